What follows belongs to an exercise in optimizing a design on an open flow for small area; a production flow would make more cautious choices.
RTL that was checked went through simulation tests only; none was proved equivalent to the original.
The runs stand in the order in which they began. Some may have run side by side, so a run need not build on the results above it, and the first need not be the original design.
The series may have gaps, and a smaller design here may also do less where the tests do not look.
Function not checked in runs 2 and 3: the RTL went through the layout flow alone.
Power and IR drop assume default switching activity.

`design/flow/run.sh`:
```
#!/bin/bash
# synth_recipe.tcl (not shown) runs the flow's synth.tcl, then flattens the netlist and writes it again
# the make line also repeats each setting of config.mk as NAME=value (left out here)
make -C /OpenROAD-flow-scripts/flow DESIGN_CONFIG=/design/flow/config.mk WORK_HOME=/design/flow/orfs CLKGATE_MAP_FILE= SYNTH_SCRIPT=/design/flow/synth_recipe.tcl finish
```
`design/flow/config.mk`:
```
export PLATFORM = sky130hd
export DESIGN_NAME = fixed_point_mul
export DESIGN_NICKNAME = fixed_point_mul
export VERILOG_FILES = /design/flow/design.v
export SDC_FILE = /design/flow/constraint.sdc
export NUM_CORES = 4
export LEC_CHECK = 0
export CAP_MARGIN = 20
export CORE_MARGIN = 2
export CORE_UTILIZATION = 40
export SLEW_MARGIN = 20
```
`design/flow/constraint.sdc`:
```
create_clock -name core_clock -period 7.2 [get_ports {clk}]
set_input_delay 1.4400 -clock core_clock [delete_from_list [all_inputs] [get_ports {clk}]]
set_output_delay 1.4400 -clock core_clock [all_outputs]
set_load 0.01 [all_outputs]
```
`design/flow/design.v`:
```
`timescale 1ns / 1ps
module fixed_point_mul#(
           parameter int_bits_A = 3,
                     frac_bits_A = 14,
                     int_bits_B = 3,
                     frac_bits_B = 14,
                     int_bits_out = 6,
                     frac_bits_out = 28,
                     intL = int_bits_A + int_bits_B,
                     fracL =  frac_bits_A + frac_bits_B
                     )(
                     input wire clk,
                     input wire rst,
                     input wire signed [int_bits_A + frac_bits_A - 1 : 0] A,
                     input wire signed [int_bits_B + frac_bits_B - 1 : 0] B,
                     output wire signed [int_bits_out + frac_bits_out - 1 : 0] product,
                     output reg overflow,
                     output reg underflow);
               reg [(intL + fracL ) : 0 ] tempprod ;
               reg sign;
               reg [( int_bits_out - 1) : 0] int_bits_outI;
               reg [( frac_bits_out - 1) : 0] frac_bits_outF;
               always @ (posedge clk) begin
                if(rst) begin
                 tempprod <= 0;
                 end else begin
                   tempprod <= $signed(A) * $signed (B);
                 end
               end 
                always @(posedge clk) begin
                  if(rst) begin
                        frac_bits_outF <= 0;
                    end else begin
                      if( frac_bits_out > fracL ) begin
                         frac_bits_outF <= {tempprod[fracL - 1 :0] , {( frac_bits_out - fracL){1'b0}}};
                      end else  begin 
                          frac_bits_outF <= tempprod[(fracL - 1) : (fracL - frac_bits_out)];
                       end
                   end
                   end
               always @(posedge clk) begin
                      if (rst) begin
                          sign <= 0;
                      end else begin
                           sign <= A[int_bits_A + frac_bits_A - 1] ^ B[int_bits_B + frac_bits_B - 1];
                       end
               end
             always @ (posedge clk ) begin
                if(rst) begin
                   int_bits_outI <= 0;
                  end else begin
                     if(int_bits_out  >= intL + 1 ) begin
                         int_bits_outI <= {{(int_bits_out - intL){sign}} , tempprod[int_bits_out  + fracL : fracL]};
                     end else begin
                       if(int_bits_out == 1 ) begin
                          int_bits_outI <= tempprod[intL + fracL - 1];
                        end else begin
                          int_bits_outI <= {sign , tempprod[int_bits_out  + fracL - 1 : fracL]};
                        end
                      end
                    end
              end
               always @ (posedge clk) begin
                  if (rst) begin
                    overflow <= 0;
                      end else begin
                         if (intL >= int_bits_out) begin
                            if (tempprod[intL + fracL]) begin
                        overflow <= (~&tempprod[intL + fracL : fracL + int_bits_out - 1] != tempprod[intL + fracL]);
                        end else begin
                        overflow <= (|tempprod[intL + fracL - 1 : fracL + int_bits_out - 1]);
                      end
                  end else begin 
                overflow <= 0;
               end
              end
             end
           always @ (posedge clk) begin
               if (rst) begin
                  underflow <= 0;
              end else begin
                  if (frac_bits_out == fracL) begin
                   underflow <= 0;
                 end else begin
                   underflow <= |tempprod[fracL - frac_bits_out - 1 : 0];
                end
               end
            end
             assign product = {frac_bits_outF  , int_bits_outI};
endmodule
```
==> impl_summary.txt, run 1 <==
----------------------------------------------------
[Status]
  Status ... timing/DRC/antenna clean

[Floorplan]
  Height of the die ... roughly 180 um
  Top-level port count ... 72
  Die area ... 32800 sq um
  Starting density of the core ... 0.408
  Num rows ... 64
  Core region area ... 30700 sq um
  Die extent in x ... approximately 180 um

[Layout]
  Area occupied by registers ... 1360 sq um
  Post-route design area ... 15700 sq um
  Area occupied by multi-input gates ... 10100 sq um
  Ratio of cells with drive above 1 in the final layout ... 0.163
  Area grow syn2layout ... 25.4%
  Number of fill cells in the layout ... ~2900
  Leading cell types in the layout, fill and taps excluded ... 297 x sky130_fd_sc_hd__inv_1, 286 x sky130_fd_sc_hd__fa_1, 144 x sky130_fd_sc_hd__and2_1, 138 x sky130_fd_sc_hd__buf_4, 128 x sky130_fd_sc_hd__nand2_1
  Layout Nets ... roughly 1900
  Final antenna diode count ... 0
  Most common library cell in the layout ignoring fill and taps ... sky130_fd_sc_hd__inv_1

[Timing]
  Achievable frequency ... approximately 0.14 GHz
  Slew at the pin with the worst max-slew slack ... 707 ps
  Final Hold Viols ... 0
  Final period utilization ... 0.973
  Setup skew after layout ... slightly below 6 ps
  Number of max-slew violations in the final report ... 0
  Final Critical Period ... roughly 7000 ps
  Max-slew headroom ... 0.529
  Setup_tns ... 0 ps
  Setup-violating endpoint count in the final report ... 0

[Clocking]
  # clock sinks ... 68
  Clock slew at reported path FFs ... 50 ps
  Worst-case clock buffer depth ... 2
  Worst-skew pair later-pin latency ... 320 ps
  Maximum level of the CTS H-tree ... 3
  Inserted Clock Buffers ... 9
  CTS Root Buffer Type ... sky130_fd_sc_hd__clkbuf_16
  TritonCTS clock tree ... done

[Critical path]
  Largest fanout of any net on the critical path ... 6
  Setup slack on the worst flop-to-flop path ... 6590 ps
  Type of element launching the critical path ... input pin
  Master of the slowest instance on the critical path ... sky130_fd_sc_hd__fa_1
  Depth of the worst register-to-register path ... 1
  Required time worst endpoint ... 7450 ps
  Crit path cell chain ... clkdlybuf4s50_1 -> buf_6 -> buf_6 -> nand2_1 -> fa_1 -> inv_1 -> fa_1 -> fa_1 -> fa_1 -> fa_1 -> inv_1 -> fa_1 -> inv_1 -> ha_4 -> and3_4 -> buf_4 -> a31oi_2 -> o31a_1 -> o21ai_2 -> a31oi_4 -> a2111oi_4 -> o21bai_1
  CP Capture Type ... flop
  Worst Path Class, Setup ... in2reg
  Critical Path Max Stage Delay ... 570 ps
  R2R Path Start ... tempprod[15]$_SDFF_PP0_
  Crit path top cell by count ... sky130_fd_sc_hd__fa_1
  End of the worst register-to-register path ... frac_bits_outF[15]$_SDFF_PP0_
  Kind of cell with the highest combined delay on the critical path ... adder cells
  Crit path DAT ... 7250 ps
  Number of stages on the worst setup path ... 22
  Number of buffer and inverter instances along the worst setup path ... 7

[Logic synthesis]
  Mapped Area ... roughly 13000 sq um
  Number of nets in the synthesized netlist ... 1732
  Leading register cell type out of synthesis ... sky130_fd_sc_hd__dfxtp_1
  Number of enable flip-flop cells after synthesis ... 0
  Synth cell types ... 45
  Mean Syn Cell Area ... 9.53 sq um
  Share of synthesized flip-flops with an asynchronous set or reset ... 0
  Post-synthesis instance total ... 1315
  Warning count from the yosys run ... 1
  Sequential cell area fraction in the yosys report ... 0.109
  Flip-flop and latch count after synthesis ... 68

[Placement]
  Standard cell area after detailed placement ... about 15000 sq um
  GPL Wtd Cong ... 0.851
  Final HPWL from detailed placement ... ~25000 um
  Number of input and output port buffers inserted ... 70

[Drt]
  Routed vias ... 9193
  Average wire per standard cell ... 15.4 um
  Count of antenna-violating nets left after detailed routing ... 0
  Total iterations of the first detailed-routing run ... 5
  Post-Route WL ... 29600 um
  Residual DRC ... 0
  Starting DRT DRC Count ... 356
  Vias per inst ... 4.78

[Worst hold path]
  Worst hold path endpoint ... frac_bits_outF[4]$_SDFF_PP0_
  Worst hold path type ... reg2reg
  Hold Crit Start ... tempprod[4]$_SDFF_PP0_
  WHS Path Cells ... 1

[GRT]
  First-pass GRT wire length ... 49300 um
  Total track usage ... 0.187
  Antenna violations before repair ... 0
  Via count of the first global-routing pass ... around 10000
  Maximum number of pins on one net before global-route repair ... 71
  Congestion Overflow GR ... 0

[Flow run]
  Max capacitance violation total ... 0

----------------------------------------------------
-- state kept, by name (all words and copies together) (netlist names) --
| register | flops |
|---|---|
| int_bits_outI | 6 |
| frac_bits_outF | 28 |
| tempprod | 34 |
-- final cells by class --
cell class / count / share of cell area
Clock buffer: 12 / 0.0163
Clock inverter: 4 / 0.00605
Inverter: 304 / 0.0726
Multi-Input combinational cell: 896 / 0.644
Sequential cell: 68 / 0.0866
Tap cell: 396 / 0.0315
Timing Repair Buffer: 242 / 0.143
-- logic make-up (layout without fill, tap and decap cells) --
group           count (synthesis)  count (layout)  synth area share
flops                          68              68             0.109
fa+ha+maj                     381             381             0.558
compound gates                 84              84            0.0439
buf+inv                       351             562             0.106
mux                             1               1          0.000899
xor+xnor                       32              32            0.0224
simple gates                  397             397             0.160
other cells                     1               1          0.000299
-- synth_stat cells, drive strengths merged (3+ instances only) --
cell,instances,area [sq um]
a211oi,4,35.0
xnor2,19,166
o21ai,19,98.9
o21a,3,22.5
inv,304,1140
nand2,135,507
ha,85,1060
and2,146,913
dfxtp,68,1360
nor2,50,188
xor2,13,114
nand3,4,20.0
a21o,6,45.0
nor2b,41,257
a31oi,3,25.0
nand2b,7,43.8
o211ai,6,50.1
buf,5,26.3
and3,3,18.8
clkbuf,42,158
fa,296,5930
nor3,6,30.0
a21oi,29,145
-- stage by stage --
step           utilization  hold WS (ps)  std cells  setup WS [ps]
3_5_place_dp         0.480           427       1878           -494
5_1_grt              0.511           461       1922          -38.5
2_1_floorplan            -           414       1315           65.6
6_report             0.511           435       1922            197
3_3_place_gp         0.480           427       1878           -426
4_1_cts              0.493           440       1894           1.97
-- what timing repair did --
item	CTS	global route
hold buffers	0	0
setup endpoints to repair	7	11
gates cloned	0	6
setup buffers	0	23
pin swaps	8	52
resized for setup	9	93
-- how the worst max path moves through the flow --
stage	from	to
global placement	A[16]	tempprod[33]$_SDFF_PP0_
global route	B[14]	tempprod[32]$_SDFF_PP0_
finish	B[9]	tempprod[33]$_SDFF_PP0_
floorplan	B[8]	tempprod[32]$_SDFF_PP0_
CTS	B[16]	tempprod[32]$_SDFF_PP0_
detailed placement	A[16]	tempprod[33]$_SDFF_PP0_
-- routing by layer --
layer / part of all wire / vias up / track usage
met5: 0 / - / 0
met4: 0.020 / 0 / 0.0410
met3: 0.031 / 37 / 0.0187
met2: 0.53 / 167 / 0.362
met1: 0.41 / 4750 / 0.223
li1: - / 4239 / -
Power of run 1 is left out: the tool's default activity adds up to more than one toggle a clock period on the data nets, which glitch-free logic cannot reach.
==> run 2, diff against run 1 <==
==> design/flow/design.v (replaced) <==
module fixed_point_mul (
    input  wire        clk,
    input  wire        rst,
    input  wire signed [16:0] A,
    input  wire signed [16:0] B,
    output wire signed [33:0] product,
    output wire        overflow,
    output reg         underflow
);
  reg [16:0] a;
  reg [16:0] b;
  reg        r1;
  wire [16:0] ag;
  wire [33:0] P;
  reg  [33:0] pr;
  always @(posedge clk) begin
    a  <= A;
    b  <= B;
    r1 <= rst;
  end
  wire clr = rst | r1;
  assign ag = clr ? 17'd0 : a;
  always @(posedge clk) begin
    pr        <= P;
    underflow <= 1'b0;
  end
  wire pn_0_0;
  wire pn_0_1;
  wire pn_0_2;
  wire pn_0_3;
  wire pn_0_4;
  wire pn_0_5;
  wire pn_0_6;
  wire pn_0_7;
  wire pn_0_8;
  wire pn_0_9;
  wire pn_0_10;
  wire pn_0_11;
  wire pn_0_12;
  wire pn_0_13;
  wire pn_0_14;
  wire pn_0_15;
  wire pn_0_16;
  wire pn_1_0;
  wire pn_1_1;
  wire pn_1_2;
  wire pn_1_3;
  wire pn_1_4;
  wire pn_1_5;
  wire pn_1_6;
  wire pn_1_7;
  wire pn_1_8;
  wire pn_1_9;
  wire pn_1_10;
  wire pn_1_11;
  wire pn_1_12;
  wire pn_1_13;
  wire pn_1_14;
  wire pn_1_15;
  wire pn_1_16;
  wire pn_2_0;
  wire pn_2_1;
  wire pn_2_2;
  wire pn_2_3;
  wire pn_2_4;
  wire pn_2_5;
  wire pn_2_6;
  wire pn_2_7;
  wire pn_2_8;
  wire pn_2_9;
  wire pn_2_10;
  wire pn_2_11;
  wire pn_2_12;
  wire pn_2_13;
  wire pn_2_14;
  wire pn_2_15;
  wire pn_2_16;
  wire pn_3_0;
  wire pn_3_1;
  wire pn_3_2;
  wire pn_3_3;
  wire pn_3_4;
  wire pn_3_5;
  wire pn_3_6;
  wire pn_3_7;
  wire pn_3_8;
  wire pn_3_9;
  wire pn_3_10;
  wire pn_3_11;
  wire pn_3_12;
  wire pn_3_13;
  wire pn_3_14;
  wire pn_3_15;
  wire pn_3_16;
  wire pn_4_0;
  wire pn_4_1;
  wire pn_4_2;
  wire pn_4_3;
  wire pn_4_4;
  wire pn_4_5;
  wire pn_4_6;
  wire pn_4_7;
  wire pn_4_8;
  wire pn_4_9;
  wire pn_4_10;
  wire pn_4_11;
  wire pn_4_12;
  wire pn_4_13;
  wire pn_4_14;
  wire pn_4_15;
  wire pn_4_16;
  wire pn_5_0;
  wire pn_5_1;
  wire pn_5_2;
  wire pn_5_3;
  wire pn_5_4;
  wire pn_5_5;
  wire pn_5_6;
  wire pn_5_7;
  wire pn_5_8;
  wire pn_5_9;
  wire pn_5_10;
  wire pn_5_11;
  wire pn_5_12;
  wire pn_5_13;
  wire pn_5_14;
  wire pn_5_15;
  wire pn_5_16;
  wire pn_6_0;
  wire pn_6_1;
  wire pn_6_2;
  wire pn_6_3;
  wire pn_6_4;
  wire pn_6_5;
  wire pn_6_6;
  wire pn_6_7;
  wire pn_6_8;
  wire pn_6_9;
  wire pn_6_10;
  wire pn_6_11;
  wire pn_6_12;
  wire pn_6_13;
  wire pn_6_14;
  wire pn_6_15;
  wire pn_6_16;
  wire pn_7_0;
  wire pn_7_1;
  wire pn_7_2;
  wire pn_7_3;
  wire pn_7_4;
  wire pn_7_5;
  wire pn_7_6;
  wire pn_7_7;
  wire pn_7_8;
  wire pn_7_9;
  wire pn_7_10;
  wire pn_7_11;
  wire pn_7_12;
  wire pn_7_13;
  wire pn_7_14;
  wire pn_7_15;
  wire pn_7_16;
  wire pn_8_0;
  wire pn_8_1;
  wire pn_8_2;
  wire pn_8_3;
  wire pn_8_4;
  wire pn_8_5;
  wire pn_8_6;
  wire pn_8_7;
  wire pn_8_8;
  wire pn_8_9;
  wire pn_8_10;
  wire pn_8_11;
  wire pn_8_12;
  wire pn_8_13;
  wire pn_8_14;
  wire pn_8_15;
  wire pn_8_16;
  wire pn_9_0;
  wire pn_9_1;
  wire pn_9_2;
  wire pn_9_3;
  wire pn_9_4;
  wire pn_9_5;
  wire pn_9_6;
  wire pn_9_7;
  wire pn_9_8;
  wire pn_9_9;
  wire pn_9_10;
  wire pn_9_11;
  wire pn_9_12;
  wire pn_9_13;
  wire pn_9_14;
  wire pn_9_15;
  wire pn_9_16;
  wire pn_10_0;
  wire pn_10_1;
  wire pn_10_2;
  wire pn_10_3;
  wire pn_10_4;
  wire pn_10_5;
  wire pn_10_6;
  wire pn_10_7;
  wire pn_10_8;
  wire pn_10_9;
  wire pn_10_10;
  wire pn_10_11;
  wire pn_10_12;
  wire pn_10_13;
  wire pn_10_14;
  wire pn_10_15;
  wire pn_10_16;
  wire pn_11_0;
  wire pn_11_1;
  wire pn_11_2;
  wire pn_11_3;
  wire pn_11_4;
  wire pn_11_5;
  wire pn_11_6;
  wire pn_11_7;
  wire pn_11_8;
  wire pn_11_9;
  wire pn_11_10;
  wire pn_11_11;
  wire pn_11_12;
  wire pn_11_13;
  wire pn_11_14;
  wire pn_11_15;
  wire pn_11_16;
  wire pn_12_0;
  wire pn_12_1;
  wire pn_12_2;
  wire pn_12_3;
  wire pn_12_4;
  wire pn_12_5;
  wire pn_12_6;
  wire pn_12_7;
  wire pn_12_8;
  wire pn_12_9;
  wire pn_12_10;
  wire pn_12_11;
  wire pn_12_12;
  wire pn_12_13;
  wire pn_12_14;
  wire pn_12_15;
  wire pn_12_16;
  wire pn_13_0;
  wire pn_13_1;
  wire pn_13_2;
  wire pn_13_3;
  wire pn_13_4;
  wire pn_13_5;
  wire pn_13_6;
  wire pn_13_7;
  wire pn_13_8;
  wire pn_13_9;
  wire pn_13_10;
  wire pn_13_11;
  wire pn_13_12;
  wire pn_13_13;
  wire pn_13_14;
  wire pn_13_15;
  wire pn_13_16;
  wire pn_14_0;
  wire pn_14_1;
  wire pn_14_2;
  wire pn_14_3;
  wire pn_14_4;
  wire pn_14_5;
  wire pn_14_6;
  wire pn_14_7;
  wire pn_14_8;
  wire pn_14_9;
  wire pn_14_10;
  wire pn_14_11;
  wire pn_14_12;
  wire pn_14_13;
  wire pn_14_14;
  wire pn_14_15;
  wire pn_14_16;
  wire pn_15_0;
  wire pn_15_1;
  wire pn_15_2;
  wire pn_15_3;
  wire pn_15_4;
  wire pn_15_5;
  wire pn_15_6;
  wire pn_15_7;
  wire pn_15_8;
  wire pn_15_9;
  wire pn_15_10;
  wire pn_15_11;
  wire pn_15_12;
  wire pn_15_13;
  wire pn_15_14;
  wire pn_15_15;
  wire pn_15_16;
  wire pn_16_0;
  wire pn_16_1;
  wire pn_16_2;
  wire pn_16_3;
  wire pn_16_4;
  wire pn_16_5;
  wire pn_16_6;
  wire pn_16_7;
  wire pn_16_8;
  wire pn_16_9;
  wire pn_16_10;
  wire pn_16_11;
  wire pn_16_12;
  wire pn_16_13;
  wire pn_16_14;
  wire pn_16_15;
  wire pn_16_16;
  wire xs289;
  wire xc289;
  wire fs1;
  wire fc1;
  wire xs293;
  wire xc293;
  wire fs2;
  wire fc2;
  wire fs3;
  wire fc3;
  wire xs299;
  wire xc299;
  wire fs4;
  wire fc4;
  wire fs5;
  wire fc5;
  wire fs6;
  wire fc6;
  wire xs307;
  wire xc307;
  wire fs7;
  wire fc7;
  wire fs8;
  wire fc8;
  wire fs9;
  wire fc9;
  wire fs10;
  wire fc10;
  wire xs317;
  wire xc317;
  wire fs11;
  wire fc11;
  wire fs12;
  wire fc12;
  wire fs13;
  wire fc13;
  wire fs14;
  wire fc14;
  wire fs15;
  wire fc15;
  wire xs329;
  wire xc329;
  wire fs16;
  wire fc16;
  wire fs17;
  wire fc17;
  wire fs18;
  wire fc18;
  wire fs19;
  wire fc19;
  wire fs20;
  wire fc20;
  wire fs21;
  wire fc21;
  wire xs343;
  wire xc343;
  wire fs22;
  wire fc22;
  wire fs23;
  wire fc23;
  wire fs24;
  wire fc24;
  wire fs25;
  wire fc25;
  wire fs26;
  wire fc26;
  wire fs27;
  wire fc27;
  wire fs28;
  wire fc28;
  wire xs359;
  wire xc359;
  wire fs29;
  wire fc29;
  wire fs30;
  wire fc30;
  wire fs31;
  wire fc31;
  wire fs32;
  wire fc32;
  wire fs33;
  wire fc33;
  wire fs34;
  wire fc34;
  wire fs35;
  wire fc35;
  wire fs36;
  wire fc36;
  wire xs377;
  wire xc377;
  wire fs37;
  wire fc37;
  wire fs38;
  wire fc38;
  wire fs39;
  wire fc39;
  wire fs40;
  wire fc40;
  wire fs41;
  wire fc41;
  wire fs42;
  wire fc42;
  wire fs43;
  wire fc43;
  wire fs44;
  wire fc44;
  wire fs45;
  wire fc45;
  wire xs397;
  wire xc397;
  wire fs46;
  wire fc46;
  wire fs47;
  wire fc47;
  wire fs48;
  wire fc48;
  wire fs49;
  wire fc49;
  wire fs50;
  wire fc50;
  wire fs51;
  wire fc51;
  wire fs52;
  wire fc52;
  wire fs53;
  wire fc53;
  wire fs54;
  wire fc54;
  wire fs55;
  wire fc55;
  wire xs419;
  wire xc419;
  wire fs56;
  wire fc56;
  wire fs57;
  wire fc57;
  wire fs58;
  wire fc58;
  wire fs59;
  wire fc59;
  wire fs60;
  wire fc60;
  wire fs61;
  wire fc61;
  wire fs62;
  wire fc62;
  wire fs63;
  wire fc63;
  wire fs64;
  wire fc64;
  wire fs65;
  wire fc65;
  wire fs66;
  wire fc66;
  wire xs443;
  wire xc443;
  wire fs67;
  wire fc67;
  wire fs68;
  wire fc68;
  wire fs69;
  wire fc69;
  wire fs70;
  wire fc70;
  wire fs71;
  wire fc71;
  wire fs72;
  wire fc72;
  wire fs73;
  wire fc73;
  wire fs74;
  wire fc74;
  wire fs75;
  wire fc75;
  wire fs76;
  wire fc76;
  wire fs77;
  wire fc77;
  wire fs78;
  wire fc78;
  wire xs469;
  wire xc469;
  wire fs79;
  wire fc79;
  wire fs80;
  wire fc80;
  wire fs81;
  wire fc81;
  wire fs82;
  wire fc82;
  wire fs83;
  wire fc83;
  wire fs84;
  wire fc84;
  wire fs85;
  wire fc85;
  wire fs86;
  wire fc86;
  wire fs87;
  wire fc87;
  wire fs88;
  wire fc88;
  wire fs89;
  wire fc89;
  wire fs90;
  wire fc90;
  wire fs91;
  wire fc91;
  wire xs497;
  wire xc497;
  wire fs92;
  wire fc92;
  wire fs93;
  wire fc93;
  wire fs94;
  wire fc94;
  wire fs95;
  wire fc95;
  wire fs96;
  wire fc96;
  wire fs97;
  wire fc97;
  wire fs98;
  wire fc98;
  wire fs99;
  wire fc99;
  wire fs100;
  wire fc100;
  wire fs101;
  wire fc101;
  wire fs102;
  wire fc102;
  wire fs103;
  wire fc103;
  wire fs104;
  wire fc104;
  wire fs105;
  wire fc105;
  wire xs527;
  wire xc527;
  wire fs106;
  wire fc106;
  wire fs107;
  wire fc107;
  wire fs108;
  wire fc108;
  wire fs109;
  wire fc109;
  wire fs110;
  wire fc110;
  wire fs111;
  wire fc111;
  wire fs112;
  wire fc112;
  wire fs113;
  wire fc113;
  wire fs114;
  wire fc114;
  wire fs115;
  wire fc115;
  wire fs116;
  wire fc116;
  wire fs117;
  wire fc117;
  wire fs118;
  wire fc118;
  wire fs119;
  wire fc119;
  wire fs120;
  wire fc120;
  wire hs1;
  wire hc1;
  wire fs121;
  wire fc121;
  wire fs122;
  wire fc122;
  wire fs123;
  wire fc123;
  wire fs124;
  wire fc124;
  wire fs125;
  wire fc125;
  wire fs126;
  wire fc126;
  wire fs127;
  wire fc127;
  wire fs128;
  wire fc128;
  wire fs129;
  wire fc129;
  wire fs130;
  wire fc130;
  wire fs131;
  wire fc131;
  wire fs132;
  wire fc132;
  wire fs133;
  wire fc133;
  wire fs134;
  wire fc134;
  wire fs135;
  wire fc135;
  wire fs136;
  wire fc136;
  wire fs137;
  wire fc137;
  wire fs138;
  wire fc138;
  wire fs139;
  wire fc139;
  wire fs140;
  wire fc140;
  wire fs141;
  wire fc141;
  wire fs142;
  wire fc142;
  wire fs143;
  wire fc143;
  wire fs144;
  wire fc144;
  wire fs145;
  wire fc145;
  wire fs146;
  wire fc146;
  wire fs147;
  wire fc147;
  wire fs148;
  wire fc148;
  wire fs149;
  wire fc149;
  wire fs150;
  wire fc150;
  wire fs151;
  wire fc151;
  wire fs152;
  wire fc152;
  wire fs153;
  wire fc153;
  wire fs154;
  wire fc154;
  wire fs155;
  wire fc155;
  wire fs156;
  wire fc156;
  wire fs157;
  wire fc157;
  wire fs158;
  wire fc158;
  wire fs159;
  wire fc159;
  wire fs160;
  wire fc160;
  wire fs161;
  wire fc161;
  wire fs162;
  wire fc162;
  wire fs163;
  wire fc163;
  wire fs164;
  wire fc164;
  wire fs165;
  wire fc165;
  wire fs166;
  wire fc166;
  wire fs167;
  wire fc167;
  wire fs168;
  wire fc168;
  wire fs169;
  wire fc169;
  wire fs170;
  wire fc170;
  wire fs171;
  wire fc171;
  wire fs172;
  wire fc172;
  wire fs173;
  wire fc173;
  wire fs174;
  wire fc174;
  wire fs175;
  wire fc175;
  wire fs176;
  wire fc176;
  wire fs177;
  wire fc177;
  wire fs178;
  wire fc178;
  wire fs179;
  wire fc179;
  wire fs180;
  wire fc180;
  wire fs181;
  wire fc181;
  wire fs182;
  wire fc182;
  wire fs183;
  wire fc183;
  wire fs184;
  wire fc184;
  wire fs185;
  wire fc185;
  wire fs186;
  wire fc186;
  wire fs187;
  wire fc187;
  wire fs188;
  wire fc188;
  wire fs189;
  wire fc189;
  wire fs190;
  wire fc190;
  wire fs191;
  wire fc191;
  wire fs192;
  wire fc192;
  wire fs193;
  wire fc193;
  wire fs194;
  wire fc194;
  wire fs195;
  wire fc195;
  wire fs196;
  wire fc196;
  wire fs197;
  wire fc197;
  wire fs198;
  wire fc198;
  wire fs199;
  wire fc199;
  wire fs200;
  wire fc200;
  wire fs201;
  wire fc201;
  wire fs202;
  wire fc202;
  wire fs203;
  wire fc203;
  wire fs204;
  wire fc204;
  wire fs205;
  wire fc205;
  wire fs206;
  wire fc206;
  wire fs207;
  wire fc207;
  wire fs208;
  wire fc208;
  wire fs209;
  wire fc209;
  wire fs210;
  wire fc210;
  wire fs211;
  wire fc211;
  wire fs212;
  wire fc212;
  wire fs213;
  wire fc213;
  wire fs214;
  wire fc214;
  wire fs215;
  wire fc215;
  wire fs216;
  wire fc216;
  wire fs217;
  wire fc217;
  wire fs218;
  wire fc218;
  wire fs219;
  wire fc219;
  wire fs220;
  wire fc220;
  wire fs221;
  wire fc221;
  wire fs222;
  wire fc222;
  wire fs223;
  wire fc223;
  wire fs224;
  wire fc224;
  wire fs225;
  wire fc225;
  wire fs226;
  wire fc226;
  wire fs227;
  wire fc227;
  wire fs228;
  wire fc228;
  wire fs229;
  wire fc229;
  wire fs230;
  wire fc230;
  wire fs231;
  wire fc231;
  wire fs232;
  wire fc232;
  wire fs233;
  wire fc233;
  wire fs234;
  wire fc234;
  wire fs235;
  wire fc235;
  wire fs236;
  wire fc236;
  wire fs237;
  wire fc237;
  wire fs238;
  wire fc238;
  wire fs239;
  wire fc239;
  assign pn_0_0 = ~(ag[0] & b[0]);
  assign pn_0_1 = ~(ag[0] & b[1]);
  assign pn_0_2 = ~(ag[0] & b[2]);
  assign pn_0_3 = ~(ag[0] & b[3]);
  assign pn_0_4 = ~(ag[0] & b[4]);
  assign pn_0_5 = ~(ag[0] & b[5]);
  assign pn_0_6 = ~(ag[0] & b[6]);
  assign pn_0_7 = ~(ag[0] & b[7]);
  assign pn_0_8 = ~(ag[0] & b[8]);
  assign pn_0_9 = ~(ag[0] & b[9]);
  assign pn_0_10 = ~(ag[0] & b[10]);
  assign pn_0_11 = ~(ag[0] & b[11]);
  assign pn_0_12 = ~(ag[0] & b[12]);
  assign pn_0_13 = ~(ag[0] & b[13]);
  assign pn_0_14 = ~(ag[0] & b[14]);
  assign pn_0_15 = ~(ag[0] & b[15]);
  assign pn_0_16 = ag[0] & b[16];
  assign pn_1_0 = ~(ag[1] & b[0]);
  assign pn_1_1 = ~(ag[1] & b[1]);
  assign pn_1_2 = ~(ag[1] & b[2]);
  assign pn_1_3 = ~(ag[1] & b[3]);
  assign pn_1_4 = ~(ag[1] & b[4]);
  assign pn_1_5 = ~(ag[1] & b[5]);
  assign pn_1_6 = ~(ag[1] & b[6]);
  assign pn_1_7 = ~(ag[1] & b[7]);
  assign pn_1_8 = ~(ag[1] & b[8]);
  assign pn_1_9 = ~(ag[1] & b[9]);
  assign pn_1_10 = ~(ag[1] & b[10]);
  assign pn_1_11 = ~(ag[1] & b[11]);
  assign pn_1_12 = ~(ag[1] & b[12]);
  assign pn_1_13 = ~(ag[1] & b[13]);
  assign pn_1_14 = ~(ag[1] & b[14]);
  assign pn_1_15 = ~(ag[1] & b[15]);
  assign pn_1_16 = ag[1] & b[16];
  assign pn_2_0 = ~(ag[2] & b[0]);
  assign pn_2_1 = ~(ag[2] & b[1]);
  assign pn_2_2 = ~(ag[2] & b[2]);
  assign pn_2_3 = ~(ag[2] & b[3]);
  assign pn_2_4 = ~(ag[2] & b[4]);
  assign pn_2_5 = ~(ag[2] & b[5]);
  assign pn_2_6 = ~(ag[2] & b[6]);
  assign pn_2_7 = ~(ag[2] & b[7]);
  assign pn_2_8 = ~(ag[2] & b[8]);
  assign pn_2_9 = ~(ag[2] & b[9]);
  assign pn_2_10 = ~(ag[2] & b[10]);
  assign pn_2_11 = ~(ag[2] & b[11]);
  assign pn_2_12 = ~(ag[2] & b[12]);
  assign pn_2_13 = ~(ag[2] & b[13]);
  assign pn_2_14 = ~(ag[2] & b[14]);
  assign pn_2_15 = ~(ag[2] & b[15]);
  assign pn_2_16 = ag[2] & b[16];
  assign pn_3_0 = ~(ag[3] & b[0]);
  assign pn_3_1 = ~(ag[3] & b[1]);
  assign pn_3_2 = ~(ag[3] & b[2]);
  assign pn_3_3 = ~(ag[3] & b[3]);
  assign pn_3_4 = ~(ag[3] & b[4]);
  assign pn_3_5 = ~(ag[3] & b[5]);
  assign pn_3_6 = ~(ag[3] & b[6]);
  assign pn_3_7 = ~(ag[3] & b[7]);
  assign pn_3_8 = ~(ag[3] & b[8]);
  assign pn_3_9 = ~(ag[3] & b[9]);
  assign pn_3_10 = ~(ag[3] & b[10]);
  assign pn_3_11 = ~(ag[3] & b[11]);
  assign pn_3_12 = ~(ag[3] & b[12]);
  assign pn_3_13 = ~(ag[3] & b[13]);
  assign pn_3_14 = ~(ag[3] & b[14]);
  assign pn_3_15 = ~(ag[3] & b[15]);
  assign pn_3_16 = ag[3] & b[16];
  assign pn_4_0 = ~(ag[4] & b[0]);
  assign pn_4_1 = ~(ag[4] & b[1]);
  assign pn_4_2 = ~(ag[4] & b[2]);
  assign pn_4_3 = ~(ag[4] & b[3]);
  assign pn_4_4 = ~(ag[4] & b[4]);
  assign pn_4_5 = ~(ag[4] & b[5]);
  assign pn_4_6 = ~(ag[4] & b[6]);
  assign pn_4_7 = ~(ag[4] & b[7]);
  assign pn_4_8 = ~(ag[4] & b[8]);
  assign pn_4_9 = ~(ag[4] & b[9]);
  assign pn_4_10 = ~(ag[4] & b[10]);
  assign pn_4_11 = ~(ag[4] & b[11]);
  assign pn_4_12 = ~(ag[4] & b[12]);
  assign pn_4_13 = ~(ag[4] & b[13]);
  assign pn_4_14 = ~(ag[4] & b[14]);
  assign pn_4_15 = ~(ag[4] & b[15]);
  assign pn_4_16 = ag[4] & b[16];
  assign pn_5_0 = ~(ag[5] & b[0]);
  assign pn_5_1 = ~(ag[5] & b[1]);
  assign pn_5_2 = ~(ag[5] & b[2]);
  assign pn_5_3 = ~(ag[5] & b[3]);
  assign pn_5_4 = ~(ag[5] & b[4]);
  assign pn_5_5 = ~(ag[5] & b[5]);
  assign pn_5_6 = ~(ag[5] & b[6]);
  assign pn_5_7 = ~(ag[5] & b[7]);
  assign pn_5_8 = ~(ag[5] & b[8]);
  assign pn_5_9 = ~(ag[5] & b[9]);
  assign pn_5_10 = ~(ag[5] & b[10]);
  assign pn_5_11 = ~(ag[5] & b[11]);
  assign pn_5_12 = ~(ag[5] & b[12]);
  assign pn_5_13 = ~(ag[5] & b[13]);
  assign pn_5_14 = ~(ag[5] & b[14]);
  assign pn_5_15 = ~(ag[5] & b[15]);
  assign pn_5_16 = ag[5] & b[16];
  assign pn_6_0 = ~(ag[6] & b[0]);
  assign pn_6_1 = ~(ag[6] & b[1]);
  assign pn_6_2 = ~(ag[6] & b[2]);
  assign pn_6_3 = ~(ag[6] & b[3]);
  assign pn_6_4 = ~(ag[6] & b[4]);
  assign pn_6_5 = ~(ag[6] & b[5]);
  assign pn_6_6 = ~(ag[6] & b[6]);
  assign pn_6_7 = ~(ag[6] & b[7]);
  assign pn_6_8 = ~(ag[6] & b[8]);
  assign pn_6_9 = ~(ag[6] & b[9]);
  assign pn_6_10 = ~(ag[6] & b[10]);
  assign pn_6_11 = ~(ag[6] & b[11]);
  assign pn_6_12 = ~(ag[6] & b[12]);
  assign pn_6_13 = ~(ag[6] & b[13]);
  assign pn_6_14 = ~(ag[6] & b[14]);
  assign pn_6_15 = ~(ag[6] & b[15]);
  assign pn_6_16 = ag[6] & b[16];
  assign pn_7_0 = ~(ag[7] & b[0]);
  assign pn_7_1 = ~(ag[7] & b[1]);
  assign pn_7_2 = ~(ag[7] & b[2]);
  assign pn_7_3 = ~(ag[7] & b[3]);
  assign pn_7_4 = ~(ag[7] & b[4]);
  assign pn_7_5 = ~(ag[7] & b[5]);
  assign pn_7_6 = ~(ag[7] & b[6]);
  assign pn_7_7 = ~(ag[7] & b[7]);
  assign pn_7_8 = ~(ag[7] & b[8]);
  assign pn_7_9 = ~(ag[7] & b[9]);
  assign pn_7_10 = ~(ag[7] & b[10]);
  assign pn_7_11 = ~(ag[7] & b[11]);
  assign pn_7_12 = ~(ag[7] & b[12]);
  assign pn_7_13 = ~(ag[7] & b[13]);
  assign pn_7_14 = ~(ag[7] & b[14]);
  assign pn_7_15 = ~(ag[7] & b[15]);
  assign pn_7_16 = ag[7] & b[16];
  assign pn_8_0 = ~(ag[8] & b[0]);
  assign pn_8_1 = ~(ag[8] & b[1]);
  assign pn_8_2 = ~(ag[8] & b[2]);
  assign pn_8_3 = ~(ag[8] & b[3]);
  assign pn_8_4 = ~(ag[8] & b[4]);
  assign pn_8_5 = ~(ag[8] & b[5]);
  assign pn_8_6 = ~(ag[8] & b[6]);
  assign pn_8_7 = ~(ag[8] & b[7]);
  assign pn_8_8 = ~(ag[8] & b[8]);
  assign pn_8_9 = ~(ag[8] & b[9]);
  assign pn_8_10 = ~(ag[8] & b[10]);
  assign pn_8_11 = ~(ag[8] & b[11]);
  assign pn_8_12 = ~(ag[8] & b[12]);
  assign pn_8_13 = ~(ag[8] & b[13]);
  assign pn_8_14 = ~(ag[8] & b[14]);
  assign pn_8_15 = ~(ag[8] & b[15]);
  assign pn_8_16 = ag[8] & b[16];
  assign pn_9_0 = ~(ag[9] & b[0]);
  assign pn_9_1 = ~(ag[9] & b[1]);
  assign pn_9_2 = ~(ag[9] & b[2]);
  assign pn_9_3 = ~(ag[9] & b[3]);
  assign pn_9_4 = ~(ag[9] & b[4]);
  assign pn_9_5 = ~(ag[9] & b[5]);
  assign pn_9_6 = ~(ag[9] & b[6]);
  assign pn_9_7 = ~(ag[9] & b[7]);
  assign pn_9_8 = ~(ag[9] & b[8]);
  assign pn_9_9 = ~(ag[9] & b[9]);
  assign pn_9_10 = ~(ag[9] & b[10]);
  assign pn_9_11 = ~(ag[9] & b[11]);
  assign pn_9_12 = ~(ag[9] & b[12]);
  assign pn_9_13 = ~(ag[9] & b[13]);
  assign pn_9_14 = ~(ag[9] & b[14]);
  assign pn_9_15 = ~(ag[9] & b[15]);
  assign pn_9_16 = ag[9] & b[16];
  assign pn_10_0 = ~(ag[10] & b[0]);
  assign pn_10_1 = ~(ag[10] & b[1]);
  assign pn_10_2 = ~(ag[10] & b[2]);
  assign pn_10_3 = ~(ag[10] & b[3]);
  assign pn_10_4 = ~(ag[10] & b[4]);
  assign pn_10_5 = ~(ag[10] & b[5]);
  assign pn_10_6 = ~(ag[10] & b[6]);
  assign pn_10_7 = ~(ag[10] & b[7]);
  assign pn_10_8 = ~(ag[10] & b[8]);
  assign pn_10_9 = ~(ag[10] & b[9]);
  assign pn_10_10 = ~(ag[10] & b[10]);
  assign pn_10_11 = ~(ag[10] & b[11]);
  assign pn_10_12 = ~(ag[10] & b[12]);
  assign pn_10_13 = ~(ag[10] & b[13]);
  assign pn_10_14 = ~(ag[10] & b[14]);
  assign pn_10_15 = ~(ag[10] & b[15]);
  assign pn_10_16 = ag[10] & b[16];
  assign pn_11_0 = ~(ag[11] & b[0]);
  assign pn_11_1 = ~(ag[11] & b[1]);
  assign pn_11_2 = ~(ag[11] & b[2]);
  assign pn_11_3 = ~(ag[11] & b[3]);
  assign pn_11_4 = ~(ag[11] & b[4]);
  assign pn_11_5 = ~(ag[11] & b[5]);
  assign pn_11_6 = ~(ag[11] & b[6]);
  assign pn_11_7 = ~(ag[11] & b[7]);
  assign pn_11_8 = ~(ag[11] & b[8]);
  assign pn_11_9 = ~(ag[11] & b[9]);
  assign pn_11_10 = ~(ag[11] & b[10]);
  assign pn_11_11 = ~(ag[11] & b[11]);
  assign pn_11_12 = ~(ag[11] & b[12]);
  assign pn_11_13 = ~(ag[11] & b[13]);
  assign pn_11_14 = ~(ag[11] & b[14]);
  assign pn_11_15 = ~(ag[11] & b[15]);
  assign pn_11_16 = ag[11] & b[16];
  assign pn_12_0 = ~(ag[12] & b[0]);
  assign pn_12_1 = ~(ag[12] & b[1]);
  assign pn_12_2 = ~(ag[12] & b[2]);
  assign pn_12_3 = ~(ag[12] & b[3]);
  assign pn_12_4 = ~(ag[12] & b[4]);
  assign pn_12_5 = ~(ag[12] & b[5]);
  assign pn_12_6 = ~(ag[12] & b[6]);
  assign pn_12_7 = ~(ag[12] & b[7]);
  assign pn_12_8 = ~(ag[12] & b[8]);
  assign pn_12_9 = ~(ag[12] & b[9]);
  assign pn_12_10 = ~(ag[12] & b[10]);
  assign pn_12_11 = ~(ag[12] & b[11]);
  assign pn_12_12 = ~(ag[12] & b[12]);
  assign pn_12_13 = ~(ag[12] & b[13]);
  assign pn_12_14 = ~(ag[12] & b[14]);
  assign pn_12_15 = ~(ag[12] & b[15]);
  assign pn_12_16 = ag[12] & b[16];
  assign pn_13_0 = ~(ag[13] & b[0]);
  assign pn_13_1 = ~(ag[13] & b[1]);
  assign pn_13_2 = ~(ag[13] & b[2]);
  assign pn_13_3 = ~(ag[13] & b[3]);
  assign pn_13_4 = ~(ag[13] & b[4]);
  assign pn_13_5 = ~(ag[13] & b[5]);
  assign pn_13_6 = ~(ag[13] & b[6]);
  assign pn_13_7 = ~(ag[13] & b[7]);
  assign pn_13_8 = ~(ag[13] & b[8]);
  assign pn_13_9 = ~(ag[13] & b[9]);
  assign pn_13_10 = ~(ag[13] & b[10]);
  assign pn_13_11 = ~(ag[13] & b[11]);
  assign pn_13_12 = ~(ag[13] & b[12]);
  assign pn_13_13 = ~(ag[13] & b[13]);
  assign pn_13_14 = ~(ag[13] & b[14]);
  assign pn_13_15 = ~(ag[13] & b[15]);
  assign pn_13_16 = ag[13] & b[16];
  assign pn_14_0 = ~(ag[14] & b[0]);
  assign pn_14_1 = ~(ag[14] & b[1]);
  assign pn_14_2 = ~(ag[14] & b[2]);
  assign pn_14_3 = ~(ag[14] & b[3]);
  assign pn_14_4 = ~(ag[14] & b[4]);
  assign pn_14_5 = ~(ag[14] & b[5]);
  assign pn_14_6 = ~(ag[14] & b[6]);
  assign pn_14_7 = ~(ag[14] & b[7]);
  assign pn_14_8 = ~(ag[14] & b[8]);
  assign pn_14_9 = ~(ag[14] & b[9]);
  assign pn_14_10 = ~(ag[14] & b[10]);
  assign pn_14_11 = ~(ag[14] & b[11]);
  assign pn_14_12 = ~(ag[14] & b[12]);
  assign pn_14_13 = ~(ag[14] & b[13]);
  assign pn_14_14 = ~(ag[14] & b[14]);
  assign pn_14_15 = ~(ag[14] & b[15]);
  assign pn_14_16 = ag[14] & b[16];
  assign pn_15_0 = ~(ag[15] & b[0]);
  assign pn_15_1 = ~(ag[15] & b[1]);
  assign pn_15_2 = ~(ag[15] & b[2]);
  assign pn_15_3 = ~(ag[15] & b[3]);
  assign pn_15_4 = ~(ag[15] & b[4]);
  assign pn_15_5 = ~(ag[15] & b[5]);
  assign pn_15_6 = ~(ag[15] & b[6]);
  assign pn_15_7 = ~(ag[15] & b[7]);
  assign pn_15_8 = ~(ag[15] & b[8]);
  assign pn_15_9 = ~(ag[15] & b[9]);
  assign pn_15_10 = ~(ag[15] & b[10]);
  assign pn_15_11 = ~(ag[15] & b[11]);
  assign pn_15_12 = ~(ag[15] & b[12]);
  assign pn_15_13 = ~(ag[15] & b[13]);
  assign pn_15_14 = ~(ag[15] & b[14]);
  assign pn_15_15 = ~(ag[15] & b[15]);
  assign pn_15_16 = ag[15] & b[16];
  assign pn_16_0 = ag[16] & b[0];
  assign pn_16_1 = ag[16] & b[1];
  assign pn_16_2 = ag[16] & b[2];
  assign pn_16_3 = ag[16] & b[3];
  assign pn_16_4 = ag[16] & b[4];
  assign pn_16_5 = ag[16] & b[5];
  assign pn_16_6 = ag[16] & b[6];
  assign pn_16_7 = ag[16] & b[7];
  assign pn_16_8 = ag[16] & b[8];
  assign pn_16_9 = ag[16] & b[9];
  assign pn_16_10 = ag[16] & b[10];
  assign pn_16_11 = ag[16] & b[11];
  assign pn_16_12 = ag[16] & b[12];
  assign pn_16_13 = ag[16] & b[13];
  assign pn_16_14 = ag[16] & b[14];
  assign pn_16_15 = ag[16] & b[15];
  assign pn_16_16 = ~(ag[16] & b[16]);
  assign xs289 = ~(pn_0_1 ^ pn_1_0);
  assign xc289 = pn_0_1 | pn_1_0;
  mul_fa u_fa1 (.x(pn_0_2), .y(pn_1_1), .z(pn_2_0), .s(fs1), .c(fc1));
  assign xs293 = ~(xc289 ^ fs1);
  assign xc293 = xc289 | fs1;
  mul_fa u_fa2 (.x(pn_0_3), .y(pn_1_2), .z(pn_2_1), .s(fs2), .c(fc2));
  mul_fa u_fa3 (.x(pn_3_0), .y(fc1), .z(fs2), .s(fs3), .c(fc3));
  assign xs299 = ~(xc293 ^ fs3);
  assign xc299 = xc293 | fs3;
  mul_fa u_fa4 (.x(pn_0_4), .y(pn_1_3), .z(pn_2_2), .s(fs4), .c(fc4));
  mul_fa u_fa5 (.x(pn_3_1), .y(pn_4_0), .z(fc2), .s(fs5), .c(fc5));
  mul_fa u_fa6 (.x(fs4), .y(fc3), .z(fs5), .s(fs6), .c(fc6));
  assign xs307 = ~(xc299 ^ fs6);
  assign xc307 = xc299 | fs6;
  mul_fa u_fa7 (.x(pn_0_5), .y(pn_1_4), .z(pn_2_3), .s(fs7), .c(fc7));
  mul_fa u_fa8 (.x(pn_3_2), .y(pn_4_1), .z(pn_5_0), .s(fs8), .c(fc8));
  mul_fa u_fa9 (.x(fc4), .y(fs7), .z(fs8), .s(fs9), .c(fc9));
  mul_fa u_fa10 (.x(fc5), .y(fs9), .z(fc6), .s(fs10), .c(fc10));
  assign xs317 = ~(xc307 ^ fs10);
  assign xc317 = xc307 | fs10;
  mul_fa u_fa11 (.x(pn_0_6), .y(pn_1_5), .z(pn_2_4), .s(fs11), .c(fc11));
  mul_fa u_fa12 (.x(pn_3_3), .y(pn_4_2), .z(pn_5_1), .s(fs12), .c(fc12));
  mul_fa u_fa13 (.x(pn_6_0), .y(fc7), .z(fc8), .s(fs13), .c(fc13));
  mul_fa u_fa14 (.x(fs11), .y(fs12), .z(fc9), .s(fs14), .c(fc14));
  mul_fa u_fa15 (.x(fs13), .y(fs14), .z(fc10), .s(fs15), .c(fc15));
  assign xs329 = ~(xc317 ^ fs15);
  assign xc329 = xc317 | fs15;
  mul_fa u_fa16 (.x(pn_0_7), .y(pn_1_6), .z(pn_2_5), .s(fs16), .c(fc16));
  mul_fa u_fa17 (.x(pn_3_4), .y(pn_4_3), .z(pn_5_2), .s(fs17), .c(fc17));
  mul_fa u_fa18 (.x(pn_6_1), .y(pn_7_0), .z(fc11), .s(fs18), .c(fc18));
  mul_fa u_fa19 (.x(fc12), .y(fs16), .z(fs17), .s(fs19), .c(fc19));
  mul_fa u_fa20 (.x(fc13), .y(fs18), .z(fs19), .s(fs20), .c(fc20));
  mul_fa u_fa21 (.x(fc14), .y(fs20), .z(fc15), .s(fs21), .c(fc21));
  assign xs343 = ~(xc329 ^ fs21);
  assign xc343 = xc329 | fs21;
  mul_fa u_fa22 (.x(pn_0_8), .y(pn_1_7), .z(pn_2_6), .s(fs22), .c(fc22));
  mul_fa u_fa23 (.x(pn_3_5), .y(pn_4_4), .z(pn_5_3), .s(fs23), .c(fc23));
  mul_fa u_fa24 (.x(pn_6_2), .y(pn_7_1), .z(pn_8_0), .s(fs24), .c(fc24));
  mul_fa u_fa25 (.x(fc16), .y(fc17), .z(fs22), .s(fs25), .c(fc25));
  mul_fa u_fa26 (.x(fs23), .y(fs24), .z(fc18), .s(fs26), .c(fc26));
  mul_fa u_fa27 (.x(fc19), .y(fs25), .z(fs26), .s(fs27), .c(fc27));
  mul_fa u_fa28 (.x(fc20), .y(fs27), .z(fc21), .s(fs28), .c(fc28));
  assign xs359 = ~(xc343 ^ fs28);
  assign xc359 = xc343 | fs28;
  mul_fa u_fa29 (.x(pn_0_9), .y(pn_1_8), .z(pn_2_7), .s(fs29), .c(fc29));
  mul_fa u_fa30 (.x(pn_3_6), .y(pn_4_5), .z(pn_5_4), .s(fs30), .c(fc30));
  mul_fa u_fa31 (.x(pn_6_3), .y(pn_7_2), .z(pn_8_1), .s(fs31), .c(fc31));
  mul_fa u_fa32 (.x(pn_9_0), .y(fc22), .z(fc23), .s(fs32), .c(fc32));
  mul_fa u_fa33 (.x(fc24), .y(fs29), .z(fs30), .s(fs33), .c(fc33));
  mul_fa u_fa34 (.x(fs31), .y(fc25), .z(fs32), .s(fs34), .c(fc34));
  mul_fa u_fa35 (.x(fs33), .y(fc26), .z(fs34), .s(fs35), .c(fc35));
  mul_fa u_fa36 (.x(fc27), .y(fs35), .z(fc28), .s(fs36), .c(fc36));
  assign xs377 = ~(xc359 ^ fs36);
  assign xc377 = xc359 | fs36;
  mul_fa u_fa37 (.x(pn_0_10), .y(pn_10_0), .z(pn_1_9), .s(fs37), .c(fc37));
  mul_fa u_fa38 (.x(pn_2_8), .y(pn_3_7), .z(pn_4_6), .s(fs38), .c(fc38));
  mul_fa u_fa39 (.x(pn_5_5), .y(pn_6_4), .z(pn_7_3), .s(fs39), .c(fc39));
  mul_fa u_fa40 (.x(pn_8_2), .y(pn_9_1), .z(fc29), .s(fs40), .c(fc40));
  mul_fa u_fa41 (.x(fc30), .y(fc31), .z(fs37), .s(fs41), .c(fc41));
  mul_fa u_fa42 (.x(fs38), .y(fs39), .z(fc32), .s(fs42), .c(fc42));
  mul_fa u_fa43 (.x(fc33), .y(fs40), .z(fs41), .s(fs43), .c(fc43));
  mul_fa u_fa44 (.x(fc34), .y(fs42), .z(fs43), .s(fs44), .c(fc44));
  mul_fa u_fa45 (.x(fc35), .y(fs44), .z(fc36), .s(fs45), .c(fc45));
  assign xs397 = ~(xc377 ^ fs45);
  assign xc397 = xc377 | fs45;
  mul_fa u_fa46 (.x(pn_0_11), .y(pn_10_1), .z(pn_11_0), .s(fs46), .c(fc46));
  mul_fa u_fa47 (.x(pn_1_10), .y(pn_2_9), .z(pn_3_8), .s(fs47), .c(fc47));
  mul_fa u_fa48 (.x(pn_4_7), .y(pn_5_6), .z(pn_6_5), .s(fs48), .c(fc48));
  mul_fa u_fa49 (.x(pn_7_4), .y(pn_8_3), .z(pn_9_2), .s(fs49), .c(fc49));
  mul_fa u_fa50 (.x(fc37), .y(fc38), .z(fc39), .s(fs50), .c(fc50));
  mul_fa u_fa51 (.x(fs46), .y(fs47), .z(fs48), .s(fs51), .c(fc51));
  mul_fa u_fa52 (.x(fs49), .y(fc40), .z(fc41), .s(fs52), .c(fc52));
  mul_fa u_fa53 (.x(fs50), .y(fs51), .z(fc42), .s(fs53), .c(fc53));
  mul_fa u_fa54 (.x(fc43), .y(fs52), .z(fs53), .s(fs54), .c(fc54));
  mul_fa u_fa55 (.x(fc44), .y(fs54), .z(fc45), .s(fs55), .c(fc55));
  assign xs419 = ~(xc397 ^ fs55);
  assign xc419 = xc397 | fs55;
  mul_fa u_fa56 (.x(pn_0_12), .y(pn_10_2), .z(pn_11_1), .s(fs56), .c(fc56));
  mul_fa u_fa57 (.x(pn_12_0), .y(pn_1_11), .z(pn_2_10), .s(fs57), .c(fc57));
  mul_fa u_fa58 (.x(pn_3_9), .y(pn_4_8), .z(pn_5_7), .s(fs58), .c(fc58));
  mul_fa u_fa59 (.x(pn_6_6), .y(pn_7_5), .z(pn_8_4), .s(fs59), .c(fc59));
  mul_fa u_fa60 (.x(pn_9_3), .y(fc46), .z(fc47), .s(fs60), .c(fc60));
  mul_fa u_fa61 (.x(fc48), .y(fc49), .z(fs56), .s(fs61), .c(fc61));
  mul_fa u_fa62 (.x(fs57), .y(fs58), .z(fs59), .s(fs62), .c(fc62));
  mul_fa u_fa63 (.x(fc50), .y(fc51), .z(fs60), .s(fs63), .c(fc63));
  mul_fa u_fa64 (.x(fs61), .y(fs62), .z(fc52), .s(fs64), .c(fc64));
  mul_fa u_fa65 (.x(fs63), .y(fc53), .z(fs64), .s(fs65), .c(fc65));
  mul_fa u_fa66 (.x(fc54), .y(fs65), .z(fc55), .s(fs66), .c(fc66));
  assign xs443 = ~(xc419 ^ fs66);
  assign xc443 = xc419 | fs66;
  mul_fa u_fa67 (.x(pn_0_13), .y(pn_10_3), .z(pn_11_2), .s(fs67), .c(fc67));
  mul_fa u_fa68 (.x(pn_12_1), .y(pn_13_0), .z(pn_1_12), .s(fs68), .c(fc68));
  mul_fa u_fa69 (.x(pn_2_11), .y(pn_3_10), .z(pn_4_9), .s(fs69), .c(fc69));
  mul_fa u_fa70 (.x(pn_5_8), .y(pn_6_7), .z(pn_7_6), .s(fs70), .c(fc70));
  mul_fa u_fa71 (.x(pn_8_5), .y(pn_9_4), .z(fc56), .s(fs71), .c(fc71));
  mul_fa u_fa72 (.x(fc57), .y(fc58), .z(fc59), .s(fs72), .c(fc72));
  mul_fa u_fa73 (.x(fs67), .y(fs68), .z(fs69), .s(fs73), .c(fc73));
  mul_fa u_fa74 (.x(fs70), .y(fc60), .z(fc61), .s(fs74), .c(fc74));
  mul_fa u_fa75 (.x(fc62), .y(fs71), .z(fs72), .s(fs75), .c(fc75));
  mul_fa u_fa76 (.x(fs73), .y(fc63), .z(fs74), .s(fs76), .c(fc76));
  mul_fa u_fa77 (.x(fs75), .y(fc64), .z(fs76), .s(fs77), .c(fc77));
  mul_fa u_fa78 (.x(fc65), .y(fs77), .z(fc66), .s(fs78), .c(fc78));
  assign xs469 = ~(xc443 ^ fs78);
  assign xc469 = xc443 | fs78;
  mul_fa u_fa79 (.x(pn_0_14), .y(pn_10_4), .z(pn_11_3), .s(fs79), .c(fc79));
  mul_fa u_fa80 (.x(pn_12_2), .y(pn_13_1), .z(pn_14_0), .s(fs80), .c(fc80));
  mul_fa u_fa81 (.x(pn_1_13), .y(pn_2_12), .z(pn_3_11), .s(fs81), .c(fc81));
  mul_fa u_fa82 (.x(pn_4_10), .y(pn_5_9), .z(pn_6_8), .s(fs82), .c(fc82));
  mul_fa u_fa83 (.x(pn_7_7), .y(pn_8_6), .z(pn_9_5), .s(fs83), .c(fc83));
  mul_fa u_fa84 (.x(fc67), .y(fc68), .z(fc69), .s(fs84), .c(fc84));
  mul_fa u_fa85 (.x(fc70), .y(fs79), .z(fs80), .s(fs85), .c(fc85));
  mul_fa u_fa86 (.x(fs81), .y(fs82), .z(fs83), .s(fs86), .c(fc86));
  mul_fa u_fa87 (.x(fc71), .y(fc72), .z(fc73), .s(fs87), .c(fc87));
  mul_fa u_fa88 (.x(fs84), .y(fs85), .z(fs86), .s(fs88), .c(fc88));
  mul_fa u_fa89 (.x(fc74), .y(fc75), .z(fs87), .s(fs89), .c(fc89));
  mul_fa u_fa90 (.x(fs88), .y(fc76), .z(fs89), .s(fs90), .c(fc90));
  mul_fa u_fa91 (.x(fc77), .y(fs90), .z(fc78), .s(fs91), .c(fc91));
  assign xs497 = ~(xc469 ^ fs91);
  assign xc497 = xc469 | fs91;
  mul_fa u_fa92 (.x(pn_0_15), .y(pn_10_5), .z(pn_11_4), .s(fs92), .c(fc92));
  mul_fa u_fa93 (.x(pn_12_3), .y(pn_13_2), .z(pn_14_1), .s(fs93), .c(fc93));
  mul_fa u_fa94 (.x(pn_15_0), .y(pn_1_14), .z(pn_2_13), .s(fs94), .c(fc94));
  mul_fa u_fa95 (.x(pn_3_12), .y(pn_4_11), .z(pn_5_10), .s(fs95), .c(fc95));
  mul_fa u_fa96 (.x(pn_6_9), .y(pn_7_8), .z(pn_8_7), .s(fs96), .c(fc96));
  mul_fa u_fa97 (.x(pn_9_6), .y(fc79), .z(fc80), .s(fs97), .c(fc97));
  mul_fa u_fa98 (.x(fc81), .y(fc82), .z(fc83), .s(fs98), .c(fc98));
  mul_fa u_fa99 (.x(fs92), .y(fs93), .z(fs94), .s(fs99), .c(fc99));
  mul_fa u_fa100 (.x(fs95), .y(fs96), .z(fc84), .s(fs100), .c(fc100));
  mul_fa u_fa101 (.x(fc85), .y(fc86), .z(fs97), .s(fs101), .c(fc101));
  mul_fa u_fa102 (.x(fs98), .y(fs99), .z(fc87), .s(fs102), .c(fc102));
  mul_fa u_fa103 (.x(fs100), .y(fc88), .z(fs101), .s(fs103), .c(fc103));
  mul_fa u_fa104 (.x(fs102), .y(fc89), .z(fs103), .s(fs104), .c(fc104));
  mul_fa u_fa105 (.x(fc90), .y(fs104), .z(fc91), .s(fs105), .c(fc105));
  assign xs527 = ~(xc497 ^ fs105);
  assign xc527 = xc497 | fs105;
  mul_fa u_fa106 (.x(pn_0_16), .y(pn_10_6), .z(pn_11_5), .s(fs106), .c(fc106));
  mul_fa u_fa107 (.x(pn_12_4), .y(pn_13_3), .z(pn_14_2), .s(fs107), .c(fc107));
  mul_fa u_fa108 (.x(pn_15_1), .y(pn_16_0), .z(pn_1_15), .s(fs108), .c(fc108));
  mul_fa u_fa109 (.x(pn_2_14), .y(pn_3_13), .z(pn_4_12), .s(fs109), .c(fc109));
  mul_fa u_fa110 (.x(pn_5_11), .y(pn_6_10), .z(pn_7_9), .s(fs110), .c(fc110));
  mul_fa u_fa111 (.x(pn_8_8), .y(pn_9_7), .z(fc92), .s(fs111), .c(fc111));
  mul_fa u_fa112 (.x(fc93), .y(fc94), .z(fc95), .s(fs112), .c(fc112));
  mul_fa u_fa113 (.x(fc96), .y(fs106), .z(fs107), .s(fs113), .c(fc113));
  mul_fa u_fa114 (.x(fs108), .y(fs109), .z(fs110), .s(fs114), .c(fc114));
  mul_fa u_fa115 (.x(fc97), .y(fc98), .z(fc99), .s(fs115), .c(fc115));
  mul_fa u_fa116 (.x(fs111), .y(fs112), .z(fs113), .s(fs116), .c(fc116));
  mul_fa u_fa117 (.x(fs114), .y(fc100), .z(fc101), .s(fs117), .c(fc117));
  mul_fa u_fa118 (.x(fs115), .y(fs116), .z(fc102), .s(fs118), .c(fc118));
  mul_fa u_fa119 (.x(fs117), .y(fc103), .z(fs118), .s(fs119), .c(fc119));
  mul_fa u_fa120 (.x(fc104), .y(fs119), .z(fc105), .s(fs120), .c(fc120));
  mul_ha u_ha1 (.x(pn_10_7), .y(pn_11_6), .s(hs1), .c(hc1));
  mul_fa u_fa121 (.x(pn_12_5), .y(pn_13_4), .z(pn_14_3), .s(fs121), .c(fc121));
  mul_fa u_fa122 (.x(pn_15_2), .y(pn_16_1), .z(pn_1_16), .s(fs122), .c(fc122));
  mul_fa u_fa123 (.x(pn_2_15), .y(pn_3_14), .z(pn_4_13), .s(fs123), .c(fc123));
  mul_fa u_fa124 (.x(pn_5_12), .y(pn_6_11), .z(pn_7_10), .s(fs124), .c(fc124));
  mul_fa u_fa125 (.x(pn_8_9), .y(pn_9_8), .z(hs1), .s(fs125), .c(fc125));
  mul_fa u_fa126 (.x(fc106), .y(fc107), .z(fc108), .s(fs126), .c(fc126));
  mul_fa u_fa127 (.x(fc109), .y(fc110), .z(fs121), .s(fs127), .c(fc127));
  mul_fa u_fa128 (.x(fs122), .y(fs123), .z(fs124), .s(fs128), .c(fc128));
  mul_fa u_fa129 (.x(fs125), .y(fc111), .z(fc112), .s(fs129), .c(fc129));
  mul_fa u_fa130 (.x(fc113), .y(fc114), .z(fs126), .s(fs130), .c(fc130));
  mul_fa u_fa131 (.x(fs127), .y(fs128), .z(fc115), .s(fs131), .c(fc131));
  mul_fa u_fa132 (.x(fs129), .y(fc116), .z(fs130), .s(fs132), .c(fc132));
  mul_fa u_fa133 (.x(fc117), .y(fs131), .z(fs132), .s(fs133), .c(fc133));
  mul_fa u_fa134 (.x(fc118), .y(fs133), .z(fc119), .s(fs134), .c(fc134));
  mul_fa u_fa135 (.x(pn_10_8), .y(pn_11_7), .z(pn_12_6), .s(fs135), .c(fc135));
  mul_fa u_fa136 (.x(pn_13_5), .y(pn_14_4), .z(pn_15_3), .s(fs136), .c(fc136));
  mul_fa u_fa137 (.x(pn_16_2), .y(pn_2_16), .z(pn_3_15), .s(fs137), .c(fc137));
  mul_fa u_fa138 (.x(pn_4_14), .y(pn_5_13), .z(pn_6_12), .s(fs138), .c(fc138));
  mul_fa u_fa139 (.x(pn_7_11), .y(pn_8_10), .z(pn_9_9), .s(fs139), .c(fc139));
  mul_fa u_fa140 (.x(hc1), .y(fc121), .z(fc122), .s(fs140), .c(fc140));
  mul_fa u_fa141 (.x(fc123), .y(fc124), .z(fs135), .s(fs141), .c(fc141));
  mul_fa u_fa142 (.x(fs136), .y(fs137), .z(fs138), .s(fs142), .c(fc142));
  mul_fa u_fa143 (.x(fs139), .y(fc125), .z(fc126), .s(fs143), .c(fc143));
  mul_fa u_fa144 (.x(fc127), .y(fc128), .z(fs140), .s(fs144), .c(fc144));
  mul_fa u_fa145 (.x(fs141), .y(fs142), .z(fc129), .s(fs145), .c(fc145));
  mul_fa u_fa146 (.x(fc130), .y(fs143), .z(fs144), .s(fs146), .c(fc146));
  mul_fa u_fa147 (.x(fc131), .y(fs145), .z(fc132), .s(fs147), .c(fc147));
  mul_fa u_fa148 (.x(fs146), .y(fc133), .z(fs147), .s(fs148), .c(fc148));
  mul_fa u_fa149 (.x(pn_10_9), .y(pn_11_8), .z(pn_12_7), .s(fs149), .c(fc149));
  mul_fa u_fa150 (.x(pn_13_6), .y(pn_14_5), .z(pn_15_4), .s(fs150), .c(fc150));
  mul_fa u_fa151 (.x(pn_16_3), .y(pn_3_16), .z(pn_4_15), .s(fs151), .c(fc151));
  mul_fa u_fa152 (.x(pn_5_14), .y(pn_6_13), .z(pn_7_12), .s(fs152), .c(fc152));
  mul_fa u_fa153 (.x(pn_8_11), .y(pn_9_10), .z(fc135), .s(fs153), .c(fc153));
  mul_fa u_fa154 (.x(fc136), .y(fc137), .z(fc138), .s(fs154), .c(fc154));
  mul_fa u_fa155 (.x(fc139), .y(fs149), .z(fs150), .s(fs155), .c(fc155));
  mul_fa u_fa156 (.x(fs151), .y(fs152), .z(fc140), .s(fs156), .c(fc156));
  mul_fa u_fa157 (.x(fc141), .y(fc142), .z(fs153), .s(fs157), .c(fc157));
  mul_fa u_fa158 (.x(fs154), .y(fs155), .z(fc143), .s(fs158), .c(fc158));
  mul_fa u_fa159 (.x(fc144), .y(fs156), .z(fs157), .s(fs159), .c(fc159));
  mul_fa u_fa160 (.x(fc145), .y(fs158), .z(fc146), .s(fs160), .c(fc160));
  mul_fa u_fa161 (.x(fs159), .y(fc147), .z(fs160), .s(fs161), .c(fc161));
  mul_fa u_fa162 (.x(pn_10_10), .y(pn_11_9), .z(pn_12_8), .s(fs162), .c(fc162));
  mul_fa u_fa163 (.x(pn_13_7), .y(pn_14_6), .z(pn_15_5), .s(fs163), .c(fc163));
  mul_fa u_fa164 (.x(pn_16_4), .y(pn_4_16), .z(pn_5_15), .s(fs164), .c(fc164));
  mul_fa u_fa165 (.x(pn_6_14), .y(pn_7_13), .z(pn_8_12), .s(fs165), .c(fc165));
  mul_fa u_fa166 (.x(pn_9_11), .y(fc149), .z(fc150), .s(fs166), .c(fc166));
  mul_fa u_fa167 (.x(fc151), .y(fc152), .z(fs162), .s(fs167), .c(fc167));
  mul_fa u_fa168 (.x(fs163), .y(fs164), .z(fs165), .s(fs168), .c(fc168));
  mul_fa u_fa169 (.x(fc153), .y(fc154), .z(fc155), .s(fs169), .c(fc169));
  mul_fa u_fa170 (.x(fs166), .y(fs167), .z(fs168), .s(fs170), .c(fc170));
  mul_fa u_fa171 (.x(fc156), .y(fc157), .z(fs169), .s(fs171), .c(fc171));
  mul_fa u_fa172 (.x(fs170), .y(fc158), .z(fc159), .s(fs172), .c(fc172));
  mul_fa u_fa173 (.x(fs171), .y(fc160), .z(fs172), .s(fs173), .c(fc173));
  mul_fa u_fa174 (.x(pn_10_11), .y(pn_11_10), .z(pn_12_9), .s(fs174), .c(fc174));
  mul_fa u_fa175 (.x(pn_13_8), .y(pn_14_7), .z(pn_15_6), .s(fs175), .c(fc175));
  mul_fa u_fa176 (.x(pn_16_5), .y(pn_5_16), .z(pn_6_15), .s(fs176), .c(fc176));
  mul_fa u_fa177 (.x(pn_7_14), .y(pn_8_13), .z(pn_9_12), .s(fs177), .c(fc177));
  mul_fa u_fa178 (.x(fc162), .y(fc163), .z(fc164), .s(fs178), .c(fc178));
  mul_fa u_fa179 (.x(fc165), .y(fs174), .z(fs175), .s(fs179), .c(fc179));
  mul_fa u_fa180 (.x(fs176), .y(fs177), .z(fc166), .s(fs180), .c(fc180));
  mul_fa u_fa181 (.x(fc167), .y(fc168), .z(fs178), .s(fs181), .c(fc181));
  mul_fa u_fa182 (.x(fs179), .y(fc169), .z(fs180), .s(fs182), .c(fc182));
  mul_fa u_fa183 (.x(fc170), .y(fs181), .z(fs182), .s(fs183), .c(fc183));
  mul_fa u_fa184 (.x(fc171), .y(fc172), .z(fs183), .s(fs184), .c(fc184));
  mul_fa u_fa185 (.x(pn_10_12), .y(pn_11_11), .z(pn_12_10), .s(fs185), .c(fc185));
  mul_fa u_fa186 (.x(pn_13_9), .y(pn_14_8), .z(pn_15_7), .s(fs186), .c(fc186));
  mul_fa u_fa187 (.x(pn_16_6), .y(pn_6_16), .z(pn_7_15), .s(fs187), .c(fc187));
  mul_fa u_fa188 (.x(pn_8_14), .y(pn_9_13), .z(fc174), .s(fs188), .c(fc188));
  mul_fa u_fa189 (.x(fc175), .y(fc176), .z(fc177), .s(fs189), .c(fc189));
  mul_fa u_fa190 (.x(fs185), .y(fs186), .z(fs187), .s(fs190), .c(fc190));
  mul_fa u_fa191 (.x(fc178), .y(fc179), .z(fs188), .s(fs191), .c(fc191));
  mul_fa u_fa192 (.x(fs189), .y(fs190), .z(fc180), .s(fs192), .c(fc192));
  mul_fa u_fa193 (.x(fc181), .y(fs191), .z(fc182), .s(fs193), .c(fc193));
  mul_fa u_fa194 (.x(fs192), .y(fc183), .z(fs193), .s(fs194), .c(fc194));
  mul_fa u_fa195 (.x(pn_10_13), .y(pn_11_12), .z(pn_12_11), .s(fs195), .c(fc195));
  mul_fa u_fa196 (.x(pn_13_10), .y(pn_14_9), .z(pn_15_8), .s(fs196), .c(fc196));
  mul_fa u_fa197 (.x(pn_16_7), .y(pn_7_16), .z(pn_8_15), .s(fs197), .c(fc197));
  mul_fa u_fa198 (.x(pn_9_14), .y(fc185), .z(fc186), .s(fs198), .c(fc198));
  mul_fa u_fa199 (.x(fc187), .y(fs195), .z(fs196), .s(fs199), .c(fc199));
  mul_fa u_fa200 (.x(fs197), .y(fc188), .z(fc189), .s(fs200), .c(fc200));
  mul_fa u_fa201 (.x(fc190), .y(fs198), .z(fs199), .s(fs201), .c(fc201));
  mul_fa u_fa202 (.x(fc191), .y(fs200), .z(fs201), .s(fs202), .c(fc202));
  mul_fa u_fa203 (.x(fc192), .y(fs202), .z(fc193), .s(fs203), .c(fc203));
  mul_fa u_fa204 (.x(pn_10_14), .y(pn_11_13), .z(pn_12_12), .s(fs204), .c(fc204));
  mul_fa u_fa205 (.x(pn_13_11), .y(pn_14_10), .z(pn_15_9), .s(fs205), .c(fc205));
  mul_fa u_fa206 (.x(pn_16_8), .y(pn_8_16), .z(pn_9_15), .s(fs206), .c(fc206));
  mul_fa u_fa207 (.x(fc195), .y(fc196), .z(fc197), .s(fs207), .c(fc207));
  mul_fa u_fa208 (.x(fs204), .y(fs205), .z(fs206), .s(fs208), .c(fc208));
  mul_fa u_fa209 (.x(fc198), .y(fc199), .z(fs207), .s(fs209), .c(fc209));
  mul_fa u_fa210 (.x(fs208), .y(fc200), .z(fc201), .s(fs210), .c(fc210));
  mul_fa u_fa211 (.x(fs209), .y(fc202), .z(fs210), .s(fs211), .c(fc211));
  mul_fa u_fa212 (.x(pn_10_15), .y(pn_11_14), .z(pn_12_13), .s(fs212), .c(fc212));
  mul_fa u_fa213 (.x(pn_13_12), .y(pn_14_11), .z(pn_15_10), .s(fs213), .c(fc213));
  mul_fa u_fa214 (.x(pn_16_9), .y(pn_9_16), .z(fc204), .s(fs214), .c(fc214));
  mul_fa u_fa215 (.x(fc205), .y(fc206), .z(fs212), .s(fs215), .c(fc215));
  mul_fa u_fa216 (.x(fs213), .y(fc207), .z(fc208), .s(fs216), .c(fc216));
  mul_fa u_fa217 (.x(fs214), .y(fs215), .z(fc209), .s(fs217), .c(fc217));
  mul_fa u_fa218 (.x(fs216), .y(fs217), .z(fc210), .s(fs218), .c(fc218));
  mul_fa u_fa219 (.x(pn_10_16), .y(pn_11_15), .z(pn_12_14), .s(fs219), .c(fc219));
  mul_fa u_fa220 (.x(pn_13_13), .y(pn_14_12), .z(pn_15_11), .s(fs220), .c(fc220));
  mul_fa u_fa221 (.x(pn_16_10), .y(fc212), .z(fc213), .s(fs221), .c(fc221));
  mul_fa u_fa222 (.x(fs219), .y(fs220), .z(fc214), .s(fs222), .c(fc222));
  mul_fa u_fa223 (.x(fc215), .y(fs221), .z(fc216), .s(fs223), .c(fc223));
  mul_fa u_fa224 (.x(fs222), .y(fc217), .z(fs223), .s(fs224), .c(fc224));
  mul_fa u_fa225 (.x(pn_11_16), .y(pn_12_15), .z(pn_13_14), .s(fs225), .c(fc225));
  mul_fa u_fa226 (.x(pn_14_13), .y(pn_15_12), .z(pn_16_11), .s(fs226), .c(fc226));
  mul_fa u_fa227 (.x(fc219), .y(fc220), .z(fs225), .s(fs227), .c(fc227));
  mul_fa u_fa228 (.x(fs226), .y(fc221), .z(fs227), .s(fs228), .c(fc228));
  mul_fa u_fa229 (.x(fc222), .y(fs228), .z(fc223), .s(fs229), .c(fc229));
  mul_fa u_fa230 (.x(pn_12_16), .y(pn_13_15), .z(pn_14_14), .s(fs230), .c(fc230));
  mul_fa u_fa231 (.x(pn_15_13), .y(pn_16_12), .z(fc225), .s(fs231), .c(fc231));
  mul_fa u_fa232 (.x(fc226), .y(fs230), .z(fc227), .s(fs232), .c(fc232));
  mul_fa u_fa233 (.x(fs231), .y(fc228), .z(fs232), .s(fs233), .c(fc233));
  mul_fa u_fa234 (.x(pn_13_16), .y(pn_14_15), .z(pn_15_14), .s(fs234), .c(fc234));
  mul_fa u_fa235 (.x(pn_16_13), .y(fc230), .z(fs234), .s(fs235), .c(fc235));
  mul_fa u_fa236 (.x(fc231), .y(fs235), .z(fc232), .s(fs236), .c(fc236));
  mul_fa u_fa237 (.x(pn_14_16), .y(pn_15_15), .z(pn_16_14), .s(fs237), .c(fc237));
  mul_fa u_fa238 (.x(fc234), .y(fs237), .z(fc235), .s(fs238), .c(fc238));
  mul_fa u_fa239 (.x(pn_15_16), .y(pn_16_15), .z(fc237), .s(fs239), .c(fc239));
  wire [17:0] fx = {1'b0, ~pn_16_16, ~fc238, ~fc236, ~fc233, ~fc229, ~fc224, ~fc218, ~fc211, ~fc203, ~fc194, ~fc184, ~fc173, ~fc161, ~fc148, ~fc134, ~fc120, ~xc527};
  wire [17:0] fy = {1'b0, ~fc239, ~fs239, ~fs238, ~fs236, ~fs233, ~fs229, ~fs224, ~fs218, ~fs211, ~fs203, ~fs194, ~fs184, ~fs173, ~fs161, ~fs148, ~fs134, ~fs120};
  wire [17:0] fsum = fx + fy + 18'd131072;
  assign P[0] = ~pn_0_0;
  assign P[1] = ~xs289;
  assign P[2] = ~xs293;
  assign P[3] = ~xs299;
  assign P[4] = ~xs307;
  assign P[5] = ~xs317;
  assign P[6] = ~xs329;
  assign P[7] = ~xs343;
  assign P[8] = ~xs359;
  assign P[9] = ~xs377;
  assign P[10] = ~xs397;
  assign P[11] = ~xs419;
  assign P[12] = ~xs443;
  assign P[13] = ~xs469;
  assign P[14] = ~xs497;
  assign P[15] = ~xs527;
  assign P[16] = fsum[0];
  assign P[17] = fsum[1];
  assign P[18] = fsum[2];
  assign P[19] = fsum[3];
  assign P[20] = fsum[4];
  assign P[21] = fsum[5];
  assign P[22] = fsum[6];
  assign P[23] = fsum[7];
  assign P[24] = fsum[8];
  assign P[25] = fsum[9];
  assign P[26] = fsum[10];
  assign P[27] = fsum[11];
  assign P[28] = fsum[12];
  assign P[29] = fsum[13];
  assign P[30] = fsum[14];
  assign P[31] = fsum[15];
  assign P[32] = fsum[16];
  assign P[33] = fsum[17];
  assign product = {pr[27:0], pr[33:28]};
  assign overflow = pr[33];
endmodule
module mul_fa (input wire x, input wire y, input wire z, output wire s, output wire c);
  assign s = x ^ y ^ z;
  assign c = (x & y) | (x & z) | (y & z);
endmodule
module mul_ha (input wire x, input wire y, output wire s, output wire c);
  assign s = x ^ y;
  assign c = x & y;
endmodule
--- a/design/flow/config.mk
+++ b/design/flow/config.mk
@@ -9,3 +9,4 @@
 export CORE_MARGIN = 2
 export CORE_UTILIZATION = 40
 export SLEW_MARGIN = 20
+export SYNTH_HIERARCHICAL = 1
==> impl_summary.txt, run 2 <==
----------------------------------------------------
[Timing]
  Final period utilization ... 1.23 (+0.258)
  Final Hold Viols ... 0 (unchanged)
  Number of max-slew violations in the final report ... 0 (unchanged)
  Post-route setup slack ... -1660 ps (-1860 ps)
  Slew at the pin with the worst max-slew slack ... 764 ps (+57.1 ps)
  Setup repair after global routing missed its margin ... yes
  Max-slew headroom ... 0.490 (-0.0388)
  Setup-violating endpoint count in the final report ... 19 (+19)
  Final Critical Period ... 8860 ps (+1860 ps)
  Setup skew after layout ... 7.37 ps (+1.55 ps)
  Achievable frequency ... 0.113 GHz (-21%)

[Drt]
  Residual DRC ... 0 (unchanged)
  Starting DRT DRC Count ... 423 (+19%)
  Vias per inst ... 5.18 (+8.3%)
  Routed vias ... 6474 (-30%)
  Post-Route WL ... 23600 um (-20%)
  Average wire per standard cell ... 18.9 um (+23%)
  Count of antenna-violating nets left after detailed routing ... 0 (unchanged)
  Total iterations of the first detailed-routing run ... 5 (unchanged)

[Critical path]
  Type of element launching the critical path ... input pin
  Last element of the critical path ... pr[24]$_DFF_P_
  Crit path DAT ... 9100 ps (+1850 ps)
  Depth of the worst register-to-register path ... 27 (+26)
  Critical Path Max Stage Delay ... 530 ps (-40 ps)
  Crit path top cell by count ... sky130_fd_sc_hd__fa_2
  R2R Path Start ... r1$_DFF_P_
  CP Capture Type ... flop
  Master of the slowest instance on the critical path ... sky130_fd_sc_hd__fa_2
  Setup slack on the worst flop-to-flop path ... -770 ps (-7360 ps)
  Number of buffer and inverter instances along the worst setup path ... 3 (-4)
  End of the worst register-to-register path ... pr[24]$_DFF_P_
  Worst Path Class, Setup ... in2reg
  Required time worst endpoint ... 7440 ps (about the same)
  Number of stages on the worst setup path ... 28 (+27%)
  Largest fanout of any net on the critical path ... 7 (+1)
  Kind of cell with the highest combined delay on the critical path ... adder cells
  Launching instance or port of the critical path ... rst

[Power]
  Power per standard cell area ... 259 nW/um^2
  Part of the power in registers ... 0.186
  Total net switching power ... 1.15 mW
  Leakage power figure ... 3.76 nW
  Fraction of power spent switching nets ... 0.404
  Worst voltage drop across the vdd grid ... 0.000212 V
  Proportion of power drawn by the clock network ... 0.163
  Power share of the combinational group ... 0.651
  Internal Power ... 1.70 mW

[Layout]
  Most common library cell in the layout ignoring fill and taps ... sky130_fd_sc_hd__nand2_1
  Util after Layout ... 0.489 (-0.0219)
  Number of fill cells in the layout ... 2041 (-29%)
  Most flops, register ... pr
  Top flop regs ... pr (34), a (17), b (17)
  Final antenna diode count ... 0 (unchanged)
  Area grow syn2layout ... 20.6%
  Area occupied by multi-input gates ... 7390 sq um (-27%)
  Area occupied by registers ... 1380 sq um (+1.5%)
  Ratio of cells with drive above 1 in the final layout ... 0.177 (+0.0147)
  Layout Nets ... 1270 (-34%)
  Leading cell types in the layout, fill and taps excluded ... 255 x sky130_fd_sc_hd__nand2_1, 221 x sky130_fd_sc_hd__fa_1, 84 x sky130_fd_sc_hd__buf_4, 69 x sky130_fd_sc_hd__dfxtp_1, 69 x sky130_fd_sc_hd__clkdlybuf4s50_1
  Max reg flops ... 34 (unchanged)

[Logic synthesis]
  Area fraction in compound gates after synthesis ... 0.0388 (-0.00514)
  Warning count from the yosys run ... 7 (+6)
  Synthesized-area fraction occupied by adder cells ... 0.572 (+0.0139)
  Combinational family with the most area after synthesis ... adder cells
  Number of nets in the synthesized netlist ... 1176 (-32%)
  Top post-synthesis cells by count ... 259 x sky130_fd_sc_hd__nand2_1, 240 x sky130_fd_sc_hd__fa_1, 69 x sky130_fd_sc_hd__dfxtp_1
  Leading register cell type out of synthesis ... sky130_fd_sc_hd__dfxtp_1
  Basic-gate share of the synthesized area counting and, or, nand and nor cells ... 0.167 (+0.00649)
  Cell type with the highest aggregate area in the netlist ... sky130_fd_sc_hd__fa_1
  Mapped Area ... 9130 sq um (-27%)
  XOR/XNOR Fraction of Synth Area ... 0.0115 (-0.0109)
  Post-synthesis instance total ... 867 (-34%)
  Share of synthesized area spent on multiplexers ... 0.00123 (+0.000335)
  Cell with the most instances after synthesis ... sky130_fd_sc_hd__nand2_1
  Largest cells by area after synthesis ... sky130_fd_sc_hd__fa_1 53%, sky130_fd_sc_hd__dfxtp_1 15%, sky130_fd_sc_hd__nand2_1 11%, sky130_fd_sc_hd__ha_1 4.5%, sky130_fd_sc_hd__and3_1 2.7%
  Mean Syn Cell Area ... 10.5 sq um (+10%)
  Synth cell types ... 54 (+20%)
  Synth top area share ... 0.526 (+0.0536)
  Share of synthesized flip-flops with an asynchronous set or reset ... 0 (unchanged)
  Number of enable flip-flop cells after synthesis ... 0 (unchanged)
  Sequential cell area fraction in the yosys report ... 0.151 (+0.0427)
  Flip-flop and latch count after synthesis ... 69 (+1.5%)

[Floorplan]
  Core region area ... 22500 sq um (-27%)
  Num rows ... 55 (-14%)
  Die area ... 24000 sq um (-27%)
  Die extent in x ... 155 um (-14%)
  Starting density of the core ... 0.406 (-0.00195)
  Height of the die ... 155 um (-14%)
  Top-level port count ... 72 (unchanged)

[Clocking]
  Inserted Clock Buffers ... 9 (unchanged)
  Worst-skew pair later-pin latency ... 350 ps (+30 ps)
  CTS Root Buffer Type ... sky130_fd_sc_hd__clkbuf_16
  Number of hold buffers added after CTS ... 0 (unchanged)
  Worst-case clock buffer depth ... 2 (unchanged)
  # clock sinks ... 69 (+1.5%)
  TritonCTS clock tree ... done
  Clock slew at reported path FFs ... 60 ps (about the same)
  Maximum level of the CTS H-tree ... 3 (unchanged)

[Status]
  Status ... failed layout checks
  Layout check faults ... negative setup slack

[Placement]
  Dpl ws ... -2480 ps (-1990 ps)
  GPL Wtd Cong ... 0.921 (+8.2%)
  Number of input and output port buffers inserted ... 70 (unchanged)
  Final HPWL from detailed placement ... 18900 um (-23%)

[GRT]
  Maximum number of pins on one net before global-route repair ... 44 (-38%)
  Congestion Overflow GR ... 0 (unchanged)
  Via count of the first global-routing pass ... 7205 (-30%)
  First-pass GRT wire length ... 38000 um (-23%)
  Total track usage ... 0.207 (+0.0198)
  Antenna violations before repair ... 0 (unchanged)

[Flow run]
  Max capacitance violation total ... 0 (unchanged)

[Worst hold path]
  Worst hold path type ... reg2reg

----------------------------------------------------
[run 2: kinds of logic after synthesis]
kind of cell | count (synthesis)
buffers and inverters | 125
other | 1
DFF | 69
muxes | 1
AOI/OAI and AO/OA | 43
and+or+nand+nor | 343
adders and majority gates | 273
xor gates and xnor gates | 12
[run 2: per-module statistics from Yosys, one instance, submodules excluded]
module           area [sq um]  cells inside  copies in the design  flip-flops and latches
mul_fa                   20.0             1                   239                       0
fixed_point_mul          4330           627                     1                      69
mul_ha                   12.5             1                     1                       0
[run 2: cell type report]
class,instances,share of cell area
multi-input cells,673,0.672
repair buffers,159,0.127
flip-flops and latches,69,0.125
well taps,285,0.0324
clock buffers,10,0.0217
inverters,49,0.0167
clock inverters,5,0.00534
[run 2: metrics by stage]
stage	power (mW)	TNS [ps]	instance area (sq um)	hold slack (ps)	instances
2_1_floorplan	1.74	-26110	9260	479	867
3_3_place_gp	2.29	-38460	10500	642	1227
3_5_place_dp	2.31	-39030	10500	629	1227
4_1_cts	2.85	-23590	10900	643	1248
5_1_grt	3.10	-27000	11000	658	1250
6_report	2.85	-23870	11000	635	1250
[run 2: layer usage]
layer | wire (um) | vias up | global-route usage | share of wire
li1 | - | 2823 | - | -
met1 | 9340 | 3338 | 0.260 | 0.40
met2 | 11600 | 253 | 0.337 | 0.49
met3 | 1720 | 60 | 0.0540 | 0.073
met4 | 986 | 0 | 0.0944 | 0.042
met5 | 0 | - | 0 | 0
[run 2: how the worst min path moves through the flow]
stage | startpoint | end | slack (ps) | depth (start not counted)
finish | a[0]$_DFF_P_ | pr[0]$_DFF_P_ | 640 | 2
detailed placement | a[0]$_DFF_P_ | pr[0]$_DFF_P_ | 630 | 2
global placement | a[0]$_DFF_P_ | pr[0]$_DFF_P_ | 640 | 2
global route | a[0]$_DFF_P_ | pr[0]$_DFF_P_ | 660 | 2
CTS | a[0]$_DFF_P_ | pr[0]$_DFF_P_ | 640 | 2
floorplan | a[0]$_DFF_P_ | pr[0]$_DFF_P_ | 480 | 1
[run 2: tightest hold or removal path: stages (launching register included)]
cell                      delay [ps]
sky130_fd_sc_hd__dfxtp_1         340
sky130_fd_sc_hd__buf_4           120
sky130_fd_sc_hd__and3_1          140
[run 2: repair_timing]
item / in CTS / in global routing
gates resized for setup: 18 / 13
pin swaps: 10 / 20
endpoints found under the setup margin: 20 / 19
gates cloned: 0 / 0
setup buffers: 6 / 2
[run 2: power groups by stage]
stage	registers [mW]	logic, mW	clock network [mW]
2_1_floorplan	0.568	1.17	0
3_3_place_gp	0.539	1.75	0
3_5_place_dp	0.538	1.77	0
4_1_cts	0.532	1.84	0.480
5_1_grt	0.539	2.07	0.491
6_report	0.529	1.85	0.465
==> run 3, diff against run 2 <==
--- a/design/flow/design.v
+++ b/design/flow/design.v
@@ -18,10 +18,10 @@
     b  <= B;
     r1 <= rst;
   end
+  assign ag = a;
   wire clr = rst | r1;
-  assign ag = clr ? 17'd0 : a;
   always @(posedge clk) begin
-    pr        <= P;
+    pr        <= clr ? 34'd0 : P;
     underflow <= 1'b0;
   end
   wire pn_0_0;
==> impl_summary.txt, run 3 <==
----------------------------------------------------
[Timing]
  Final Critical Period ... 7600 ps (-1250 ps)
  Setup skew after layout ... 15.2 ps (+7.81 ps)
  Slew at the pin with the worst max-slew slack ... 644 ps (-119 ps)
  Achievable frequency ... 0.131 GHz (+16%)
  Hold Worst Slack ... 620 ps (-15.2 ps)
  Setup-violating endpoint count in the final report ... 14 (-5)
  Final period utilization ... 1.06 (-0.174)
  Setup repair after global routing missed its margin ... yes
  Final Hold Viols ... 0 (unchanged)
  Number of max-slew violations in the final report ... 0 (unchanged)
  Max-slew headroom ... 0.570 (+0.0797)
  Post-route setup slack ... -405 ps (+1250 ps)

[Critical path]
  Depth of the worst register-to-register path ... 25 (-7.4%)
  R2R Path Start ... a[0]$_DFF_P_
  CP Capture Type ... flop
  Crit path top cell by count ... sky130_fd_sc_hd__fa_2
  Largest fanout of any net on the critical path ... 5 (-2)
  Setup slack on the worst flop-to-flop path ... -400 ps (+370 ps)
  Master of the slowest instance on the critical path ... sky130_fd_sc_hd__fa_1
  Type of element launching the critical path ... flop
  Number of buffer and inverter instances along the worst setup path ... 2 (-1)
  Critical Path Max Stage Delay ... 500 ps (-30 ps)
  Crit path DAT ... 7890 ps (-1210 ps)
  Kind of cell with the highest combined delay on the critical path ... adder cells
  End of the worst register-to-register path ... pr[32]$_SDFF_PP0_
  Worst Path Class, Setup ... reg2reg
  Required time worst endpoint ... 7490 ps (+50 ps)

[Logic synthesis]
  Synth top area share ... 0.530 (+0.00305)
  Share of synthesized flip-flops with an asynchronous set or reset ... 0 (unchanged)
  Synth cell types ... 43 (-20%)
  Number of nets in the synthesized netlist ... 1194 (+1.5%)
  Largest cells by area after synthesis ... sky130_fd_sc_hd__fa_1 53%, sky130_fd_sc_hd__dfxtp_1 15%, sky130_fd_sc_hd__nand2_1 11%, sky130_fd_sc_hd__ha_1 4.6%, sky130_fd_sc_hd__and2_1 3.5%
  Cell with the most instances after synthesis ... sky130_fd_sc_hd__nand2_1
  Area fraction in compound gates after synthesis ... 0.0397 (+0.000914)
  Flip-flop and latch count after synthesis ... 69 (unchanged)
  Post-synthesis instance total ... 885 (+2.1%)
  Top post-synthesis cells by count ... 265 x sky130_fd_sc_hd__nand2_1, 240 x sky130_fd_sc_hd__fa_1, 70 x sky130_fd_sc_hd__clkbuf_1
  Combinational family with the most area after synthesis ... adder cells
  Leading register cell type out of synthesis ... sky130_fd_sc_hd__dfxtp_1
  Cell type with the highest aggregate area in the netlist ... sky130_fd_sc_hd__fa_1
  Mapped Area ... 9070 sq um (-0.58%)
  Sequential cell area fraction in the yosys report ... 0.152 (+0.000877)
  XOR/XNOR Fraction of Synth Area ... 0.00290 (-0.00862)
  Number of enable flip-flop cells after synthesis ... 0 (unchanged)
  Basic-gate share of the synthesized area counting and, or, nand and nor cells ... 0.172 (+0.00524)
  Synthesized-area fraction occupied by adder cells ... 0.575 (+0.00331)
  Mean Syn Cell Area ... 10.3 sq um (-2.6%)
  Share of synthesized area spent on multiplexers ... 0.00552 (+0.00428)
  Warning count from the yosys run ... 7 (unchanged)

[Status]
  Status ... failed layout checks
  Layout check faults ... negative setup slack

[Clocking]
  TritonCTS clock tree ... done
  # clock sinks ... 69 (unchanged)
  Clock slew at reported path FFs ... 60 ps (about the same)
  Inserted Clock Buffers ... 9 (unchanged)
  CTS Root Buffer Type ... sky130_fd_sc_hd__clkbuf_16
  Maximum level of the CTS H-tree ... 3 (unchanged)
  Worst-skew pair later-pin latency ... 360 ps (about the same)
  Worst-case clock buffer depth ... 2 (unchanged)
  Number of hold buffers added after CTS ... 0 (unchanged)

[Worst hold path]
  Hold Crit Start ... r1$_DFF_P_
  WHS Path Cells ... 2 (unchanged)
  Worst hold path endpoint ... pr[31]$_SDFF_PP0_
  Worst hold path type ... reg2reg

[Drt]
  Residual DRC ... 0 (unchanged)
  Total iterations of the first detailed-routing run ... 6 (+1)
  Starting DRT DRC Count ... 437 (+3.3%)
  Average wire per standard cell ... 20.2 um (+7.0%)
  Count of antenna-violating nets left after detailed routing ... 0 (unchanged)
  Routed vias ... 6516 (+0.65%)
  Post-Route WL ... 25200 um (+6.8%)
  Vias per inst ... 5.23 (+0.89%)

[Floorplan]
  Core region area ... 22400 sq um (-0.31%)
  Num rows ... 55 (unchanged)
  Top-level port count ... 72 (unchanged)
  Starting density of the core ... 0.404 (-0.00110)
  Height of the die ... 155 um (-0.28%)
  Die extent in x ... 155 um (-0.28%)
  Die area ... 23900 sq um (-0.57%)

[Layout]
  Top flop regs ... pr (34), a (17), b (17)
  Ratio of cells with drive above 1 in the final layout ... 0.137 (-0.0400)
  Most flops, register ... pr
  Most common library cell in the layout ignoring fill and taps ... sky130_fd_sc_hd__nand2_1
  Final antenna diode count ... 0 (unchanged)
  Layout Nets ... 1267 (-0.24%)
  Area grow syn2layout ... 19.3%
  Max reg flops ... 34 (unchanged)
  Leading cell types in the layout, fill and taps excluded ... 261 x sky130_fd_sc_hd__nand2_1, 224 x sky130_fd_sc_hd__fa_1, 70 x sky130_fd_sc_hd__clkdlybuf4s50_1, 62 x sky130_fd_sc_hd__dfxtp_1, 61 x sky130_fd_sc_hd__buf_4

[Flow run]
  Max capacitance violation total ... 0 (unchanged)

[GRT]
  Congestion Overflow GR ... 0 (unchanged)
  Antenna violations before repair ... 0 (unchanged)
  First-pass GRT wire length ... 40200 um (+5.7%)
  Maximum number of pins on one net before global-route repair ... 24 (-45%)
  Via count of the first global-routing pass ... 7117 (-1.2%)
  Total track usage ... 0.223 (+0.0164)

[Placement]
  GPL Wtd Cong ... 0.885 (-3.9%)
  Dpl ws ... -539 ps (+1940 ps)
  Number of input and output port buffers inserted ... 70 (unchanged)
  Final HPWL from detailed placement ... 19500 um (+2.8%)

----------------------------------------------------
## run 3: changes by cell type in the layout (fill, tap and decap cells not counted), moves of 5 or more
cell and change:
sky130_fd_sc_hd__nand2_1 +6, sky130_fd_sc_hd__or3_1 +5, sky130_fd_sc_hd__xnor2_1 -5, sky130_fd_sc_hd__and2_1 +38, sky130_fd_sc_hd__mux2i_1 +5, sky130_fd_sc_hd__buf_4 -23
sky130_fd_sc_hd__nor2_1 +11, sky130_fd_sc_hd__dfxtp_1 -7, sky130_fd_sc_hd__and3_1 -38, sky130_fd_sc_hd__inv_1 +5
## run 3: area by class of cell
cell class / instances / area, sq um
Multi-Input combinational cell: 692 / 7390
Fill cell: 2073 / 11600
Clock inverter: 6 / 65.1
Sequential cell: 69 / 1400
Clock buffer: 9 / 225
Timing Repair Buffer: 134 / 1190
Tap cell: 285 / 357
Inverter: 52 / 195
## run 3: how the worst max path moves through the flow
| stage | startpoint | end | slack, ps | cells after the start |
|---|---|---|---|---|
| detailed placement | a[0]$_DFF_P_ | pr[32]$_SDFF_PP0_ | -540 | 25 |
| finish | a[0]$_DFF_P_ | pr[32]$_SDFF_PP0_ | -400 | 25 |
| floorplan | a[0]$_DFF_P_ | pr[32]$_SDFF_PP0_ | -420 | 27 |
| CTS | a[0]$_DFF_P_ | pr[32]$_SDFF_PP0_ | -380 | 25 |
| global placement | a[0]$_DFF_P_ | pr[32]$_SDFF_PP0_ | -500 | 25 |
| global route | a[2]$_DFF_P_ | pr[32]$_SDFF_PP0_ | -620 | 25 |
## run 3: through the flow
stage               cells  utilization  setup TNS [ps]  cell area (sq um)
finish               1247        0.483           -3650              10800
global route         1247        0.483           -7070              10800
global placement     1229        0.462           -4960              10400
detailed placement   1229        0.462           -5690              10400
floorplan             885            -           -2110               9250
CTS                  1246        0.481           -3160              10800
## run 3: layer usage
layer	wire length, um	global-route usage
met5	0	0
met2	11100	0.334
met1	11400	0.327
met4	556	0.0653
met3	2210	0.0504
## run 3: worst reg2reg max path: stages (launching register included)
cell and delay, ps:
sky130_fd_sc_hd__dfxtp_4 390, sky130_fd_sc_hd__nand2_4 50, sky130_fd_sc_hd__fa_2 470, sky130_fd_sc_hd__fa_2 360, sky130_fd_sc_hd__fa_2 390, sky130_fd_sc_hd__fa_2 370
sky130_fd_sc_hd__fa_2 360, sky130_fd_sc_hd__fa_2 350, sky130_fd_sc_hd__fa_2 350, sky130_fd_sc_hd__fa_2 350, sky130_fd_sc_hd__fa_2 350, sky130_fd_sc_hd__fa_2 360
sky130_fd_sc_hd__fa_2 340, sky130_fd_sc_hd__fa_2 350, sky130_fd_sc_hd__fa_2 350, sky130_fd_sc_hd__fa_2 350, sky130_fd_sc_hd__fa_1 500, sky130_fd_sc_hd__inv_2 50
sky130_fd_sc_hd__ha_4 160, sky130_fd_sc_hd__inv_2 50, sky130_fd_sc_hd__fa_2 200, sky130_fd_sc_hd__nor2b_2 50, sky130_fd_sc_hd__o31a_1 290, sky130_fd_sc_hd__o21a_1 230
sky130_fd_sc_hd__a221oi_2 260, sky130_fd_sc_hd__mux2i_1 200
## run 3: cell families (layout without fill, tap and decap cells)
group | Yosys count | count (layout)
AND/OR/NAND/NOR | 360 | 360
adder cells (fa/ha/maj) | 273 | 273
buffers and inverters | 124 | 201
flip-flops | 69 | 69
AO/OA/AOI/OAI | 50 | 50
multiplexers | 5 | 5
XOR/XNOR | 3 | 3
other | 1 | 1
## run 3: per-module statistics from Yosys, one instance, submodules excluded
module	area [sq um]	cells	flops+latches	copies in the design
mul_ha	12.5	1	0	1
mul_fa	20.0	1	0	239
fixed_point_mul	4280	645	69	1
## run 3: repair_timing
item | 4_1_cts | 5_1_grt
pin swaps | 19 | 5
setup buffers | 2 | 1
endpoints found under the setup margin | 15 | 16
resized for setup | 32 | 5
Power of run 3 is not shown: the default activity estimate is doubtful for this run.

-- afterwards: timing with drivers on the ports --
The results above use ideal ports. As a check the final layouts listed here were re-extracted and re-timed, cells and wires unchanged.
Step 1: set_driving_cell puts a clkbuf_16 on clk and a buf_2 on each other input, an assumption about the parent block.
Step 2, shift: input delay + t, output delay - t, t = (earliest + latest rising clock arrival at the registers) / 2. This alone moves slack from input paths to output paths.
Three values: ideal, step 1, step 2; two values: the first two.
run	t, ns	slack for setup (ns)	worst hold slack (ns)	worst slew at a driven data input, ns
run 1	0.354	0.197 / 0.209 / -0.146	0.435 / 0.435 / 0.435	0.04
run 2	0.390	-1.658 / -1.655 / -2.045	0.635 / 0.635 / 0.635	0.05
run 3	0.396	-0.405 / -0.405 / -0.405	0.620 / 0.620 / 0.620	0.05
With both steps, setup timing fails in run 1, where it was met with ideal ports. For run 2, which loses most, drivers alone change the setup slack by +0.003 ns; drivers and shift together by -0.387 ns.
